From an optimization exercise on the open Yosys and OpenROAD flow, aimed at small area; shortcuts taken in it are not production practice. Only simulation tests tie the RTL to the original design; equivalence was not proved. Order is by start time. A run may have started before the one above it ended, and the first run may already hold edits. Not every run is shown, and edits may drop behaviour that the tests do not exercise.

===== flow/run.sh =====
#!/bin/bash
# synth_recipe.tcl (not shown) runs the flow's synth.tcl, then flattens the netlist and writes it again
# the make line also repeats each setting of config.mk as NAME=value (left out here)
make -C /OpenROAD-flow-scripts/flow DESIGN_CONFIG=/design/flow/config.mk WORK_HOME=/design/flow/orfs CLKGATE_MAP_FILE= SYNTH_SCRIPT=/design/flow/synth_recipe.tcl finish

===== flow/config.mk =====
export PLATFORM = sky130hd
export DESIGN_NAME = GameRAMControll
export DESIGN_NICKNAME = GameRAMControll
export VERILOG_FILES = /design/flow/design.v
export SDC_FILE = /design/flow/constraint.sdc
export NUM_CORES = 4
export LEC_CHECK = 0
export CAP_MARGIN = 20
export CORE_MARGIN = 2
export CORE_UTILIZATION = 30
export SLEW_MARGIN = 20

===== flow/constraint.sdc =====
create_clock -name core_clock -period 10.0 [get_ports {clk}]
set_input_delay 2.0000 -clock core_clock [delete_from_list [all_inputs] [get_ports {clk}]]
set_output_delay 2.0000 -clock core_clock [all_outputs]
set_load 0.01 [all_outputs]

===== flow/design.v =====
`timescale 1ns / 1ps
 module GameRAMControll(
 	clk,
 	rst,
 	system_status,
 	pad_key,
 	pad_pressed,
	game_table_output,
	state,
	score
 );
 	input clk;
 	input rst;
 	input [2:0] system_status;
 	input [3:0] pad_key;
 	input pad_pressed;
 	reg [3:0] clear_counter;
 	output reg [3:0] state;
 	reg [3:0] state_next;
 	reg move_available;
 	wire move_basic_check;
 	reg [2:0] block_gen_type, block_type, block_type_next;
 	reg [1:0] block_rotate,block_rotate_next;
 	reg [6:0] block_A, block_B, block_C, block_D, block_next_A, block_next_B, block_next_C, block_next_D;
 	reg [99:0] game_table;
 	output reg [7:0] score;
 	reg [7:0] score_next;
 	output [99:0] game_table_output;
 	always @(posedge clk or posedge rst)
 	begin
 		if(rst)
 		begin
 			block_gen_type<=3'b010;
 		end
 		else
 		begin
 			block_gen_type<={block_gen_type[1:0],block_gen_type[2]^block_gen_type[0]};
 		end
 	end
 	wire [127:0] game_table_rd = {28'hfff_ffff, game_table};
 	always @*
 	begin
 		block_type = block_type_next;
 		block_next_A = block_A;
 		block_next_B = block_B;
 		block_next_C = block_C;
 		block_next_D = block_D;
 		block_rotate_next = block_rotate;
 		move_available = 1'b0;
 		case(state)
 			4'b0000:
 			begin
 				if(system_status == 3'b110)
 				begin
 					state_next = 4'b0001;
 				end
 				else
 				begin
 					state_next = 4'b0000;
 				end
 			end
 			4'b0001:
 			begin
 				case(block_gen_type)
 					3'b001:{block_type,block_next_A,block_next_B,block_next_C,block_next_D} = {3'b001,7'd4 ,7'd5 ,7'd14,7'd15};
 					3'b010:{block_type,block_next_A,block_next_B,block_next_C,block_next_D} = {3'b010,7'd25,7'd24,7'd14,7'd4 };
 					3'b011:{block_type,block_next_A,block_next_B,block_next_C,block_next_D} = {3'b011,7'd24,7'd25,7'd15,7'd5 };
 					3'b100:{block_type,block_next_A,block_next_B,block_next_C,block_next_D} = {3'b100,7'd5 ,7'd15,7'd25,7'd35};
 					3'b101:{block_type,block_next_A,block_next_B,block_next_C,block_next_D} = {3'b101,7'd5 ,7'd4 ,7'd14,7'd13};
 					3'b110:{block_type,block_next_A,block_next_B,block_next_C,block_next_D} = {3'b110,7'd4 ,7'd5 ,7'd15,7'd16};
 					3'b111:{block_type,block_next_A,block_next_B,block_next_C,block_next_D} = {3'b111,7'd6 ,7'd5 ,7'd4 ,7'd15};
 					default:{block_type,block_next_A,block_next_B,block_next_C,block_next_D}  = {3'b000  ,7'd0 ,7'd0 ,7'd0 ,7'd0 };  
 				endcase
 				block_rotate_next = 2'b00;
 				move_available = 1'b0;
 				if(game_table_rd[block_next_A] || game_table_rd[block_next_B] || game_table_rd[block_next_C] || game_table_rd[block_next_D])
 				begin
 					state_next = 4'b0000;
 				end
 				else if(system_status == 3'b111)
 				begin
 					state_next = 4'b0000;
 				end
 				else
 				begin
 					state_next = 4'b0010;
 				end
 			end
 			4'b0010:
 			begin
 				move_available = 1'b0;
 				block_rotate_next = block_rotate;
				if( 0)  
 				begin
 					state_next = 4'b1001;
 				end
 				else if(pad_pressed && pad_key == 4'd4)  
 				begin
 					state_next = 4'b1001;
 				end
 				else if(pad_pressed && pad_key == 4'd1) 
 				begin
 					state_next = 4'b1010;
 				end
 				else if(pad_pressed && pad_key == 4'd7) 
 				begin
 					state_next = 4'b1011;
 				end
 				else if (pad_pressed && pad_key == 4'd0) 
 				begin
 					state_next = 4'b1100;
 				end
 				else if(system_status == 3'b111)
 				begin
 					state_next = 4'b0000;
 				end
 				else
 				begin
 					state_next =4'b0010;
 				end
 			end
 			4'b1001:
 			begin
 				block_next_A = block_A + 7'd10;
 				block_next_B = block_B + 7'd10;
 				block_next_C = block_C + 7'd10;
 				block_next_D = block_D + 7'd10;
 				block_rotate_next = block_rotate;
 				move_available = (move_basic_check && (block_A < 7'd90) && (block_B < 7'd90) && (block_C < 7'd90) && (block_D < 7'd90));
				if(move_available)
 				begin
					state_next = 4'b0011;
 				end
 				else
 				begin
 					state_next = 4'b0100;
 				end
 			end
 			4'b1010:
 			begin
 				block_next_A = block_A - 7'd1;
 				block_next_B = block_B - 7'd1;
 				block_next_C = block_C - 7'd1;
 				block_next_D = block_D - 7'd1;
 				block_rotate_next = block_rotate;
 				move_available = (move_basic_check && (block_A % 7'd10 != 7'd0 ) && (block_B % 7'd10 != 7'd0 ) && (block_C % 7'd10 != 7'd0 ) && (block_D % 7'd10 != 7'd0 ));
				state_next = 4'b0011;
 			end
 			4'b1011:
 			begin
 				block_next_A = block_A + 7'd1;
 				block_next_B = block_B + 7'd1;
 				block_next_C = block_C + 7'd1;
 				block_next_D = block_D + 7'd1;
 				block_rotate_next = block_rotate;
 				move_available = (move_basic_check && ((block_A+7'd1) % 7'd10 != 7'd0 ) && ((block_B+7'd1) % 7'd10 != 7'd0 ) && ((block_C+7'd1) % 7'd10 != 7'd0 ) && ((block_D+7'd1) % 7'd10 != 7'd0 ));
				state_next = 4'b0011;
 			end
 			4'b1100:
 			begin
 				case({block_type_next,block_rotate})
 					{3'b011,2'b00}:{block_next_A,block_next_B,block_next_C,block_next_D} = {block_A-7'd9 ,block_B-7'd20,block_C-7'd11,block_D-7'd2 };
 					{3'b011,2'b01}:{block_next_A,block_next_B,block_next_C,block_next_D} = {block_A-7'd11,block_B-7'd2 ,block_C+7'd9 ,block_D+7'd20};
 					{3'b011,2'b10}:{block_next_A,block_next_B,block_next_C,block_next_D} = {block_A+7'd9 ,block_B+7'd20,block_C+7'd11,block_D+7'd2 };
 					{3'b011,2'b11}:{block_next_A,block_next_B,block_next_C,block_next_D} = {block_A+7'd11,block_B+7'd2 ,block_C-7'd9 ,block_D-7'd20};
 					{3'b010,2'b00}:{block_next_A,block_next_B,block_next_C,block_next_D} = {block_A-7'd9 ,block_B+7'd2 ,block_C+7'd11,block_D+7'd20};
 					{3'b010,2'b01}:{block_next_A,block_next_B,block_next_C,block_next_D} = {block_A-7'd11,block_B-7'd20,block_C-7'd9 ,block_D+7'd2 };
 					{3'b010,2'b10}:{block_next_A,block_next_B,block_next_C,block_next_D} = {block_A+7'd9 ,block_B-7'd2 ,block_C-7'd11,block_D-7'd20};
 					{3'b010,2'b11}:{block_next_A,block_next_B,block_next_C,block_next_D} = {block_A+7'd11,block_B+7'd20,block_C+7'd9 ,block_D-7'd2 };
 					{3'b101,2'b00}:{block_next_A,block_next_B,block_next_C,block_next_D} = {block_A-7'd11,block_B+7'd0 ,block_C-7'd9 ,block_D+7'd2 };
 					{3'b101,2'b01}:{block_next_A,block_next_B,block_next_C,block_next_D} = {block_A+7'd9 ,block_B+7'd0 ,block_C-7'd11,block_D-7'd20};
 					{3'b101,2'b10}:{block_next_A,block_next_B,block_next_C,block_next_D} = {block_A+7'd11,block_B+7'd0 ,block_C+7'd9 ,block_D-7'd2 };
 					{3'b101,2'b11}:{block_next_A,block_next_B,block_next_C,block_next_D} = {block_A-7'd9 ,block_B+7'd0 ,block_C+7'd11,block_D+7'd20};
 					{3'b110,2'b00}:{block_next_A,block_next_B,block_next_C,block_next_D} = {block_A+7'd11,block_B+7'd0 ,block_C-7'd9 ,block_D-7'd20};
 					{3'b110,2'b01}:{block_next_A,block_next_B,block_next_C,block_next_D} = {block_A-7'd9 ,block_B+7'd0 ,block_C-7'd11,block_D-7'd2 };
 					{3'b110,2'b10}:{block_next_A,block_next_B,block_next_C,block_next_D} = {block_A-7'd11,block_B+7'd0 ,block_C+7'd9 ,block_D+7'd20};
 					{3'b110,2'b11}:{block_next_A,block_next_B,block_next_C,block_next_D} = {block_A+7'd9 ,block_B+7'd0 ,block_C+7'd11,block_D+7'd2 };
 					{3'b111,2'b00}:{block_next_A,block_next_B,block_next_C,block_next_D} = {block_A-7'd2 ,block_B+7'd9 ,block_C+7'd20,block_D+7'd0 };
 					{3'b111,2'b01}:{block_next_A,block_next_B,block_next_C,block_next_D} = {block_A+7'd20,block_B+7'd11,block_C+7'd2 ,block_D+7'd0 };
 					{3'b111,2'b10}:{block_next_A,block_next_B,block_next_C,block_next_D} = {block_A+7'd2 ,block_B-7'd9 ,block_C-7'd20,block_D+7'd0 };
 					{3'b111,2'b11}:{block_next_A,block_next_B,block_next_C,block_next_D} = {block_A-7'd20,block_B-7'd11,block_C-7'd2 ,block_D+7'd0 };
 					{3'b100,2'b00}:{block_next_A,block_next_B,block_next_C,block_next_D} = {block_A+7'd19,block_B+7'd10,block_C+7'd1 ,block_D-7'd8 };
 					{3'b100,2'b01}:{block_next_A,block_next_B,block_next_C,block_next_D} = {block_A+7'd12,block_B+7'd1 ,block_C-7'd10,block_D-7'd21};
 					{3'b100,2'b10}:{block_next_A,block_next_B,block_next_C,block_next_D} = {block_A-7'd19,block_B-7'd10,block_C-7'd1 ,block_D+7'd8 };
 					{3'b100,2'b11}:{block_next_A,block_next_B,block_next_C,block_next_D} = {block_A-7'd12,block_B-7'd1 ,block_C+7'd10,block_D+7'd21};
 					{3'b001,2'b00}:{block_next_A,block_next_B,block_next_C,block_next_D} = {block_A+7'd0 ,block_B+7'd0 ,block_C+7'd0 ,block_D+7'd0 };
 					{3'b001,2'b01}:{block_next_A,block_next_B,block_next_C,block_next_D} = {block_A+7'd0 ,block_B+7'd0 ,block_C+7'd0 ,block_D+7'd0 };
 					{3'b001,2'b10}:{block_next_A,block_next_B,block_next_C,block_next_D} = {block_A+7'd0 ,block_B+7'd0 ,block_C+7'd0 ,block_D+7'd0 };
 					{3'b001,2'b11}:{block_next_A,block_next_B,block_next_C,block_next_D} = {block_A+7'd0 ,block_B+7'd0 ,block_C+7'd0 ,block_D+7'd0 };
 					default:;
 				endcase
				move_available = move_basic_check;
				if(move_available)
				begin
	 				block_rotate_next = block_rotate + 1'b1;
				end
				state_next = 4'b0011;
			end
			4'b0011:
			begin
 				state_next = 4'b0010;
 				block_rotate_next = block_rotate;
 			end
 			4'b0100:
 			begin
 				if(clear_counter == 4'd0 && game_table[9:0] != 10'b1111_1111_11&& game_table[19:10] != 10'b1111_1111_11&& game_table[29:20] != 10'b1111_1111_11&& game_table[39:30] != 10'b1111_1111_11&& game_table[49:40] != 10'b1111_1111_11&& game_table[59:50] != 10'b1111_1111_11&& game_table[69:60] != 10'b1111_1111_11&& game_table[79:70] != 10'b1111_1111_11&& game_table[89:80] != 10'b1111_1111_11&& game_table[99:90] != 10'b1111_1111_11)
 				begin
 					state_next = 4'b0001;
 				end
 				else
 				begin
 					state_next = 4'b0100;
 				end
 			end
 			default:
 			begin
 				move_available = 1'b0;
 				state_next = 4'b0000;
 			end
 		endcase
 	end
	always @(posedge clk or posedge rst)
 	begin
 		if (rst)
 		begin
 			state <= 4'b0000;
 			block_rotate <= 2'd0;
 			block_type_next <= 3'b000;
 		end
 		else
 		begin
 			state <= state_next;
 			block_rotate <= block_rotate_next;
 			block_type_next <= block_type;
 		end
 	end
 	assign game_table_output = game_table;
 	always @(posedge clk or posedge rst) begin
 		if (rst)
 		begin
 			score <= 8'd0;
 		end
 		else if (state == 4'b0100)
 		begin
 			case(clear_counter)
 				4'd0:if(game_table[9:0] == 10'b1111_1111_11) score <= score+1'b1;
 				4'd1:if(game_table[19:10] == 10'b1111_1111_11) score <= score+1'b1;
 				4'd2:if(game_table[29:20] == 10'b1111_1111_11) score <= score+1'b1;
 				4'd3:if(game_table[39:30] == 10'b1111_1111_11) score <= score+1'b1;
 				4'd4:if(game_table[49:40] == 10'b1111_1111_11) score <= score+1'b1;
 				4'd5:if(game_table[59:50] == 10'b1111_1111_11) score <= score+1'b1;
 				4'd6:if(game_table[69:60] == 10'b1111_1111_11) score <= score+1'b1;
 				4'd7:if(game_table[79:70] == 10'b1111_1111_11) score <= score+1'b1;
 				4'd8:if(game_table[89:80] == 10'b1111_1111_11) score <= score+1'b1;
 				4'd9:if(game_table[99:90] == 10'b1111_1111_11) score <= score+1'b1;
 			endcase
 		end
 	end
	always @(posedge clk or posedge rst)
 	begin
 		if(rst)
 		begin
 			game_table <= 100'd0;
 			{block_A, block_B, block_C, block_D} <= 28'd0;
 		end
 		else if(state == 4'b0000)
 		begin
 			game_table <= 100'd0;
 		end
 		else if(state == 4'b0100)
 		begin
 				case(clear_counter)
 					4'd0:
 					begin
 						if(game_table[9:0] == 10'b1111_1111_11)
 						begin
 							game_table[9:0]  <= {10'd0};
 						end
 					end
 					4'd1:
 					begin
 						if(game_table[19:10] == 10'b1111_1111_11)
 						begin
 							game_table[19:0] <= {game_table[9:0],10'd0};
 						end
 					end
 					4'd2:
 					begin
 						if(game_table[29:20] == 10'b1111_1111_11)
 						begin
 							game_table[29:0] <= {game_table[19:0],10'd0};
 						end
 					end
 					4'd3:
 					begin
 						if(game_table[39:30] == 10'b1111_1111_11)
 						begin
 							game_table[39:0] <= {game_table[29:0],10'd0};
 						end
 					end
 					4'd4:
 					begin
 						if(game_table[49:40] == 10'b1111_1111_11)
 						begin
 							game_table[49:0] <= {game_table[39:0],10'd0};
 						end
 					end
 					4'd5:
 					begin
 						if(game_table[59:50] == 10'b1111_1111_11)
 						begin
 							game_table[59:0] <= {game_table[49:0],10'd0};
 						end
 					end
 					4'd6:
 					begin
 						if(game_table[69:60] == 10'b1111_1111_11)
 						begin
 							game_table[69:0] <= {game_table[59:0],10'd0};
 						end
 					end
 					4'd7:
 					begin
 						if(game_table[79:70] == 10'b1111_1111_11)
 						begin
 							game_table[79:0] <= {game_table[69:0],10'd0};
 						end
 					end
 					4'd8:
 					begin
 						if(game_table[89:80] == 10'b1111_1111_11)
 						begin
 							game_table[89:0] <= {game_table[79:0],10'd0};
 						end
 					end
 					4'd9:
 					begin
 						if(game_table[99:90] == 10'b1111_1111_11)
 						begin
 							game_table[99:0] <= {game_table[89:0],10'd0};
 						end
 					end
 				endcase
 		end
 		else if((state[3] == 1'b1 && move_available) || (state == 4'b0001))
 		begin
			if(state != 4'b0001)
 			begin
 				game_table[block_A] <= 1'b0;
 				game_table[block_B] <= 1'b0;
 				game_table[block_C] <= 1'b0;
 				game_table[block_D] <= 1'b0;
 			end
 			game_table[block_next_A] <= 1'b1;
 			game_table[block_next_B] <= 1'b1;
 			game_table[block_next_C] <= 1'b1;
 			game_table[block_next_D] <= 1'b1;
 			block_A <= block_next_A;
 			block_B <= block_next_B;
 			block_C <= block_next_C;
 			block_D <= block_next_D;
 		end
 	end
 	always @(posedge clk or posedge rst) begin
 		if (rst)
 		begin
 			clear_counter <= 4'd9;
 		end
 		else if (clear_counter == 4'd0)
 		begin
 			clear_counter <= 4'd9;	
 		end
 		else if(state == 4'b0100)
 		begin
 			clear_counter <= clear_counter - 1'b1;
 		end
 		else
 		begin
 			clear_counter <= 4'd9;	
 		end
 	end
 	assign move_basic_check = (((block_next_A == block_A || block_next_A == block_B || block_next_A == block_C || block_next_A == block_D) && game_table_rd[block_next_A]) || (~(block_next_A == block_A || block_next_A == block_B || block_next_A == block_C || block_next_A == block_D) && ~game_table_rd[block_next_A])) &&
 			       			  (((block_next_B == block_A || block_next_B == block_B || block_next_B == block_C || block_next_B == block_D) && game_table_rd[block_next_B]) || (~(block_next_B == block_A || block_next_B == block_B || block_next_B == block_C || block_next_B == block_D) && ~game_table_rd[block_next_B])) &&
 					 		  (((block_next_C == block_A || block_next_C == block_B || block_next_C == block_C || block_next_C == block_D) && game_table_rd[block_next_C]) || (~(block_next_C == block_A || block_next_C == block_B || block_next_C == block_C || block_next_C == block_D) && ~game_table_rd[block_next_C])) &&
 					 		  (((block_next_D == block_A || block_next_D == block_B || block_next_D == block_C || block_next_D == block_D) && game_table_rd[block_next_D]) || (~(block_next_D == block_A || block_next_D == block_B || block_next_D == block_C || block_next_D == block_D) && ~game_table_rd[block_next_D]));
 endmodule

==> notes.md, run 1 <==
# TYPE chip_impl_metric gauge
chip_impl_info{name="synth_top_family_by_area",value="compound AO/OA/AOI/OAI gates"} 1
chip_impl_metric{name="first_global_vias",unit=""} 38200
chip_impl_metric{name="sequential_cell_area",unit="mm²"} 0.00381
chip_impl_metric{name="layout-drive-gt1-share",unit="%"} 10.1
chip_impl_metric{name="cts.sink_count",unit=""} 152
chip_impl_metric{name="detail_route.wl_per_cell",unit="µm"} 39.6
chip_impl_metric{name="report.final.slew_viol_count",unit=""} 0
chip_impl_metric{name="postSynth.asyncResetShare",unit="%"} 100
chip_impl_metric{name="route.met2.wl",unit="µm"} 92300
chip_impl_metric{name="fp.dieW",unit="µm"} 329
chip_impl_metric{name="clk_path_buf_depth",unit=""} 2
chip_impl_metric{name="data_arrival_time_of_the_critical_path",unit="ps"} 8280
chip_impl_info{name="yosys-top-cells-area",value="sky130_fd_sc_hd__dfrtp_1 (12%), sky130_fd_sc_hd__nand2_1 (5.8%), sky130_fd_sc_hd__xnor2_1 (5.8%), sky130_fd_sc_hd__a21oi_1 (5.6%), sky130_fd_sc_hd__o21ai_0 (5.4%)"} 1
chip_impl_metric{name="compound_gate_portion_of_the_synthesized_area",unit="%"} 36.6
chip_impl_metric{name="synthSimpleGateAreaFrac",unit="%"} 22.5
chip_impl_metric{name="period_minus_slack",unit="ps"} 7870
chip_impl_metric{name="final_min_period_over_clock_period",unit="%"} 78.7
chip_impl_info{name="top_ff_cell_synth",value="sky130_fd_sc_hd__dfrtp_1"} 1
chip_impl_metric{name="routedLengthMet1",unit="µm"} 86700
chip_impl_metric{name="synthMuxAreaShare",unit="%"} 9.68
chip_impl_metric{name="post_synth_instance_area",unit="mm²"} 0.0316
chip_impl_metric{name="final_core_utilization",unit="%"} 33.5
chip_impl_metric{name="detail-route-antenna-nets",unit=""} 0
chip_impl_metric{name="htree_num_levels",unit=""} 4
chip_impl_info{name="yosys.area.top_type",value="sky130_fd_sc_hd__dfrtp_1"} 1
chip_impl_metric{name="vias",unit=""} 42200
chip_impl_metric{name="worstPathRequired",unit="ps"} 10410
chip_impl_metric{name="multi_input_gate_area",unit="mm²"} 0.0258
chip_impl_info{name="startpoint_type",value="flip-flop"} 1
chip_impl_metric{name="mappedNetlistNets",unit=""} 4662
chip_impl_metric{name="yosysSeqAreaShare",unit="%"} 12.0
chip_impl_info{name="cts.root.buffer_cell",value="sky130_fd_sc_hd__clkbuf_16"} 1
chip_impl_metric{name="die_area",unit="mm²"} 0.108
chip_impl_metric{name="worst-path-max-fanout",unit=""} 44
chip_impl_metric{name="syn_inst",unit=""} 4521
chip_impl_info{name="top_layer",value="met5"} 1
chip_impl_metric{name="dieHeight",unit="µm"} 329
chip_impl_metric{name="grt_use_total",unit="%"} 41.2
chip_impl_metric{name="slew_headroom",unit="%"} 19.2
chip_impl_metric{name="met3_length",unit="µm"} 31400
chip_impl_metric{name="report.final.hold_viol_count",unit=""} 0
chip_impl_metric{name="synth.ff_latch_count",unit=""} 152
chip_impl_metric{name="grt_start_max_net_pins",unit=""} 95
chip_impl_metric{name="drt_drc_violations_left",unit=""} 0
chip_impl_info{name="endpoint_kind",value="flip-flop"} 1
chip_impl_metric{name="yosys.area_share.adder",unit="%"} 5.49
chip_impl_metric{name="post_cts_hold_buffer_count",unit=""} 0
chip_impl_metric{name="layout.nets",unit=""} 4588
chip_impl_metric{name="tightest_slew",unit="ps"} 1200
chip_impl_metric{name="timing.final.setup_violations",unit=""} 0
chip_impl_metric{name="postSynthAreaPerCell",unit="µm²"} 7.00
chip_impl_metric{name="areaGrowthSynthToFinish",unit="%"} 11.3
chip_impl_metric{name="clock_buffer_count_from_cts",unit=""} 17
chip_impl_metric{name="worst_clock_skew",unit="ps"} 29.3
chip_impl_metric{name="rows",unit=""} 119
chip_impl_metric{name="grt_overflow",unit=""} 0
chip_impl_metric{name="dr.pass1.iters",unit=""} 14
chip_impl_metric{name="io-pin-count",unit=""} 122
chip_impl_metric{name="yosysTopAreaCellShare",unit="%"} 11.8
chip_impl_info{name="timing.setup.critical_path_class",value="reg2reg"} 1
chip_impl_metric{name="initial_drc_count",unit=""} 7623
chip_impl_metric{name="max_cap_violations",unit=""} 0
chip_impl_metric{name="yosys_warnings",unit=""} 1
chip_impl_metric{name="drt-total-wl",unit="µm"} 232000
chip_impl_metric{name="starting_density_of_the_core",unit="%"} 30.1
chip_impl_info{name="timing.hold.worst.class",value="reg2reg"} 1
chip_impl_metric{name="fin_setup_tns",unit="ps"} 0
chip_impl_metric{name="num-fill-cells",unit=""} 11400
chip_impl_metric{name="postCtsSetupRepairBufs",unit=""} 0
chip_impl_info{name="tritoncts",value="built"} 1
chip_impl_info{name="outcome",value="timing/DRC/antenna clean"} 1
chip_impl_metric{name="grt_antenna_before_repair",unit=""} 20
chip_impl_metric{name="fmax",unit="GHz"} 0.127
chip_impl_metric{name="global_route_wire_length_before_repair",unit="µm"} 315000
chip_impl_metric{name="vias_per_cell",unit=""} 7.20
chip_impl_metric{name="number_of_synthesized_flops_with_an_enable_pin",unit=""} 0
chip_impl_metric{name="yosys.area_share.xor_xnor",unit="%"} 6.91
chip_impl_metric{name="gpl_congestion",unit=""} 1.12
chip_impl_metric{name="yosysUniqueCellTypes",unit=""} 123
chip_impl_metric{name="detailedPlacementHpwl",unit="µm"} 173000
chip_impl_metric{name="clkSlewWorstSetupHoldPaths",unit="ps"} 80
chip_impl_metric{name="number_of_input_and_output_port_buffers_inserted",unit=""} 121
chip_impl_info{name="grt_setup_unrepaired",value="false"} 1
chip_impl_metric{name="insertion_delay",unit="ps"} 550
chip_impl_metric{name="fp.coreArea",unit="mm²"} 0.105
chip_impl_metric{name="postCtsResizedCells",unit=""} 0
chip_impl_info{name="final_cell_mix",value="sky130_fd_sc_hd__nand2_1 (492), sky130_fd_sc_hd__a21oi_1 (353), sky130_fd_sc_hd__o21ai_0 (336), sky130_fd_sc_hd__nor2_1 (320), sky130_fd_sc_hd__o22ai_1 (237)"} 1
chip_impl_info{name="most_frequent_standard_cell_in_the_layout_excluding_fill_and_tap_cells",value="sky130_fd_sc_hd__nand2_1"} 1
## final timing paths
kind	start	end	slack, ps	cells after the start
max	block_rotate[0]	game_table[73]	2130	18
min	clear_counter[0]	clear_counter[0]	480	1
max reg2reg	block_rotate[0]	game_table[73]	2130	18
min reg2reg	clear_counter[0]	clear_counter[0]	480	1
max in group asynchronous	rst	game_table[95]	6970	4
min in group asynchronous	rst	clear_counter[2]	1890	2
## area by class of cell
| cell class | count | area share (%) |
|---|---|---|
| diodes | 8 | 0.0569 |
| clock buffers | 17 | 1.21 |
| clock inverters | 15 | 0.441 |
| inverters | 115 | 1.24 |
| multi-input cells | 3837 | 73.4 |
| flip-flops and latches | 152 | 10.8 |
| well taps | 1391 | 4.94 |
| repair buffers | 324 | 7.92 |
## critical path: stages, from the launching register on
cell	delay, ps
sky130_fd_sc_hd__dfrtp_1	400
sky130_fd_sc_hd__ha_1	610
sky130_fd_sc_hd__and4bb_2	670
sky130_fd_sc_hd__inv_1	360
sky130_fd_sc_hd__fa_1	560
sky130_fd_sc_hd__nand3_1	210
sky130_fd_sc_hd__a31o_2	240
sky130_fd_sc_hd__o21ai_4	70
sky130_fd_sc_hd__inv_2	630
sky130_fd_sc_hd__a211oi_1	200
sky130_fd_sc_hd__a2111oi_0	740
sky130_fd_sc_hd__nor3_1	130
sky130_fd_sc_hd__or4_1	520
sky130_fd_sc_hd__and3_1	190
sky130_fd_sc_hd__or3_4	410
sky130_fd_sc_hd__a31oi_4	280
sky130_fd_sc_hd__nand3_4	300
sky130_fd_sc_hd__a21oi_4	780
sky130_fd_sc_hd__mux2_4	360
## metal layers
layer  GRT usage, %  vias to the layer above
met3           14.7                      972
li1               -                    17100
met5          0.710                        -
met1           51.2                    20400
met4           30.0                       18
met2           58.2                     3748
## through the flow
| step | hold slack (ps) | instances | setup slack [ps] | area, µm² |
|---|---|---|---|---|
| after floorplan | 353 | 4521 | 3910 | 31600 |
| after global placement | 460 | 5815 | 2450 | 34500 |
| after detailed placement | 469 | 5817 | 2430 | 34500 |
| after CTS | 484 | 5849 | 2380 | 35100 |
| after global routing | 510 | 5851 | 2020 | 35200 |
| final | 480 | 5859 | 2130 | 35200 |
## cells by family (layout without fill, tap and decap cells)
group	count (synthesis)	after routing
adder cells (fa/ha/maj)	131	131
multiplexers	267	267
XOR/XNOR	246	246
flip-flops	152	152
other	0	8
AND/OR/NAND/NOR	1474	1474
buffers and inverters	532	471
AO/OA/AOI/OAI	1719	1719
## cell usage after synthesis (14+ instances only)
cell,count
sky130_fd_sc_hd__o221ai_1,80
sky130_fd_sc_hd__a221o_1,15
sky130_fd_sc_hd__o31ai_1,19
sky130_fd_sc_hd__and2_1,33
sky130_fd_sc_hd__mux2_1,24
sky130_fd_sc_hd__nand2b_1,40
sky130_fd_sc_hd__o32ai_1,14
sky130_fd_sc_hd__mux2_2,31
sky130_fd_sc_hd__mux2_4,59
sky130_fd_sc_hd__nor3_1,141
sky130_fd_sc_hd__or2_2,19
sky130_fd_sc_hd__a211oi_1,57
sky130_fd_sc_hd__inv_1,95
sky130_fd_sc_hd__mux2i_1,151
sky130_fd_sc_hd__nor4_1,18
sky130_fd_sc_hd__o211ai_1,65
sky130_fd_sc_hd__a21oi_1,354
sky130_fd_sc_hd__clkbuf_1,303
sky130_fd_sc_hd__nor2_1,322
sky130_fd_sc_hd__a311oi_1,14
sky130_fd_sc_hd__nor3b_1,16
sky130_fd_sc_hd__nand4_1,66
sky130_fd_sc_hd__nor2b_1,37
sky130_fd_sc_hd__nand3_1,134
sky130_fd_sc_hd__nand2_1,492
sky130_fd_sc_hd__xor2_1,35
sky130_fd_sc_hd__o2111ai_1,14
sky130_fd_sc_hd__a221oi_1,78
sky130_fd_sc_hd__a32oi_1,21
sky130_fd_sc_hd__a21o_1,44
sky130_fd_sc_hd__o21a_1,17
sky130_fd_sc_hd__buf_1,35
sky130_fd_sc_hd__dfrtp_1,149
sky130_fd_sc_hd__buf_2,71
sky130_fd_sc_hd__ha_1,118
sky130_fd_sc_hd__a31oi_1,62
sky130_fd_sc_hd__and3_1,40
sky130_fd_sc_hd__inv_2,15
sky130_fd_sc_hd__or3_1,32
sky130_fd_sc_hd__xnor2_1,209
sky130_fd_sc_hd__a22oi_1,60
sky130_fd_sc_hd__o22ai_1,237
sky130_fd_sc_hd__o21ai_0,340
## sequential cells by signal, indices dropped and copies added (netlist names)
signal	count
block_C	7
block_gen_type	3
state	4
block_A	7
score	8
block_D	7
clear_counter	4
game_table	100
block_B	7
block_type_next	3
block_rotate	2
Power of run 1 is not shown: the default activity estimate is doubtful for this run.
==> inputs of run 2 (changes only) <==
==> flow/design.v (replaced) <==
`timescale 1ns / 1ps
module GameRAMControll(
	clk,
	rst,
	system_status,
	pad_key,
	pad_pressed,
	game_table_output,
	state,
	score
);
	input clk;
	input rst;
	input [2:0] system_status;
	input [3:0] pad_key;
	input pad_pressed;
	output [99:0] game_table_output;
	output reg [3:0] state;
	output reg [7:0] score;
	localparam ST_STOP   = 4'b0000;
	localparam ST_CREATE = 4'b0001;
	localparam ST_WAIT   = 4'b0010;
	localparam ST_DOWN   = 4'b1001;
	localparam ST_LEFT   = 4'b1010;
	localparam ST_RIGHT  = 4'b1011;
	localparam ST_ROTATE = 4'b1100;
	localparam ST_PAUSE  = 4'b0011;
	localparam ST_CLEAR  = 4'b0100;
	function [12:0] dech(input [3:0] v);
		begin
			dech[0]  = ~v[3] & ~v[2] & ~v[1] & ~v[0];
			dech[1]  = ~v[3] & ~v[2] & ~v[1] &  v[0];
			dech[2]  = ~v[3] & ~v[2] &  v[1] & ~v[0];
			dech[3]  = ~v[3] & ~v[2] &  v[1] &  v[0];
			dech[4]  = ~v[3] &  v[2] & ~v[1] & ~v[0];
			dech[5]  =  v[2] & ~v[1] &  v[0];
			dech[6]  =  v[2] &  v[1] & ~v[0];
			dech[7]  =  v[2] &  v[1] &  v[0];
			dech[8]  =  v[3] & ~v[2] & ~v[1] & ~v[0];
			dech[9]  =  v[3] & ~v[2] & ~v[1] &  v[0];
			dech[10] =  v[3] &  v[1] & ~v[0];
			dech[11] =  v[3] &  v[1] &  v[0];
			dech[12] =  v[3] &  v[2];
		end
	endfunction
	function [7:0] decl(input [2:0] v);
		begin
			decl[0] = ~v[2] & ~v[1] & ~v[0];
			decl[1] = ~v[2] & ~v[1] &  v[0];
			decl[2] = ~v[2] &  v[1] & ~v[0];
			decl[3] = ~v[2] &  v[1] &  v[0];
			decl[4] =  v[2] & ~v[1] & ~v[0];
			decl[5] =  v[2] & ~v[1] &  v[0];
			decl[6] =  v[2] &  v[1] & ~v[0];
			decl[7] =  v[2] &  v[1] &  v[0];
		end
	endfunction
	reg [2:0] lfsr;
	reg [2:0] ty;
	reg [1:0] rot;
	reg [3:0] cc;
	reg vis;
	reg [99:0] S;
	reg [27:0] pos;    
	always @(posedge clk or posedge rst)
		if (rst) lfsr <= 3'b010;
		else lfsr <= {lfsr[1:0], lfsr[2] ^ lfsr[0]};
	reg [51:0] HL;
	reg [31:0] LL;
	reg [99:0] P;
	integer i, k;
	always @* begin
		for (k = 0; k < 4; k = k + 1) begin
			HL[13*k +: 13] = dech(pos[7*k+3 +: 4]) & {13{vis}};
			LL[8*k +: 8] = decl(pos[7*k +: 3]);
		end
		for (i = 0; i < 100; i = i + 1)
			P[i] = (HL[i/8] & LL[i%8]) | (HL[13+i/8] & LL[8+i%8]) |
			       (HL[26+i/8] & LL[16+i%8]) | (HL[39+i/8] & LL[24+i%8]);
	end
	assign game_table_output = S | P;
	wire st_stop   = (state == ST_STOP);
	wire st_create = (state == ST_CREATE);
	wire st_down   = (state == ST_DOWN);
	wire st_left   = (state == ST_LEFT);
	wire st_right  = (state == ST_RIGHT);
	wire st_rot    = (state == ST_ROTATE);
	wire st_clear  = (state == ST_CLEAR);
	reg [27:0] dl;
	always @* begin
		if (st_down) dl = {7'd10, 7'd10, 7'd10, 7'd10};
		else if (st_left) dl = {-7'd1, -7'd1, -7'd1, -7'd1};
		else if (st_right) dl = {7'd1, 7'd1, 7'd1, 7'd1};
		else case ({ty, rot})
			{3'd3, 2'd0}: dl = {-7'd2,  -7'd11, -7'd20, -7'd9 };
			{3'd3, 2'd1}: dl = { 7'd20,  7'd9,  -7'd2,  -7'd11};
			{3'd3, 2'd2}: dl = { 7'd2,   7'd11,  7'd20,  7'd9 };
			{3'd3, 2'd3}: dl = {-7'd20, -7'd9,   7'd2,   7'd11};
			{3'd2, 2'd0}: dl = { 7'd20,  7'd11,  7'd2,  -7'd9 };
			{3'd2, 2'd1}: dl = { 7'd2,  -7'd9,  -7'd20, -7'd11};
			{3'd2, 2'd2}: dl = {-7'd20, -7'd11, -7'd2,   7'd9 };
			{3'd2, 2'd3}: dl = {-7'd2,   7'd9,   7'd20,  7'd11};
			{3'd5, 2'd0}: dl = { 7'd2,  -7'd9,   7'd0,  -7'd11};
			{3'd5, 2'd1}: dl = {-7'd20, -7'd11,  7'd0,   7'd9 };
			{3'd5, 2'd2}: dl = {-7'd2,   7'd9,   7'd0,   7'd11};
			{3'd5, 2'd3}: dl = { 7'd20,  7'd11,  7'd0,  -7'd9 };
			{3'd6, 2'd0}: dl = {-7'd20, -7'd9,   7'd0,   7'd11};
			{3'd6, 2'd1}: dl = {-7'd2,  -7'd11,  7'd0,  -7'd9 };
			{3'd6, 2'd2}: dl = { 7'd20,  7'd9,   7'd0,  -7'd11};
			{3'd6, 2'd3}: dl = { 7'd2,   7'd11,  7'd0,   7'd9 };
			{3'd7, 2'd0}: dl = { 7'd0,   7'd20,  7'd9,  -7'd2 };
			{3'd7, 2'd1}: dl = { 7'd0,   7'd2,   7'd11,  7'd20};
			{3'd7, 2'd2}: dl = { 7'd0,  -7'd20, -7'd9,   7'd2 };
			{3'd7, 2'd3}: dl = { 7'd0,  -7'd2,  -7'd11, -7'd20};
			{3'd4, 2'd0}: dl = {-7'd8,   7'd1,   7'd10,  7'd19};
			{3'd4, 2'd1}: dl = {-7'd21, -7'd10,  7'd1,   7'd12};
			{3'd4, 2'd2}: dl = { 7'd8,  -7'd1,  -7'd10, -7'd19};
			{3'd4, 2'd3}: dl = { 7'd21,  7'd10, -7'd1,  -7'd12};
			default: dl = 28'd0;
		endcase
	end
	reg [27:0] tg;
	reg [3:0] tfree;
	reg [12:0] th;
	reg [7:0] tl;
	reg [12:0] rowhit;
	integer h;
	always @* begin
		for (k = 0; k < 4; k = k + 1) begin
			tg[7*k +: 7] = pos[7*k +: 7] + dl[7*k +: 7];
			th = dech(tg[7*k+3 +: 4]);
			tl = decl(tg[7*k +: 3]);
			for (h = 0; h < 13; h = h + 1)
				rowhit[h] = th[h] & |(tl & ((h == 12) ? {4'd0, S[99:96]} : S[8*h +: 8]));
			tfree[k] = (tg[7*k +: 7] < 7'd100) & ~|rowhit;
		end
	end
	reg edge_l, edge_r;
	always @* begin
		edge_l = 1'b0;
		edge_r = 1'b0;
		for (i = 0; i < 10; i = i + 1) begin
			edge_l = edge_l | P[10*i];
			edge_r = edge_r | P[10*i+9];
		end
	end
	wire ok = &tfree & ~(st_left & edge_l) & ~(st_right & edge_r);
	reg [27:0] sp;
	reg spawn_hit;
	always @* begin
		case (lfsr)
			3'd1: begin sp = {7'd15, 7'd14, 7'd5,  7'd4 }; spawn_hit = S[4] | S[5] | S[14] | S[15]; end
			3'd2: begin sp = {7'd4,  7'd14, 7'd24, 7'd25}; spawn_hit = S[25] | S[24] | S[14] | S[4]; end
			3'd3: begin sp = {7'd5,  7'd15, 7'd25, 7'd24}; spawn_hit = S[24] | S[25] | S[15] | S[5]; end
			3'd4: begin sp = {7'd35, 7'd25, 7'd15, 7'd5 }; spawn_hit = S[5] | S[15] | S[25] | S[35]; end
			3'd5: begin sp = {7'd13, 7'd14, 7'd4,  7'd5 }; spawn_hit = S[5] | S[4] | S[14] | S[13]; end
			3'd6: begin sp = {7'd16, 7'd15, 7'd5,  7'd4 }; spawn_hit = S[4] | S[5] | S[15] | S[16]; end
			3'd7: begin sp = {7'd15, 7'd4,  7'd5,  7'd6 }; spawn_hit = S[6] | S[5] | S[4] | S[15]; end
			default: begin sp = 28'd0; spawn_hit = S[0]; end
		endcase
	end
	wire [9:0] full;
	genvar gi;
	generate for (gi = 0; gi < 10; gi = gi + 1) begin : g_full
		assign full[gi] = &S[10*gi +: 10];
	end endgenerate
	wire [12:0] cch = dech(cc);
	wire [9:0] ccl = cch[9:0];
	wire full_cc = |(full & ccl);
	wire clr_shift = st_clear & full_cc;
	wire [9:0] upto = {ccl[9], |ccl[9:8], |ccl[9:7], |ccl[9:6], |ccl[9:5], |ccl[9:4], |ccl[9:3], |ccl[9:2], |ccl[9:1], 1'b1};
	reg [3:0] state_next;
	always @* begin
		case (state)
			ST_STOP: state_next = (system_status == 3'b110) ? ST_CREATE : ST_STOP;
			ST_CREATE: state_next = (spawn_hit || system_status == 3'b111) ? ST_STOP : ST_WAIT;
			ST_WAIT:
				if (pad_pressed && pad_key == 4'd4) state_next = ST_DOWN;
				else if (pad_pressed && pad_key == 4'd1) state_next = ST_LEFT;
				else if (pad_pressed && pad_key == 4'd7) state_next = ST_RIGHT;
				else if (pad_pressed && pad_key == 4'd0) state_next = ST_ROTATE;
				else if (system_status == 3'b111) state_next = ST_STOP;
				else state_next = ST_WAIT;
			ST_DOWN: state_next = ok ? ST_PAUSE : ST_CLEAR;
			ST_LEFT, ST_RIGHT, ST_ROTATE: state_next = ST_PAUSE;
			ST_PAUSE: state_next = ST_WAIT;
			ST_CLEAR: state_next = (cc == 4'd0 && full == 10'd0) ? ST_CREATE : ST_CLEAR;
			default: state_next = ST_STOP;
		endcase
	end
	wire land = st_down & ~ok;
	wire moving = (st_down | st_left | st_right | st_rot) & ok;
	always @(posedge clk or posedge rst)
		if (rst) begin
			state <= ST_STOP;
			score <= 8'd0;
			cc <= 4'd9;
			vis <= 1'b0;
		end else begin
			state <= state_next;
			if (clr_shift) score <= score + 8'd1;
			if (cc == 4'd0 || !st_clear) cc <= 4'd9;
			else cc <= cc - 4'd1;
			if (st_stop || land) vis <= 1'b0;
			else if (st_create) vis <= 1'b1;
		end
	always @(posedge clk) begin
		if (st_create) begin
			ty <= lfsr;
			rot <= 2'd0;
			pos <= sp;
		end else if (moving) begin
			if (st_rot) rot <= rot + 2'd1;
			pos <= tg;
		end
	end
	wire [9:0] rA = {10{~st_stop & clr_shift}} & upto;
	wire [9:0] rH = {10{~st_stop}} & ~({10{clr_shift}} & upto);
	reg [99:0] Sn;
	always @* begin
		for (i = 0; i < 10; i = i + 1)
			Sn[i] = (rH[0] & S[i]) | (land & P[i]);
		for (i = 10; i < 100; i = i + 1)
			Sn[i] = (rA[i/10] & S[i-10]) | (rH[i/10] & S[i]) | (land & P[i]);
	end
	always @(posedge clk or posedge rst)
		if (rst) S <= 100'd0;
		else S <= Sn;
endmodule
==> notes.md, run 2 <==
# TYPE chip_impl_metric gauge
chip_impl_info{name="outcome",value="timing/DRC/antenna clean"} 1
chip_impl_metric{name="worst_clock_skew",unit="ps"} 23.5
chip_impl_metric{name="mappedNetlistNets",unit=""} 2275
chip_impl_info{name="cts.root.buffer_cell",value="sky130_fd_sc_hd__clkbuf_16"} 1
chip_impl_info{name="endpoint_kind",value="flip-flop"} 1
chip_impl_metric{name="postCtsResizedCells",unit=""} 0
chip_impl_metric{name="clkSlewWorstSetupHoldPaths",unit="ps"} 80
chip_impl_metric{name="areaGrowthSynthToFinish",unit="%"} 14.3
chip_impl_metric{name="io-pin-count",unit=""} 122
chip_impl_info{name="rr_startpoint",value="rot[1]"} 1
chip_impl_metric{name="report.final.hold_viol_count",unit=""} 0
chip_impl_metric{name="worstPathRequired",unit="ps"} 10310
chip_impl_info{name="top_register",value="S"} 1
chip_impl_metric{name="worst_r2r_path_depth",unit=""} 16
chip_impl_info{name="grt_setup_unrepaired",value="false"} 1
chip_impl_info{name="yosys-top-cells-area",value="sky130_fd_sc_hd__dfrtp_1 (17%), sky130_fd_sc_hd__nand2_1 (7.1%), sky130_fd_sc_hd__o21ai_0 (6.5%), sky130_fd_sc_hd__edfxtp_1 (5.5%), sky130_fd_sc_hd__mux4_2 (4.4%)"} 1
chip_impl_info{name="holdCritStartpoint",value="score[4]"} 1
chip_impl_metric{name="worst-path-max-fanout",unit=""} 96
chip_impl_metric{name="data_arrival_time_of_the_critical_path",unit="ps"} 7400
chip_impl_metric{name="yosysUniqueCellTypes",unit=""} 92
chip_impl_metric{name="starting_density_of_the_core",unit="%"} 30.2
chip_impl_info{name="timing.hold.worst.class",value="reg2reg"} 1
chip_impl_info{name="yosys-top-cells-count",value="sky130_fd_sc_hd__nand2_1 (319), sky130_fd_sc_hd__o21ai_0 (221), sky130_fd_sc_hd__clkbuf_1 (150)"} 1
chip_impl_info{name="top_layer",value="met5"} 1
chip_impl_metric{name="yosys.area_share.xor_xnor",unit="%"} 2.27
chip_impl_metric{name="die_area",unit="mm²"} 0.0584
chip_impl_info{name="top_ff_cell_synth",value="sky130_fd_sc_hd__dfrtp_1"} 1
chip_impl_metric{name="htree_num_levels",unit=""} 4
chip_impl_metric{name="yosysTopAreaCellShare",unit="%"} 17.3
chip_impl_metric{name="gpl_congestion",unit=""} 0.992
chip_impl_metric{name="syn_inst",unit=""} 2224
chip_impl_metric{name="timing.critical_path.slowest_cell_delay",unit="ps"} 850
chip_impl_metric{name="global_route_wire_length_before_repair",unit="µm"} 133000
chip_impl_metric{name="max_cap_violations",unit=""} 0
chip_impl_metric{name="fin_setup_tns",unit="ps"} 0
chip_impl_info{name="critical-path-slowest-cell",value="sky130_fd_sc_hd__a21o_4"} 1
chip_impl_metric{name="vias_per_cell",unit=""} 6.76
chip_impl_metric{name="synth.ff_latch_count",unit=""} 153
chip_impl_metric{name="layout-drive-gt1-share",unit="%"} 8.67
chip_impl_metric{name="routedLengthMet1",unit="µm"} 35900
chip_impl_metric{name="slew_headroom",unit="%"} 18.9
chip_impl_metric{name="number_of_synthesized_flops_with_an_enable_pin",unit=""} 31
chip_impl_metric{name="number_of_input_and_output_port_buffers_inserted",unit=""} 121
chip_impl_metric{name="drt-total-wl",unit="µm"} 92800
chip_impl_metric{name="insertion_delay",unit="ps"} 490
chip_impl_metric{name="fp.coreArea",unit="mm²"} 0.0561
chip_impl_info{name="layout_top_registers",value="S x100, pos x28, score x8"} 1
chip_impl_info{name="hold_path_end",value="score[4]"} 1
chip_impl_metric{name="postSynthAreaPerCell",unit="µm²"} 7.61
chip_impl_metric{name="num_antenna_cells",unit=""} 0
chip_impl_metric{name="period_minus_slack",unit="ps"} 7090
chip_impl_metric{name="initial_drc_count",unit=""} 3825
chip_impl_info{name="setup.worst_path.start",value="rot[1]"} 1
chip_impl_metric{name="cp_num_buf_inv",unit=""} 2
chip_impl_metric{name="postCtsSetupRepairBufs",unit=""} 0
chip_impl_metric{name="grt_overflow",unit=""} 0
chip_impl_info{name="crit_path_top_cell_by_count",value="sky130_fd_sc_hd__o21ai_0"} 1
chip_impl_metric{name="dieHeight",unit="µm"} 242
chip_impl_metric{name="synthMuxAreaShare",unit="%"} 9.52
chip_impl_metric{name="post_cts_hold_buffer_count",unit=""} 0
chip_impl_metric{name="drt_drc_violations_left",unit=""} 0
chip_impl_metric{name="hold_path_depth",unit=""} 1
chip_impl_info{name="critical_path.top_delay_family",value="compound AO/OA/AOI/OAI gates"} 1
chip_impl_metric{name="post_synth_instance_area",unit="mm²"} 0.0169
chip_impl_metric{name="dr.pass1.iters",unit=""} 8
chip_impl_metric{name="detail-route-antenna-nets",unit=""} 0
chip_impl_metric{name="rows",unit=""} 87
chip_impl_metric{name="grt_antenna_before_repair",unit=""} 6
chip_impl_metric{name="max_ffs_per_register",unit=""} 100
chip_impl_metric{name="layout.nets",unit=""} 2265
chip_impl_metric{name="cts.sink_count",unit=""} 153
chip_impl_metric{name="fmax",unit="GHz"} 0.141
chip_impl_metric{name="clk_path_buf_depth",unit=""} 2
chip_impl_info{name="tritoncts",value="built"} 1
chip_impl_metric{name="first_global_vias",unit=""} 18400
chip_impl_metric{name="compound_gate_portion_of_the_synthesized_area",unit="%"} 27.6
chip_impl_info{name="yosys.area.top_type",value="sky130_fd_sc_hd__dfrtp_1"} 1
chip_impl_info{name="startpoint_type",value="flip-flop"} 1
chip_impl_metric{name="timing.final.setup_violations",unit=""} 0
chip_impl_metric{name="report.final.slew_viol_count",unit=""} 0
chip_impl_metric{name="yosys.area_share.adder",unit="%"} 3.21
chip_impl_metric{name="final_min_period_over_clock_period",unit="%"} 70.9
chip_impl_metric{name="yosys_warnings",unit=""} 1
chip_impl_metric{name="met3_length",unit="µm"} 11500
chip_impl_metric{name="clock_buffer_count_from_cts",unit=""} 17
chip_impl_metric{name="detailedPlacementHpwl",unit="µm"} 67300
chip_impl_metric{name="num-fill-cells",unit=""} 5860
chip_impl_info{name="rr_endpoint",value="S[68]"} 1
chip_impl_metric{name="grt_use_total",unit="%"} 30.7
chip_impl_metric{name="yosysSeqAreaShare",unit="%"} 23.5
chip_impl_metric{name="detail_route.wl_per_cell",unit="µm"} 31.1
chip_impl_metric{name="tightest_slew",unit="ps"} 1220
chip_impl_metric{name="fp.dieW",unit="µm"} 242
chip_impl_metric{name="grt_start_max_net_pins",unit=""} 97
chip_impl_info{name="most_frequent_standard_cell_in_the_layout_excluding_fill_and_tap_cells",value="sky130_fd_sc_hd__nand2_1"} 1
chip_impl_metric{name="layout.cell_area.non_filler",unit="mm²"} 0.0194
chip_impl_info{name="final_cell_mix",value="sky130_fd_sc_hd__nand2_1 (318), sky130_fd_sc_hd__o21ai_0 (217), sky130_fd_sc_hd__nor2_1 (125), sky130_fd_sc_hd__clkdlybuf4s50_1 (121), sky130_fd_sc_hd__dfrtp_1 (117)"} 1
chip_impl_metric{name="total_cell_area_at_the_placement_stage",unit="mm²"} 0.0187
chip_impl_metric{name="route.met2.wl",unit="µm"} 38200
chip_impl_metric{name="postSynth.asyncResetShare",unit="%"} 78.4
chip_impl_metric{name="vias",unit=""} 20200
chip_impl_info{name="cells_traversed_along_the_worst_timing_path",value="inv_1 -> ha_1 -> o21ai_0 -> a22oi_1 -> o21ai_0 -> fa_1 -> xor2_4 -> buf_4 -> mux4_2 -> o21ai_0 -> o21ai_0 -> o2111a_1 -> a311oi_1 -> nor4b_4 -> a21o_4 -> o21ai_0"} 1
chip_impl_metric{name="synthSimpleGateAreaFrac",unit="%"} 28.4
chip_impl_info{name="timing.setup.critical_path_class",value="reg2reg"} 1
chip_impl_metric{name="worst_hold_slack",unit="ps"} 496
chip_impl_metric{name="final_core_utilization",unit="%"} 34.5
chip_impl_info{name="synth.most_common_cell",value="sky130_fd_sc_hd__nand2_1"} 1
chip_impl_info{name="synth_top_family_by_area",value="simple AND/OR/NAND/NOR gates"} 1
chip_impl_metric{name="worst-r2r-setup-slack",unit="ps"} 2910
-- run 2: cell count changes after synthesis, sizes merged, moves of 84 or more --
| cell | before | now |
|---|---|---|
| a21oi | 363 | 79 |
| xnor2 | 210 | 24 |
| clkbuf | 303 | 156 |
| o21ai | 351 | 262 |
| mux2 | 114 | 24 |
| mux2i | 152 | 44 |
| nand2 | 492 | 319 |
| inv | 110 | 26 |
| o22ai | 237 | 104 |
| nor2 | 325 | 125 |
| nor3 | 143 | 31 |
-- run 2: layout make-up --
type	instances	area, µm²	share of cell area [%]
Clock inverter	15	180	0.931
Sequential cell	153	3980	20.5
Tap cell	756	946	4.89
Inverter	27	104	0.536
Timing Repair Buffer	169	1570	8.10
Multi-Input combinational cell	1846	12200	62.8
Clock buffer	17	425	2.20
-- run 2: metal layers --
layer / track usage, % / vias to the layer above
li1: - / 8379
met4: 19.9 / 6
met2: 44.5 / 1621
met5: 0 / -
met1: 40.6 / 9788
met3: 7.49 / 376
-- run 2: worst reg2reg max path, stage by stage (launching register included) --
cell and delay, ps:
sky130_fd_sc_hd__dfxtp_1 740, sky130_fd_sc_hd__inv_1 330, sky130_fd_sc_hd__ha_1 810, sky130_fd_sc_hd__o21ai_0 210, sky130_fd_sc_hd__a22oi_1 180, sky130_fd_sc_hd__o21ai_0 180
sky130_fd_sc_hd__fa_1 580, sky130_fd_sc_hd__xor2_4 700, sky130_fd_sc_hd__buf_4 360, sky130_fd_sc_hd__mux4_2 510, sky130_fd_sc_hd__o21ai_0 160, sky130_fd_sc_hd__o21ai_0 100
sky130_fd_sc_hd__o2111a_1 260, sky130_fd_sc_hd__a311oi_1 280, sky130_fd_sc_hd__nor4b_4 360, sky130_fd_sc_hd__a21o_4 850, sky130_fd_sc_hd__o21ai_0 330
-- run 2: cells by family after synthesis --
family	Yosys count
flip-flops	153
XOR/XNOR	39
adder cells (fa/ha/maj)	41
buffers and inverters	225
AO/OA/AOI/OAI	723
AND/OR/NAND/NOR	936
multiplexers	107
-- run 2: through the flow --
step	setup slack [ps]	std cells
5_1_grt	2490	2983
2_1_floorplan	3900	2224
3_5_place_dp	2930	2951
6_report	2910	2983
3_3_place_gp	3090	2950
4_1_cts	2930	2983
-- run 2: how the worst max path moves through the flow --
| stage | endpoint | slack, ps | cells after the start |
|---|---|---|---|
| 6_report | S[68] | 2910 | 16 |
| 5_1_grt | S[47] | 2490 | 16 |
| 4_1_cts | S[62] | 2930 | 16 |
| 3_5_place_dp | S[62] | 2930 | 16 |
| 3_3_place_gp | S[62] | 3090 | 16 |
| 2_1_floorplan | pos[0] | 3900 | 19 |
Power of run 2 is not shown: the default activity estimate is doubtful for this run.
==> inputs of run 3 (changes only) <==
==> flow/flow/run.sh (new file) <==
#!/bin/bash
# Own layout flow: the standard synthesis, then the combinational logic
# re-mapped by ABC for area (registers kept as they are, same names and
# cells), then the standard layout from floorplan to finish.
set -euo pipefail
WORK=$(pwd)
HERE=$(cd "$(dirname "${BASH_SOURCE[0]}")" && pwd)
R=$WORK/orfs/results/${FLOW_PLATFORM:-sky130hd}/GameRAMControll/base
LIB=$FLOW_HOME/platforms/sky130hd/lib/sky130_fd_sc_hd__tt_025C_1v80.lib
YOSYS=$(command -v yosys || echo /OpenROAD-flow-scripts/tools/install/yosys/bin/yosys)

bash standard.sh synth > "$WORK/flow_1_synth.log" 2>&1
cp "$R/1_2_yosys.v" "$WORK/std_1_2_yosys.v"

DU=""
DU=$(awk '/^export DONT_USE_CELLS/{f=1} f{print} f&&!/\\$/{f=0}' "$FLOW_HOME/platforms/sky130hd/config.mk" \
  | sed 's/export DONT_USE_CELLS *+*=//; s/\\//g' | tr -s ' \t\n' '\n' | grep sky130 | sed 's/^/-dont_use /' | tr '\n' ' ')

sed -e "s#@LIB@#$LIB#g" -e "s#@IN@#$WORK/std_1_2_yosys.v#g" -e "s#@OUT@#$WORK/reopt.v#g" \
    -e "s#@SCR@#$HERE/area.abc#g" -e "s#@DU@#$DU#g" -e "s#@STAT@#$WORK/reopt_stat.txt#g" \
    "$HERE/reopt.ys" > "$WORK/reopt_run.ys"
"$YOSYS" -s "$WORK/reopt_run.ys" > "$WORK/flow_2_reopt.log" 2>&1

cp "$WORK/reopt.v" "$R/1_2_yosys.v"
rm -f "$R/1_synth.odb" "$R/1_synth.sdc"
bash standard.sh > "$WORK/flow_3_layout.log" 2>&1
==> flow/flow/area.abc (new file) <==
strash; dc2; dch -f; &get -n; &nf -R 1000; &put; strash; dc2; dch -f; &get -n; &nf -R 1000; &put
==> flow/flow/reopt.ys (new file) <==
read_liberty -ignore_miss_func @LIB@
read_verilog @IN@
hierarchy -top GameRAMControll
blackbox sky130_fd_sc_hd__df* sky130_fd_sc_hd__edf*
flatten
hierarchy -top GameRAMControll
opt -purge
abc -script @SCR@ -liberty @LIB@ @DU@
opt_clean -purge
hilomap -singleton -hicell sky130_fd_sc_hd__conb_1 HI -locell sky130_fd_sc_hd__conb_1 LO
splitnets
opt_clean -purge
tee -o @STAT@ stat -liberty @LIB@
write_verilog -noattr -nohex -nodec @OUT@
==> flow/standard.sh (new file) <==
#!/bin/bash
# synth_recipe.tcl (not shown) runs the flow's synth.tcl, then flattens the netlist and writes it again
# the make line also repeats each setting of config.mk as NAME=value (left out here)
make -C /OpenROAD-flow-scripts/flow DESIGN_CONFIG=/design/flow/config.mk WORK_HOME=/design/flow/orfs CLKGATE_MAP_FILE= SYNTH_SCRIPT=/design/flow/synth_recipe.tcl "${@:-finish}"
removed: flow/run.sh
==> notes.md, run 3 <==
# TYPE chip_impl_metric gauge
chip_impl_metric{name="report.final.slew_viol_count",unit=""} 0
chip_impl_metric{name="grt_overflow",unit=""} 0
chip_impl_metric{name="fmax",unit="GHz"} 0.134
chip_impl_metric{name="areaGrowthSynthToFinish",unit="%"} 23.5
chip_impl_metric{name="grt_start_max_net_pins",unit=""} 66
chip_impl_metric{name="postCtsResizedCells",unit=""} 0
chip_impl_metric{name="post_synth_instance_area",unit="mm²"} 0.0140
chip_impl_metric{name="detailedPlacementHpwl",unit="µm"} 69900
chip_impl_metric{name="max_ffs_per_register",unit=""} 100
chip_impl_metric{name="syn_inst",unit=""} 1914
chip_impl_metric{name="worstPathRequired",unit="ps"} 10350
chip_impl_metric{name="multi_input_gate_area",unit="mm²"} 0.0101
chip_impl_metric{name="vias",unit=""} 20100
chip_impl_metric{name="grt_use_total",unit="%"} 40.8
chip_impl_info{name="tritoncts",value="built"} 1
chip_impl_metric{name="timing.final.setup_violations",unit=""} 0
chip_impl_metric{name="post_cts_hold_buffer_count",unit=""} 0
chip_impl_info{name="timing.setup.critical_path_class",value="reg2reg"} 1
chip_impl_metric{name="data_arrival_time_of_the_critical_path",unit="ps"} 7840
chip_impl_metric{name="vias_per_cell",unit=""} 7.30
chip_impl_metric{name="dieHeight",unit="µm"} 220
chip_impl_metric{name="global_route_wire_length_before_repair",unit="µm"} 138000
chip_impl_metric{name="clkSlewWorstSetupHoldPaths",unit="ps"} 70
chip_impl_metric{name="period_minus_slack",unit="ps"} 7490
chip_impl_metric{name="report.final.hold_viol_count",unit=""} 0
chip_impl_metric{name="mappedNetlistNets",unit=""} 1924
chip_impl_metric{name="postSynthAreaPerCell",unit="µm²"} 7.32
chip_impl_metric{name="num-fill-cells",unit=""} 4891
chip_impl_info{name="timing.hold.worst.class",value="reg2reg"} 1
chip_impl_metric{name="first_global_vias",unit=""} 18200
chip_impl_metric{name="fp.coreArea",unit="mm²"} 0.0464
chip_impl_info{name="top_register",value="S"} 1
chip_impl_metric{name="yosys_warnings",unit=""} 1
chip_impl_info{name="most_frequent_standard_cell_in_the_layout_excluding_fill_and_tap_cells",value="sky130_fd_sc_hd__nand2_1"} 1
chip_impl_metric{name="drt-total-wl",unit="µm"} 100000
chip_impl_metric{name="fp.dieW",unit="µm"} 220
chip_impl_metric{name="worst-path-max-fanout",unit=""} 61
chip_impl_info{name="cts.root.buffer_cell",value="sky130_fd_sc_hd__clkbuf_16"} 1
chip_impl_metric{name="rows",unit=""} 79
chip_impl_metric{name="starting_density_of_the_core",unit="%"} 30.2
chip_impl_metric{name="cts.sink_count",unit=""} 153
chip_impl_metric{name="tightest_slew",unit="ps"} 1240
chip_impl_metric{name="layout-drive-gt1-share",unit="%"} 6.50
chip_impl_metric{name="layout.nets",unit=""} 2137
chip_impl_info{name="grt_setup_unrepaired",value="false"} 1
chip_impl_metric{name="die_area",unit="mm²"} 0.0485
chip_impl_metric{name="clock_buffer_count_from_cts",unit=""} 17
chip_impl_metric{name="clk_path_buf_depth",unit=""} 2
chip_impl_metric{name="gpl_congestion",unit=""} 1.05
chip_impl_metric{name="detail_route.wl_per_cell",unit="µm"} 36.5
chip_impl_info{name="endpoint_kind",value="flip-flop"} 1
chip_impl_metric{name="htree_num_levels",unit=""} 4
chip_impl_info{name="layout_top_registers",value="S x100, pos x28, score x8"} 1
chip_impl_metric{name="postCtsSetupRepairBufs",unit=""} 0
chip_impl_info{name="final_cell_mix",value="sky130_fd_sc_hd__nand2_1 (323), sky130_fd_sc_hd__nor2_1 (252), sky130_fd_sc_hd__o22ai_1 (212), sky130_fd_sc_hd__clkdlybuf4s50_1 (121), sky130_fd_sc_hd__dfrtp_1 (117)"} 1
chip_impl_metric{name="io-pin-count",unit=""} 122
chip_impl_metric{name="fin_setup_tns",unit="ps"} 0
chip_impl_metric{name="worst_clock_skew",unit="ps"} 18.1
chip_impl_metric{name="drt_drc_violations_left",unit=""} 0
chip_impl_info{name="outcome",value="timing/DRC/antenna clean"} 1
chip_impl_metric{name="sequential_cell_area",unit="mm²"} 0.00398
chip_impl_metric{name="max_cap_violations",unit=""} 0
chip_impl_metric{name="insertion_delay",unit="ps"} 520
chip_impl_metric{name="initial_drc_count",unit=""} 4260
chip_impl_metric{name="detail-route-antenna-nets",unit=""} 0
chip_impl_metric{name="grt_antenna_before_repair",unit=""} 2
chip_impl_metric{name="slew_headroom",unit="%"} 17.1
chip_impl_info{name="startpoint_type",value="flip-flop"} 1
chip_impl_metric{name="number_of_input_and_output_port_buffers_inserted",unit=""} 121
chip_impl_metric{name="dr.pass1.iters",unit=""} 10
chip_impl_metric{name="final_min_period_over_clock_period",unit="%"} 74.9
[run 3: changes by cell type in the layout (fill, tap and decap cells not counted), moves of 35 or more]
cell	change
sky130_fd_sc_hd__a221oi_1	-66
sky130_fd_sc_hd__a22oi_1	+45
sky130_fd_sc_hd__clkinv_1	+35
sky130_fd_sc_hd__ha_1	-37
sky130_fd_sc_hd__mux2i_1	-35
sky130_fd_sc_hd__nand2b_1	-61
sky130_fd_sc_hd__nand3_1	-36
sky130_fd_sc_hd__nor2_1	+127
sky130_fd_sc_hd__nor3_1	+39
sky130_fd_sc_hd__o21ai_0	-124
sky130_fd_sc_hd__o21ai_1	-44
sky130_fd_sc_hd__o221ai_1	+85
sky130_fd_sc_hd__o22ai_1	+108
sky130_fd_sc_hd__or3_1	+49
[run 3: area by class of cell]
| cell class | count | area share, % |
|---|---|---|
| sequential | 153 | 23.0 |
| inverter | 37 | 0.817 |
| timing repair buffer | 194 | 10.2 |
| multi-input combinational | 1724 | 58.1 |
| antenna | 2 | 0.0289 |
| clock inverter | 14 | 1.07 |
| clock buffer | 18 | 2.48 |
| tap | 607 | 4.39 |
[run 3: stage by stage]
stage          hold slack (ps)  setup slack, ps  instance area [µm²]  utilization [%]  std cells
4_1_cts                    478             2640                17300             37.3       2747
5_1_grt                    494             2100                17300             37.3       2747
2_1_floorplan              443             2980                14000                -       1914
3_5_place_dp               468             2660                16700             36.0       2715
3_3_place_gp               462             2460                16700             35.9       2715
6_report                   468             2510                17300             37.3       2749
[run 3: path summary, 6_finish.rpt]
check | slack (ps) | depth (start not counted) | to | start
worst max-delay path | 2510 | 21 | S[65] | state[0]
worst min-delay path | 470 | 1 | score[7] | score[7]
worst max register to register | 2510 | 21 | S[65] | state[0]
worst min register to register | 470 | 1 | score[7] | score[7]
max in group asynchronous | 6620 | 3 | S[91] | rst
min in group asynchronous | 1950 | 2 | score[0] | rst
[run 3: worst max-delay path, cell delays in order, from the launching register on]
cell and delay (ps):
sky130_fd_sc_hd__dfrtp_1 560, sky130_fd_sc_hd__nor2b_1 240, sky130_fd_sc_hd__nand2_1 130, sky130_fd_sc_hd__nor2_1 650, sky130_fd_sc_hd__nor2_1 270, sky130_fd_sc_hd__o21ai_0 310, sky130_fd_sc_hd__maj3_1 390, sky130_fd_sc_hd__nand2b_1 70
sky130_fd_sc_hd__o21ai_0 180, sky130_fd_sc_hd__clkinv_1 130, sky130_fd_sc_hd__maj3_1 390, sky130_fd_sc_hd__o21ai_0 330, sky130_fd_sc_hd__or2_0 190, sky130_fd_sc_hd__nand2_1 80, sky130_fd_sc_hd__xnor2_1 720, sky130_fd_sc_hd__nor3_1 190
sky130_fd_sc_hd__nor4_1 310, sky130_fd_sc_hd__o2111ai_1 140, sky130_fd_sc_hd__or3_1 570, sky130_fd_sc_hd__nand2_4 680, sky130_fd_sc_hd__buf_4 530, sky130_fd_sc_hd__o221ai_1 200
[run 3: per-layer routing]
layer	track usage, %	wire length, µm	vias to the layer above
li1	-	-	8010
met2	57.3	40200	1882
met1	52.1	37800	9697
met5	0.404	30	-
met4	24.2	7290	2
met3	16.8	14900	480
Power of run 3 is not shown: the default activity estimate is doubtful for this run.
==> inputs of run 4 (changes only) <==
--- a/flow/design.v
+++ b/flow/design.v
@@ -80,3 +80,4 @@
 	end
-	assign game_table_output = S | P;
+	reg valid;
+	assign game_table_output = (S & {100{valid}}) | P;
 	wire st_stop   = (state == ST_STOP);
@@ -88,7 +89,14 @@
 	wire st_clear  = (state == ST_CLEAR);
+	wire k_down  = pad_pressed & (pad_key == 4'd4);
+	wire k_left  = pad_pressed & (pad_key == 4'd1);
+	wire k_right = pad_pressed & (pad_key == 4'd7);
+	wire st_wait = (state == ST_WAIT);
+	wire m_down  = st_down | (st_wait & k_down);
+	wire m_left  = st_left | (st_wait & k_left);
+	wire m_right = st_right | (st_wait & k_right);
 	reg [27:0] dl;
 	always @* begin
-		if (st_down) dl = {7'd10, 7'd10, 7'd10, 7'd10};
-		else if (st_left) dl = {-7'd1, -7'd1, -7'd1, -7'd1};
-		else if (st_right) dl = {7'd1, 7'd1, 7'd1, 7'd1};
+		if (m_down) dl = {7'd10, 7'd10, 7'd10, 7'd10};
+		else if (m_left) dl = {-7'd1, -7'd1, -7'd1, -7'd1};
+		else if (m_right) dl = {7'd1, 7'd1, 7'd1, 7'd1};
 		else case ({ty, rot})
@@ -122,3 +130,11 @@
 	reg [27:0] tg;
-	reg [3:0] tfree;
+	reg [3:0] tin;
+	always @* begin
+		for (k = 0; k < 4; k = k + 1) begin
+			tg[7*k +: 7] = pos[7*k +: 7] + dl[7*k +: 7];
+			tin[k] = (tg[7*k +: 7] < 7'd100);
+		end
+	end
+	wire [13:0] ra = st_wait ? tg[13:0] : tg[27:14];
+	reg [1:0] rfree;
 	reg [12:0] th;
@@ -128,11 +144,12 @@
 	always @* begin
-		for (k = 0; k < 4; k = k + 1) begin
-			tg[7*k +: 7] = pos[7*k +: 7] + dl[7*k +: 7];
-			th = dech(tg[7*k+3 +: 4]);
-			tl = decl(tg[7*k +: 3]);
+		for (k = 0; k < 2; k = k + 1) begin
+			th = dech(ra[7*k+3 +: 4]);
+			tl = decl(ra[7*k +: 3]);
 			for (h = 0; h < 13; h = h + 1)
 				rowhit[h] = th[h] & |(tl & ((h == 12) ? {4'd0, S[99:96]} : S[8*h +: 8]));
-			tfree[k] = (tg[7*k +: 7] < 7'd100) & ~|rowhit;
-		end
-	end
+			rfree[k] = ~|rowhit;
+		end
+	end
+	reg free_ab;
+	always @(posedge clk) free_ab <= &rfree;
 	reg edge_l, edge_r;
@@ -146,3 +163,3 @@
 	end
-	wire ok = &tfree & ~(st_left & edge_l) & ~(st_right & edge_r);
+	wire ok = free_ab & (&rfree) & (&tin) & ~(st_left & edge_l) & ~(st_right & edge_r);
 	reg [27:0] sp;
@@ -196,9 +213,8 @@
 			score <= 8'd0;
-			cc <= 4'd9;
 			vis <= 1'b0;
+			valid <= 1'b0;
 		end else begin
 			state <= state_next;
+			valid <= 1'b1;
 			if (clr_shift) score <= score + 8'd1;
-			if (cc == 4'd0 || !st_clear) cc <= 4'd9;
-			else cc <= cc - 4'd1;
 			if (st_stop || land) vis <= 1'b0;
@@ -206,2 +222,5 @@
 		end
+	always @(posedge clk)
+		if (cc == 4'd0 || !st_clear) cc <= 4'd9;
+		else cc <= cc - 4'd1;
 	always @(posedge clk) begin
@@ -225,5 +244,3 @@
 	end
-	always @(posedge clk or posedge rst)
-		if (rst) S <= 100'd0;
-		else S <= Sn;
+	always @(posedge clk) S <= Sn;
 endmodule
==> flow/run.sh (new file) <==
#!/bin/bash
# synth_recipe.tcl (not shown) runs the flow's synth.tcl, then flattens the netlist and writes it again
# the make line also repeats each setting of config.mk as NAME=value (left out here)
make -C /OpenROAD-flow-scripts/flow DESIGN_CONFIG=/design/flow/config.mk WORK_HOME=/design/flow/orfs CLKGATE_MAP_FILE= SYNTH_SCRIPT=/design/flow/synth_recipe.tcl finish
removed: flow/flow/run.sh
removed: flow/flow/area.abc
removed: flow/flow/reopt.ys
removed: flow/standard.sh
==> notes.md, run 4 <==
# TYPE chip_impl_metric gauge
chip_impl_metric{name="postSynth.asyncResetShare",unit="%"} 11.0
chip_impl_metric{name="synth.ff_latch_count",unit=""} 155
chip_impl_metric{name="yosysSeqAreaShare",unit="%"} 21.8
chip_impl_metric{name="die_area",unit="mm²"} 0.0553
chip_impl_metric{name="number_of_input_and_output_port_buffers_inserted",unit=""} 121
chip_impl_info{name="endpoint_kind",value="flip-flop"} 1
chip_impl_metric{name="slew_headroom",unit="%"} 14.9
chip_impl_metric{name="data_arrival_time_of_the_critical_path",unit="ps"} 8830
chip_impl_info{name="setup.worst_path.start",value="pad_key[1]"} 1
chip_impl_metric{name="worstPathRequired",unit="ps"} 10190
chip_impl_info{name="startpoint_type",value="input port"} 1
chip_impl_metric{name="dieHeight",unit="µm"} 235
chip_impl_info{name="yosys-top-cells-count",value="sky130_fd_sc_hd__nand2_1 (479), sky130_fd_sc_hd__clkbuf_1 (161), sky130_fd_sc_hd__o22ai_1 (118)"} 1
chip_impl_metric{name="report.final.hold_viol_count",unit=""} 0
chip_impl_metric{name="clock_buffer_count_from_cts",unit=""} 17
chip_impl_metric{name="post_synth_instance_area",unit="mm²"} 0.0160
chip_impl_info{name="yosys-top-cells-area",value="sky130_fd_sc_hd__dfxtp_1 (13%), sky130_fd_sc_hd__nand2_1 (11%), sky130_fd_sc_hd__edfxtp_1 (5.8%), sky130_fd_sc_hd__a221oi_1 (5.5%), sky130_fd_sc_hd__o22ai_1 (4.6%)"} 1
chip_impl_metric{name="fp.coreArea",unit="mm²"} 0.0528
chip_impl_metric{name="postCtsResizedCells",unit=""} 0
chip_impl_metric{name="fin_setup_tns",unit="ps"} 0
chip_impl_metric{name="fp.dieW",unit="µm"} 235
chip_impl_metric{name="global_route_wire_length_before_repair",unit="µm"} 138000
chip_impl_metric{name="detail-route-antenna-nets",unit=""} 0
chip_impl_metric{name="cts.sink_count",unit=""} 155
chip_impl_metric{name="vias",unit=""} 20100
chip_impl_metric{name="worst-path-max-fanout",unit=""} 28
chip_impl_info{name="top_register",value="S"} 1
chip_impl_info{name="cts.root.buffer_cell",value="sky130_fd_sc_hd__clkbuf_16"} 1
chip_impl_info{name="grt_setup_unrepaired",value="false"} 1
chip_impl_metric{name="vias_per_cell",unit=""} 6.89
chip_impl_info{name="yosys.area.top_type",value="sky130_fd_sc_hd__dfxtp_1"} 1
chip_impl_metric{name="gpl_congestion",unit=""} 1.11
chip_impl_metric{name="yosysUniqueCellTypes",unit=""} 103
chip_impl_metric{name="grt_start_max_net_pins",unit=""} 89
chip_impl_metric{name="post_cts_hold_buffer_count",unit=""} 0
chip_impl_info{name="synth.most_common_cell",value="sky130_fd_sc_hd__nand2_1"} 1
chip_impl_metric{name="num_antenna_cells",unit=""} 0
chip_impl_metric{name="mappedNetlistNets",unit=""} 2264
chip_impl_metric{name="detail_route.wl_per_cell",unit="µm"} 33.5
chip_impl_metric{name="areaGrowthSynthToFinish",unit="%"} 14.7
chip_impl_metric{name="dr.pass1.iters",unit=""} 7
chip_impl_metric{name="fmax",unit="GHz"} 0.116
chip_impl_metric{name="layout-drive-gt1-share",unit="%"} 10.6
chip_impl_info{name="final_cell_mix",value="sky130_fd_sc_hd__nand2_1 (478), sky130_fd_sc_hd__clkdlybuf4s50_1 (121), sky130_fd_sc_hd__o22ai_1 (118), sky130_fd_sc_hd__nor2_1 (114), sky130_fd_sc_hd__dfxtp_1 (107)"} 1
chip_impl_info{name="most_frequent_standard_cell_in_the_layout_excluding_fill_and_tap_cells",value="sky130_fd_sc_hd__nand2_1"} 1
chip_impl_metric{name="clk_path_buf_depth",unit=""} 2
chip_impl_metric{name="period_minus_slack",unit="ps"} 8650
chip_impl_metric{name="grt_overflow",unit=""} 0
chip_impl_metric{name="grt_use_total",unit="%"} 34.0
chip_impl_metric{name="number_of_synthesized_flops_with_an_enable_pin",unit=""} 31
chip_impl_metric{name="layout.nets",unit=""} 2274
chip_impl_metric{name="grt_antenna_before_repair",unit=""} 1
chip_impl_metric{name="io-pin-count",unit=""} 122
chip_impl_metric{name="clkSlewWorstSetupHoldPaths",unit="ps"} 70
chip_impl_metric{name="layout_setup_ws",unit="ps"} 1350
chip_impl_metric{name="syn_inst",unit=""} 2213
chip_impl_metric{name="report.final.slew_viol_count",unit=""} 0
chip_impl_metric{name="drt-total-wl",unit="µm"} 97900
chip_impl_metric{name="drt_drc_violations_left",unit=""} 0
chip_impl_info{name="rr_endpoint",value="pos[6]"} 1
chip_impl_info{name="timing.setup.critical_path_class",value="in2reg"} 1
chip_impl_metric{name="starting_density_of_the_core",unit="%"} 30.4
chip_impl_metric{name="htree_num_levels",unit=""} 4
chip_impl_metric{name="worst_hold_slack",unit="ps"} 480
chip_impl_info{name="outcome",value="timing/DRC/antenna clean"} 1
chip_impl_info{name="layout_top_registers",value="S x100, pos x28, score x8"} 1
chip_impl_metric{name="initial_drc_count",unit=""} 3695
chip_impl_metric{name="worst-r2r-setup-slack",unit="ps"} 2690
chip_impl_metric{name="yosys_warnings",unit=""} 1
chip_impl_metric{name="postCtsSetupRepairBufs",unit=""} 0
chip_impl_metric{name="yosysTopAreaCellShare",unit="%"} 13.4
chip_impl_info{name="timing.hold.worst.class",value="reg2reg"} 1
chip_impl_info{name="tritoncts",value="built"} 1
chip_impl_info{name="rr_startpoint",value="rot[1]"} 1
chip_impl_info{name="top_ff_cell_synth",value="sky130_fd_sc_hd__dfxtp_1"} 1
chip_impl_metric{name="first_global_vias",unit=""} 18300
chip_impl_metric{name="tightest_slew",unit="ps"} 1280
chip_impl_metric{name="timing.final.setup_violations",unit=""} 0
chip_impl_metric{name="rows",unit=""} 84
chip_impl_metric{name="final_min_period_over_clock_period",unit="%"} 86.5
chip_impl_metric{name="max_ffs_per_register",unit=""} 100
chip_impl_metric{name="worst_clock_skew",unit="ps"} 14.5
chip_impl_metric{name="dpl_worst_slack",unit="ps"} 1110
chip_impl_info{name="cp-endpoint",value="pos[6]"} 1
chip_impl_metric{name="max_cap_violations",unit=""} 0
chip_impl_metric{name="detailedPlacementHpwl",unit="µm"} 74000
chip_impl_metric{name="postSynthAreaPerCell",unit="µm²"} 7.25
chip_impl_metric{name="insertion_delay",unit="ps"} 480
chip_impl_metric{name="worst_r2r_path_depth",unit=""} 17
-- run 4: worst min path at each step --
stage | end | cells past startpoint | slack [ps] | from
after detailed placement | score[7] | 1 | 470 | score[7]
after global routing | score[7] | 1 | 520 | score[7]
after floorplan | lfsr[1] | 0 | 400 | lfsr[0]
after global placement | score[7] | 1 | 460 | score[7]
after CTS | score[7] | 1 | 480 | score[7]
final | score[7] | 1 | 480 | score[7]
-- run 4: cells by family after synthesis --
| family | after synthesis | share of synthesized area [%] |
|---|---|---|
| and+or+nand+nor | 1021 | 30.6 |
| AOI/OAI and AO/OA | 684 | 32.6 |
| buffers and inverters | 227 | 6.07 |
| DFF | 155 | 21.8 |
| muxes | 49 | 3.42 |
| adders and majority gates | 41 | 3.39 |
| xor gates and xnor gates | 35 | 2.09 |
| other | 1 | 0.0234 |
-- run 4: cell type report --
cell class | instances | area [µm²]
multi-input combinational | 1831 | 11600
timing repair buffer | 192 | 1750
tap | 688 | 861
clock inverter | 14 | 111
inverter | 26 | 97.6
sequential | 155 | 3500
clock buffer | 18 | 439
fill | 5607 | 34400
-- run 4: per-layer routing --
metal	GRT usage (%)	routed length, µm
met1	43.2	38300
met2	51.8	41800
met3	11.4	12200
met4	16.4	5580
met5	0	0
-- run 4: worst max-delay path, cell delays in order --
cell	delay, ps
sky130_fd_sc_hd__clkdlybuf4s50_1	560
sky130_fd_sc_hd__nor4b_2	500
sky130_fd_sc_hd__nand4_1	170
sky130_fd_sc_hd__a21oi_2	640
sky130_fd_sc_hd__a21oi_1	190
sky130_fd_sc_hd__ha_1	280
sky130_fd_sc_hd__fa_1	960
sky130_fd_sc_hd__nor2b_1	440
sky130_fd_sc_hd__and3_1	280
sky130_fd_sc_hd__or2_0	720
sky130_fd_sc_hd__a221o_1	280
sky130_fd_sc_hd__nor4_1	50
sky130_fd_sc_hd__a31oi_1	320
sky130_fd_sc_hd__a221oi_2	130
sky130_fd_sc_hd__o2111ai_2	420
sky130_fd_sc_hd__nor3_2	130
sky130_fd_sc_hd__or4_1	480
sky130_fd_sc_hd__buf_4	270
-- run 4: per-stage QoR --
step / util (%) / cell area [µm²] / instances
6_report: 34.9 / 18400 / 2924
5_1_grt: 34.9 / 18400 / 2924
3_5_place_dp: 33.7 / 17800 / 2884
2_1_floorplan: - / 16000 / 2213
3_3_place_gp: 33.6 / 17800 / 2879
4_1_cts: 34.7 / 18300 / 2916
Power of run 4 is not shown: the default activity estimate is doubtful for this run.
==> inputs of run 5 (changes only) <==
--- a/flow/design.v
+++ b/flow/design.v
@@ -73,4 +73,4 @@
 		for (k = 0; k < 4; k = k + 1) begin
-			HL[13*k +: 13] = dech(pos[7*k+3 +: 4]) & {13{vis}};
-			LL[8*k +: 8] = decl(pos[7*k +: 3]);
+			HL[13*k +: 13] = dech(pos[7*k+3 +: 4]);
+			LL[8*k +: 8] = decl(pos[7*k +: 3]) & {8{vis}};
 		end
@@ -96,35 +96,29 @@
 	wire m_right = st_right | (st_wait & k_right);
-	reg [27:0] dl;
-	always @* begin
-		if (m_down) dl = {7'd10, 7'd10, 7'd10, 7'd10};
-		else if (m_left) dl = {-7'd1, -7'd1, -7'd1, -7'd1};
-		else if (m_right) dl = {7'd1, 7'd1, 7'd1, 7'd1};
-		else case ({ty, rot})
-			{3'd3, 2'd0}: dl = {-7'd2,  -7'd11, -7'd20, -7'd9 };
-			{3'd3, 2'd1}: dl = { 7'd20,  7'd9,  -7'd2,  -7'd11};
-			{3'd3, 2'd2}: dl = { 7'd2,   7'd11,  7'd20,  7'd9 };
-			{3'd3, 2'd3}: dl = {-7'd20, -7'd9,   7'd2,   7'd11};
-			{3'd2, 2'd0}: dl = { 7'd20,  7'd11,  7'd2,  -7'd9 };
-			{3'd2, 2'd1}: dl = { 7'd2,  -7'd9,  -7'd20, -7'd11};
-			{3'd2, 2'd2}: dl = {-7'd20, -7'd11, -7'd2,   7'd9 };
-			{3'd2, 2'd3}: dl = {-7'd2,   7'd9,   7'd20,  7'd11};
-			{3'd5, 2'd0}: dl = { 7'd2,  -7'd9,   7'd0,  -7'd11};
-			{3'd5, 2'd1}: dl = {-7'd20, -7'd11,  7'd0,   7'd9 };
-			{3'd5, 2'd2}: dl = {-7'd2,   7'd9,   7'd0,   7'd11};
-			{3'd5, 2'd3}: dl = { 7'd20,  7'd11,  7'd0,  -7'd9 };
-			{3'd6, 2'd0}: dl = {-7'd20, -7'd9,   7'd0,   7'd11};
-			{3'd6, 2'd1}: dl = {-7'd2,  -7'd11,  7'd0,  -7'd9 };
-			{3'd6, 2'd2}: dl = { 7'd20,  7'd9,   7'd0,  -7'd11};
-			{3'd6, 2'd3}: dl = { 7'd2,   7'd11,  7'd0,   7'd9 };
-			{3'd7, 2'd0}: dl = { 7'd0,   7'd20,  7'd9,  -7'd2 };
-			{3'd7, 2'd1}: dl = { 7'd0,   7'd2,   7'd11,  7'd20};
-			{3'd7, 2'd2}: dl = { 7'd0,  -7'd20, -7'd9,   7'd2 };
-			{3'd7, 2'd3}: dl = { 7'd0,  -7'd2,  -7'd11, -7'd20};
-			{3'd4, 2'd0}: dl = {-7'd8,   7'd1,   7'd10,  7'd19};
-			{3'd4, 2'd1}: dl = {-7'd21, -7'd10,  7'd1,   7'd12};
-			{3'd4, 2'd2}: dl = { 7'd8,  -7'd1,  -7'd10, -7'd19};
-			{3'd4, 2'd3}: dl = { 7'd21,  7'd10, -7'd1,  -7'd12};
-			default: dl = 28'd0;
-		endcase
-	end
+	reg [27:0] bm;
+	reg sgn;
+	always @* begin
+		sgn = 1'b0;
+		if (m_down) bm = {7'd10, 7'd10, 7'd10, 7'd10};
+		else if (m_left) begin bm = {7'd1, 7'd1, 7'd1, 7'd1}; sgn = 1'b1; end
+		else if (m_right) bm = {7'd1, 7'd1, 7'd1, 7'd1};
+		else begin
+			sgn = rot[1];
+			case ({ty, rot[0]})
+			{3'd3, 1'd0}: bm = {-7'd2,  -7'd11, -7'd20, -7'd9 };
+			{3'd3, 1'd1}: bm = { 7'd20,  7'd9,  -7'd2,  -7'd11};
+			{3'd2, 1'd0}: bm = { 7'd20,  7'd11,  7'd2,  -7'd9 };
+			{3'd2, 1'd1}: bm = { 7'd2,  -7'd9,  -7'd20, -7'd11};
+			{3'd5, 1'd0}: bm = { 7'd2,  -7'd9,   7'd0,  -7'd11};
+			{3'd5, 1'd1}: bm = {-7'd20, -7'd11,  7'd0,   7'd9 };
+			{3'd6, 1'd0}: bm = {-7'd20, -7'd9,   7'd0,   7'd11};
+			{3'd6, 1'd1}: bm = {-7'd2,  -7'd11,  7'd0,  -7'd9 };
+			{3'd7, 1'd0}: bm = { 7'd0,   7'd20,  7'd9,  -7'd2 };
+			{3'd7, 1'd1}: bm = { 7'd0,   7'd2,   7'd11,  7'd20};
+			{3'd4, 1'd0}: bm = {-7'd8,   7'd1,   7'd10,  7'd19};
+			{3'd4, 1'd1}: bm = {-7'd21, -7'd10,  7'd1,   7'd12};
+			default: bm = 28'd0;
+			endcase
+		end
+	end
+	wire [27:0] dl = bm ^ {28{sgn}};
 	reg [27:0] tg;
@@ -133,3 +127,3 @@
 		for (k = 0; k < 4; k = k + 1) begin
-			tg[7*k +: 7] = pos[7*k +: 7] + dl[7*k +: 7];
+			tg[7*k +: 7] = pos[7*k +: 7] + dl[7*k +: 7] + {6'd0, sgn};
 			tin[k] = (tg[7*k +: 7] < 7'd100);
==> flow/flow/run.sh (new file) <==
#!/bin/bash
# Own layout flow: the standard synthesis, then the combinational logic
# re-mapped by ABC for area (registers kept as they are, same names and
# cells), then the standard layout from floorplan to finish.
set -euo pipefail
WORK=$(pwd)
HERE=$(cd "$(dirname "${BASH_SOURCE[0]}")" && pwd)
R=$WORK/orfs/results/${FLOW_PLATFORM:-sky130hd}/GameRAMControll/base
LIB=$FLOW_HOME/platforms/sky130hd/lib/sky130_fd_sc_hd__tt_025C_1v80.lib
YOSYS=$(command -v yosys || echo /OpenROAD-flow-scripts/tools/install/yosys/bin/yosys)

bash standard.sh synth > "$WORK/flow_1_synth.log" 2>&1
cp "$R/1_2_yosys.v" "$WORK/std_1_2_yosys.v"

DU=""
DU=$(awk '/^export DONT_USE_CELLS/{f=1} f{print} f&&!/\\$/{f=0}' "$FLOW_HOME/platforms/sky130hd/config.mk" \
  | sed 's/export DONT_USE_CELLS *+*=//; s/\\//g' | tr -s ' \t\n' '\n' | grep sky130 | sed 's/^/-dont_use /' | tr '\n' ' ')

sed -e "s#@LIB@#$LIB#g" -e "s#@IN@#$WORK/std_1_2_yosys.v#g" -e "s#@OUT@#$WORK/reopt.v#g" \
    -e "s#@SCR@#$HERE/area.abc#g" -e "s#@DU@#$DU#g" -e "s#@STAT@#$WORK/reopt_stat.txt#g" \
    "$HERE/reopt.ys" > "$WORK/reopt_run.ys"
"$YOSYS" -s "$WORK/reopt_run.ys" > "$WORK/flow_2_reopt.log" 2>&1

cp "$WORK/reopt.v" "$R/1_2_yosys.v"
rm -f "$R/1_synth.odb" "$R/1_synth.sdc"
# port buffers as small buffers; clock tree of small buffers, no dummy loads
bash standard.sh "BUFFER_PORTS_ARGS=-buffer_cell sky130_fd_sc_hd__buf_1" \
  "CTS_ARGS=-sink_clustering_enable -repair_clock_nets -dont_use_dummy_load -buf_list sky130_fd_sc_hd__clkbuf_8 -root_buf sky130_fd_sc_hd__clkbuf_16" \
  finish > "$WORK/flow_3_layout.log" 2>&1
==> flow/flow/area.abc (new file) <==
&get -n; &st; &deepsyn -T 60; &put; dch -f; &get -n; &nf -R 1000 -p -F 8 -A 4 -a; &put
==> flow/flow/reopt.ys (new file) <==
read_liberty -ignore_miss_func @LIB@
read_verilog @IN@
hierarchy -top GameRAMControll
blackbox sky130_fd_sc_hd__df* sky130_fd_sc_hd__edf*
flatten
hierarchy -top GameRAMControll
opt -purge
abc -script @SCR@ -liberty @LIB@ @DU@
opt_clean -purge
hilomap -singleton -hicell sky130_fd_sc_hd__conb_1 HI -locell sky130_fd_sc_hd__conb_1 LO
splitnets
opt_clean -purge
tee -o @STAT@ stat -liberty @LIB@
write_verilog -noattr -nohex -nodec @OUT@
==> flow/standard.sh (new file) <==
#!/bin/bash
# synth_recipe.tcl (not shown) runs the flow's synth.tcl, then flattens the netlist and writes it again
# the make line also repeats each setting of config.mk as NAME=value (left out here)
make -C /OpenROAD-flow-scripts/flow DESIGN_CONFIG=/design/flow/config.mk WORK_HOME=/design/flow/orfs CLKGATE_MAP_FILE= SYNTH_SCRIPT=/design/flow/synth_recipe.tcl "${@:-finish}"
--- a/flow/config.mk
+++ b/flow/config.mk
@@ -10,2 +10,4 @@
 export CORE_UTILIZATION = 30
+export GPL_TIMING_DRIVEN = 0
+export SETUP_SLACK_MARGIN = 0.8
 export SLEW_MARGIN = 20
removed: flow/run.sh
==> notes.md, run 5 <==
# TYPE chip_impl_metric gauge
chip_impl_metric{name="fp.coreArea",unit="mm²"} 0.0386
chip_impl_metric{name="detail-route-antenna-nets",unit=""} 0
chip_impl_metric{name="layout-drive-gt1-share",unit="%"} 4.20
chip_impl_metric{name="max_cap_violations",unit=""} 0
chip_impl_metric{name="global_route_wire_length_before_repair",unit="µm"} 88500
chip_impl_metric{name="groute.layer.met1.usage",unit="%"} 37.7
chip_impl_info{name="tritoncts",value="built"} 1
chip_impl_metric{name="layout.nets",unit=""} 1797
chip_impl_metric{name="mappedNetlistNets",unit=""} 1632
chip_impl_info{name="grt_setup_unrepaired",value="false"} 1
chip_impl_metric{name="insertion_delay",unit="ps"} 430
chip_impl_metric{name="timing.final.setup_violations",unit=""} 0
chip_impl_metric{name="die_area",unit="mm²"} 0.0405
chip_impl_metric{name="dr.pass1.iters",unit=""} 10
chip_impl_metric{name="report.final.slew_viol_count",unit=""} 0
chip_impl_info{name="critical-path-slowest-cell",value="sky130_fd_sc_hd__or4_1"} 1
chip_impl_metric{name="yosys_warnings",unit=""} 1
chip_impl_info{name="holdCritStartpoint",value="score[7]"} 1
chip_impl_metric{name="clkSlewWorstSetupHoldPaths",unit="ps"} 60
chip_impl_info{name="endpoint_kind",value="flip-flop"} 1
chip_impl_metric{name="drt-total-wl",unit="µm"} 60800
chip_impl_metric{name="vias_per_cell",unit=""} 6.58
chip_impl_metric{name="worst_r2r_path_depth",unit=""} 27
chip_impl_metric{name="fmax",unit="GHz"} 0.112
chip_impl_metric{name="rows",unit=""} 72
chip_impl_metric{name="detailedPlacementHpwl",unit="µm"} 42800
chip_impl_metric{name="starting_density_of_the_core",unit="%"} 30.3
chip_impl_info{name="grt-busiest-layer",value="met2"} 1
chip_impl_metric{name="cts.sink_count",unit=""} 155
chip_impl_metric{name="data_arrival_time_of_the_critical_path",unit="ps"} 9030
chip_impl_metric{name="dieHeight",unit="µm"} 201
chip_impl_info{name="final_cell_mix",value="sky130_fd_sc_hd__nand2_1 (358), sky130_fd_sc_hd__o22ai_1 (210), sky130_fd_sc_hd__nor2_1 (174), sky130_fd_sc_hd__o21ai_0 (143), sky130_fd_sc_hd__buf_1 (120)"} 1
chip_impl_metric{name="worst-path-max-fanout",unit=""} 14
chip_impl_metric{name="post_cts_hold_buffer_count",unit=""} 0
chip_impl_metric{name="gr-usage-met3",unit="%"} 10.1
chip_impl_metric{name="report.final.hold_viol_count",unit=""} 0
chip_impl_info{name="timing.hold.worst.class",value="reg2reg"} 1
chip_impl_metric{name="slew_headroom",unit="%"} 22.9
chip_impl_metric{name="grt_overflow",unit=""} 0
chip_impl_metric{name="initial_drc_count",unit=""} 2695
chip_impl_metric{name="timing.critical_path.slowest_cell_delay",unit="ps"} 580
chip_impl_info{name="rr_startpoint",value="state[1]"} 1
chip_impl_metric{name="postSynthAreaPerCell",unit="µm²"} 7.19
chip_impl_metric{name="max_ffs_per_register",unit=""} 100
chip_impl_info{name="cts.root.buffer_cell",value="sky130_fd_sc_hd__clkbuf_16"} 1
chip_impl_metric{name="worstPathRequired",unit="ps"} 10110
chip_impl_info{name="rr_endpoint",value="pos[2]"} 1
chip_impl_info{name="most_frequent_standard_cell_in_the_layout_excluding_fill_and_tap_cells",value="sky130_fd_sc_hd__nand2_1"} 1
chip_impl_metric{name="sequential_cell_area",unit="mm²"} 0.00350
chip_impl_metric{name="clk_path_buf_depth",unit=""} 2
chip_impl_metric{name="multi_input_gate_area",unit="mm²"} 0.00833
chip_impl_metric{name="detail_route.wl_per_cell",unit="µm"} 26.4
chip_impl_metric{name="clock_buffer_count_from_cts",unit=""} 17
chip_impl_metric{name="fp.dieW",unit="µm"} 201
chip_impl_metric{name="vias",unit=""} 15200
chip_impl_metric{name="tightest_slew",unit="ps"} 1140
chip_impl_info{name="top_register",value="S"} 1
chip_impl_metric{name="areaGrowthSynthToFinish",unit="%"} 15.9
chip_impl_info{name="startpoint_type",value="input port"} 1
chip_impl_metric{name="met2_usage",unit="%"} 42.0
chip_impl_metric{name="number_of_input_and_output_port_buffers_inserted",unit=""} 121
chip_impl_metric{name="grt_use_total",unit="%"} 28.8
chip_impl_metric{name="worst_clock_skew",unit="ps"} 36.8
chip_impl_metric{name="num-fill-cells",unit=""} 4207
chip_impl_metric{name="drt_drc_violations_left",unit=""} 0
chip_impl_info{name="hold_path_end",value="score[7]"} 1
chip_impl_info{name="layout_top_registers",value="S x100, pos x28, score x8"} 1
chip_impl_metric{name="final_min_period_over_clock_period",unit="%"} 89.1
chip_impl_metric{name="grt_start_max_net_pins",unit=""} 69
chip_impl_metric{name="worst_hold_slack",unit="ps"} 494
chip_impl_metric{name="post_synth_instance_area",unit="mm²"} 0.0117
chip_impl_metric{name="io-pin-count",unit=""} 122
chip_impl_info{name="outcome",value="timing/DRC/antenna clean"} 1
chip_impl_metric{name="period_minus_slack",unit="ps"} 8910
chip_impl_metric{name="first_global_vias",unit=""} 13700
chip_impl_metric{name="gpl_congestion",unit=""} 0.975
chip_impl_metric{name="fin_setup_tns",unit="ps"} 0
chip_impl_info{name="crit_path_top_cell_by_count",value="sky130_fd_sc_hd__maj3_1"} 1
chip_impl_metric{name="htree_num_levels",unit=""} 4
chip_impl_metric{name="grt_antenna_before_repair",unit=""} 0
chip_impl_metric{name="hold_path_depth",unit=""} 1
chip_impl_metric{name="syn_inst",unit=""} 1622
chip_impl_info{name="timing.setup.critical_path_class",value="in2reg"} 1
chip_impl_metric{name="worst-r2r-setup-slack",unit="ps"} 1340
## run 5: cell types whose count changed in the layout (fill, tap and decap cells not counted), moves of 48 or more
cell / delta
sky130_fd_sc_hd__clkdlybuf4s50_1: -121
sky130_fd_sc_hd__buf_1: +120
sky130_fd_sc_hd__nand2_1: -120
sky130_fd_sc_hd__a221oi_1: -92
sky130_fd_sc_hd__o22ai_1: +92
sky130_fd_sc_hd__a22oi_1: +71
sky130_fd_sc_hd__o21ai_0: +68
sky130_fd_sc_hd__nor2_1: +60
sky130_fd_sc_hd__nor3_1: -55
sky130_fd_sc_hd__o221ai_2: -48
## run 5: routing by layer
layer | wire (µm) | vias to the layer above | share of wire, %
li1 | - | 6602 | -
met5 | 0 | - | 0
met3 | 8160 | 250 | 13
met1 | 24300 | 7052 | 40
met4 | 3220 | 0 | 5.3
met2 | 25100 | 1265 | 41
## run 5: per-stage QoR
stage	util, %	std cells	setup WS (ps)	instance area, µm²
after floorplan	-	1622	1010	11700
after global placement	33.2	2261	-2430	12800
after detailed placement	34.0	2276	-957	13100
after CTS	34.8	2299	829	13400
after global routing	35.1	2303	768	13500
final	35.1	2304	1090	13500
## run 5: worst max path at each step
stage	from	end	slack [ps]	cells after the start
2_1_floorplan	pad_pressed	pos[0]	1010	27
3_3_place_gp	pad_key[2]	S[41]	-2430	30
3_5_place_dp	pad_key[2]	pos[1]	-960	28
4_1_cts	pad_key[2]	pos[2]	830	30
5_1_grt	pad_pressed	pos[2]	770	31
6_report	pad_pressed	pos[2]	1090	31
## run 5: worst max-delay path: cells and delay by family
family | cells | cell delay, ps
AND/OR/NAND/NOR | 14 | 2500
AO/OA/AOI/OAI | 7 | 1630
adder cells (fa/ha/maj) | 4 | 1640
multiplexers | 2 | 600
XOR/XNOR | 1 | 240
buffers and inverters | 3 | 390
## run 5: layout make-up
class	instances	share of cell area, %
Sequential cell	155	25.9
Inverter	16	0.444
Tap cell	518	4.79
Clock buffer	17	1.81
Antenna cell	1	0.0185
Timing Repair Buffer	145	5.36
Multi-Input combinational cell	1452	61.7
## run 5: what timing repair did
item                                    in CTS  in global routing
pin swaps                                    3                  1
gates resized for setup                      8                 13
endpoints found under the setup margin     134                129
gates cloned                                 1                  0
buffers inserted                             5                  4
Power of run 5 is not shown: the default activity estimate is doubtful for this run.
==> inputs of run 6 (changes only) <==
--- a/flow/flow/run.sh
+++ b/flow/flow/run.sh
@@ -27,3 +27,3 @@
 bash standard.sh "BUFFER_PORTS_ARGS=-buffer_cell sky130_fd_sc_hd__buf_1" \
-  "CTS_ARGS=-sink_clustering_enable -repair_clock_nets -dont_use_dummy_load -buf_list sky130_fd_sc_hd__clkbuf_8 -root_buf sky130_fd_sc_hd__clkbuf_16" \
+  "CTS_ARGS=-sink_clustering_enable -repair_clock_nets -dont_use_dummy_load -sink_clustering_size 20 -buf_list sky130_fd_sc_hd__clkbuf_8 -root_buf sky130_fd_sc_hd__clkbuf_16" \
   finish > "$WORK/flow_3_layout.log" 2>&1
--- a/flow/config.mk
+++ b/flow/config.mk
@@ -11,3 +11,3 @@
 export GPL_TIMING_DRIVEN = 0
-export SETUP_SLACK_MARGIN = 0.8
+export SETUP_SLACK_MARGIN = 0.4
 export SLEW_MARGIN = 20
==> notes.md, run 6 <==
# TYPE chip_impl_metric gauge
chip_impl_metric{name="detail_route.wl_per_cell",unit="µm"} 26.3
chip_impl_metric{name="detail-route-antenna-nets",unit=""} 0
chip_impl_info{name="endpoint_kind",value="flip-flop"} 1
chip_impl_metric{name="post_cts_hold_buffer_count",unit=""} 0
chip_impl_metric{name="first_global_vias",unit=""} 13900
chip_impl_metric{name="grt_antenna_before_repair",unit=""} 0
chip_impl_metric{name="tightest_slew",unit="ps"} 1140
chip_impl_metric{name="dr.pass1.iters",unit=""} 10
chip_impl_metric{name="fp.coreArea",unit="mm²"} 0.0386
chip_impl_metric{name="clkSlewWorstSetupHoldPaths",unit="ps"} 70
chip_impl_metric{name="clk_path_buf_depth",unit=""} 2
chip_impl_metric{name="detailedPlacementHpwl",unit="µm"} 43000
chip_impl_metric{name="worst_clock_skew",unit="ps"} 30.4
chip_impl_metric{name="starting_density_of_the_core",unit="%"} 30.3
chip_impl_info{name="final_cell_mix",value="sky130_fd_sc_hd__nand2_1 (359), sky130_fd_sc_hd__o22ai_1 (210), sky130_fd_sc_hd__nor2_1 (175), sky130_fd_sc_hd__o21ai_0 (143), sky130_fd_sc_hd__buf_1 (121)"} 1
chip_impl_metric{name="postSynthAreaPerCell",unit="µm²"} 7.19
chip_impl_metric{name="global_route_wire_length_before_repair",unit="µm"} 88900
chip_impl_metric{name="worst-path-max-fanout",unit=""} 14
chip_impl_metric{name="multi_input_gate_area",unit="mm²"} 0.00830
chip_impl_metric{name="num-fill-cells",unit=""} 4207
chip_impl_info{name="crit_path_top_cell_by_count",value="sky130_fd_sc_hd__maj3_1"} 1
chip_impl_metric{name="final-instance-count-excl-fill",unit=""} 2307
chip_impl_info{name="timing.hold.worst.class",value="reg2reg"} 1
chip_impl_info{name="startpoint_type",value="input port"} 1
chip_impl_metric{name="period_minus_slack",unit="ps"} 9240
chip_impl_metric{name="vias",unit=""} 15200
chip_impl_metric{name="clock_buffer_count_from_cts",unit=""} 17
chip_impl_info{name="cts.root.buffer_cell",value="sky130_fd_sc_hd__clkbuf_16"} 1
chip_impl_metric{name="areaGrowthSynthToFinish",unit="%"} 15.8
chip_impl_metric{name="mappedNetlistNets",unit=""} 1632
chip_impl_info{name="holdCritStartpoint",value="score[7]"} 1
chip_impl_metric{name="layout.nets",unit=""} 1800
chip_impl_info{name="timing.setup.critical_path_class",value="in2reg"} 1
chip_impl_info{name="tritoncts",value="built"} 1
chip_impl_metric{name="max_ffs_per_register",unit=""} 100
chip_impl_metric{name="die_area",unit="mm²"} 0.0405
chip_impl_metric{name="final_min_period_over_clock_period",unit="%"} 92.4
chip_impl_metric{name="max_cap_violations",unit=""} 0
chip_impl_metric{name="drt-total-wl",unit="µm"} 60700
chip_impl_metric{name="grt_start_max_net_pins",unit=""} 68
chip_impl_metric{name="drt_drc_violations_left",unit=""} 0
chip_impl_metric{name="final_core_utilization",unit="%"} 35.0
chip_impl_metric{name="syn_inst",unit=""} 1622
chip_impl_metric{name="timing.critical_path.slowest_cell_delay",unit="ps"} 590
chip_impl_metric{name="dieHeight",unit="µm"} 201
chip_impl_metric{name="insertion_delay",unit="ps"} 430
chip_impl_info{name="critical-path-slowest-cell",value="sky130_fd_sc_hd__or4_1"} 1
chip_impl_info{name="grt_setup_unrepaired",value="false"} 1
chip_impl_info{name="setup.worst_path.start",value="pad_key[2]"} 1
chip_impl_metric{name="fmax",unit="GHz"} 0.108
chip_impl_metric{name="layout-drive-gt1-share",unit="%"} 4.14
chip_impl_info{name="most_frequent_standard_cell_in_the_layout_excluding_fill_and_tap_cells",value="sky130_fd_sc_hd__nand2_1"} 1
chip_impl_metric{name="number_of_input_and_output_port_buffers_inserted",unit=""} 121
chip_impl_metric{name="report.final.hold_viol_count",unit=""} 0
chip_impl_info{name="outcome",value="timing/DRC/antenna clean"} 1
chip_impl_metric{name="grt_use_total",unit="%"} 28.9
chip_impl_metric{name="slew_headroom",unit="%"} 23.8
chip_impl_info{name="rr_startpoint",value="state[1]"} 1
chip_impl_metric{name="htree_num_levels",unit=""} 4
chip_impl_metric{name="fp.dieW",unit="µm"} 201
chip_impl_metric{name="rows",unit=""} 72
chip_impl_metric{name="timing.final.setup_violations",unit=""} 0
chip_impl_metric{name="yosys_warnings",unit=""} 1
chip_impl_metric{name="initial_drc_count",unit=""} 2446
chip_impl_metric{name="vias_per_cell",unit=""} 6.57
chip_impl_metric{name="grt_overflow",unit=""} 0
chip_impl_metric{name="sequential_cell_area",unit="mm²"} 0.00350
chip_impl_metric{name="post_synth_instance_area",unit="mm²"} 0.0117
chip_impl_metric{name="data_arrival_time_of_the_critical_path",unit="ps"} 9360
chip_impl_metric{name="placed_cells",unit=""} 2280
chip_impl_metric{name="worstPathRequired",unit="ps"} 10120
chip_impl_info{name="layout_top_registers",value="S x100, pos x28, score x8"} 1
chip_impl_metric{name="io-pin-count",unit=""} 122
chip_impl_info{name="top_register",value="S"} 1
chip_impl_metric{name="report.final.slew_viol_count",unit=""} 0
chip_impl_metric{name="cts.sink_count",unit=""} 155
chip_impl_metric{name="gpl_congestion",unit=""} 0.996
## run 6: through the flow
step	hold slack, ps	TNS, ps	setup slack (ps)	cell area [µm²]
final	499	0	762	13500
after global routing	535	0	386	13500
after CTS	504	0	420	13400
after detailed placement	489	-55370	-969	13100
after global placement	458	-400580	-3070	12800
after floorplan	454	0	573	11700
## run 6: per-layer routing
metal / routed length [µm] / vias up / part of all wire (%) / GRT usage, %
met1: 24300 / 7087 / 40 / 38.3
met4: 3000 / 0 / 4.9 / 13.0
li1: - / 6602 / - / -
met3: 8320 / 252 / 14 / 9.72
met5: 0 / - / 0 / 0
met2: 25000 / 1217 / 41 / 42.4
## run 6: layout make-up
type / instances / share of cell area, %
multi-input combinational: 1452 / 61.4
sequential: 155 / 25.9
timing repair buffer: 148 / 5.55
tap: 518 / 4.80
clock buffer: 17 / 1.82
inverter: 16 / 0.445
antenna: 1 / 0.0185
## run 6: path summary, 6_finish.rpt
path	slack, ps	endpoint	cells after the start
setup / recovery	760	pos[24]	28
hold / removal	500	score[7]	1
setup reg to reg	1020	pos[24]	29
hold reg to reg	500	score[7]	1
max in group asynchronous	8040	valid	2
min in group asynchronous	1560	state[3]	2
## run 6: worst max-delay path, delay by kind of cell
family | cells | cell delay (ps)
muxes | 2 | 620
and+or+nand+nor | 11 | 2590
xor gates and xnor gates | 1 | 240
AOI/OAI and AO/OA | 8 | 1880
buffers and inverters | 2 | 380
adders and majority gates | 4 | 1630
## run 6: timing repair
action / CTS / global route
endpoints found under the setup margin: 132 / 129
pin swaps: 2 / 3
resized for setup: 5 / 11
cloned: 1 / 0
setup buffers: 4 / 4
Power of run 6 is not shown: the default activity estimate is doubtful for this run.
==> inputs of run 7 (changes only) <==
--- a/flow/config.mk
+++ b/flow/config.mk
@@ -11,3 +11,3 @@
 export GPL_TIMING_DRIVEN = 0
-export SETUP_SLACK_MARGIN = 0.4
+export SETUP_SLACK_MARGIN = 0.1
 export SLEW_MARGIN = 20
==> notes.md, run 7 <==
# TYPE chip_impl_metric gauge
chip_impl_metric{name="gr-usage-met3",unit="%"} 9.75
chip_impl_metric{name="drt-total-wl",unit="µm"} 60300
chip_impl_metric{name="timing.critical_path.slowest_cell_delay",unit="ps"} 590
chip_impl_metric{name="detail-route-antenna-nets",unit=""} 0
chip_impl_metric{name="clk_path_buf_depth",unit=""} 2
chip_impl_metric{name="number_of_input_and_output_port_buffers_inserted",unit=""} 121
chip_impl_metric{name="layout-drive-gt1-share",unit="%"} 3.59
chip_impl_info{name="critical-path-slowest-cell",value="sky130_fd_sc_hd__or4_1"} 1
chip_impl_metric{name="timing.final.setup_violations",unit=""} 0
chip_impl_metric{name="areaGrowthSynthToFinish",unit="%"} 15.3
chip_impl_metric{name="cts.sink_count",unit=""} 155
chip_impl_metric{name="first_global_vias",unit=""} 13700
chip_impl_metric{name="mappedNetlistNets",unit=""} 1632
chip_impl_metric{name="global_route_wire_length_before_repair",unit="µm"} 87700
chip_impl_metric{name="gpl_congestion",unit=""} 0.988
chip_impl_metric{name="yosys_warnings",unit=""} 1
chip_impl_metric{name="multi_input_gate_area",unit="mm²"} 0.00829
chip_impl_metric{name="slew_headroom",unit="%"} 28.1
chip_impl_metric{name="die_area",unit="mm²"} 0.0405
chip_impl_info{name="critical_path.top_delay_family",value="simple AND/OR/NAND/NOR gates"} 1
chip_impl_metric{name="worst_clock_skew",unit="ps"} 38.1
chip_impl_metric{name="worst_r2r_path_depth",unit=""} 29
chip_impl_metric{name="grt_overflow",unit=""} 0
chip_impl_metric{name="final_core_utilization",unit="%"} 34.9
chip_impl_info{name="timing.hold.worst.class",value="reg2reg"} 1
chip_impl_metric{name="drt_drc_violations_left",unit=""} 0
chip_impl_metric{name="layout.nets",unit=""} 1793
chip_impl_metric{name="cp_num_buf_inv",unit=""} 2
chip_impl_metric{name="vias",unit=""} 15200
chip_impl_metric{name="dr.pass1.iters",unit=""} 9
chip_impl_metric{name="worst-path-max-fanout",unit=""} 14
chip_impl_metric{name="max_ffs_per_register",unit=""} 100
chip_impl_metric{name="fp.coreArea",unit="mm²"} 0.0386
chip_impl_metric{name="fp.dieW",unit="µm"} 201
chip_impl_metric{name="worst-r2r-setup-slack",unit="ps"} 790
chip_impl_metric{name="clkSlewWorstSetupHoldPaths",unit="ps"} 60
chip_impl_metric{name="detailedPlacementHpwl",unit="µm"} 42700
chip_impl_metric{name="groute.layer.met1.usage",unit="%"} 37.7
chip_impl_metric{name="fmax",unit="GHz"} 0.105
chip_impl_metric{name="layout.cell_area.non_filler",unit="mm²"} 0.0135
chip_impl_metric{name="num-fill-cells",unit=""} 4162
chip_impl_metric{name="tightest_slew",unit="ps"} 1060
chip_impl_metric{name="dieHeight",unit="µm"} 201
chip_impl_metric{name="clock_buffer_count_from_cts",unit=""} 17
chip_impl_info{name="crit_path_top_cell_by_count",value="sky130_fd_sc_hd__maj3_1"} 1
chip_impl_metric{name="report.final.hold_viol_count",unit=""} 0
chip_impl_metric{name="syn_inst",unit=""} 1622
chip_impl_metric{name="rows",unit=""} 72
chip_impl_metric{name="report.final.slew_viol_count",unit=""} 0
chip_impl_info{name="endpoint_kind",value="flip-flop"} 1
chip_impl_info{name="tritoncts",value="built"} 1
chip_impl_metric{name="htree_num_levels",unit=""} 4
chip_impl_metric{name="vias_per_cell",unit=""} 6.63
chip_impl_metric{name="postSynthAreaPerCell",unit="µm²"} 7.19
chip_impl_metric{name="initial_drc_count",unit=""} 2773
chip_impl_metric{name="hold_path_depth",unit=""} 1
chip_impl_metric{name="grt_use_total",unit="%"} 28.6
chip_impl_info{name="cts.root.buffer_cell",value="sky130_fd_sc_hd__clkbuf_16"} 1
chip_impl_metric{name="period_minus_slack",unit="ps"} 9540
chip_impl_metric{name="max_cap_violations",unit=""} 0
chip_impl_metric{name="grt_antenna_before_repair",unit=""} 2
chip_impl_info{name="outcome",value="timing/DRC/antenna clean"} 1
chip_impl_info{name="top_register",value="S"} 1
chip_impl_metric{name="io-pin-count",unit=""} 122
chip_impl_metric{name="data_arrival_time_of_the_critical_path",unit="ps"} 9650
chip_impl_info{name="final_cell_mix",value="sky130_fd_sc_hd__nand2_1 (359), sky130_fd_sc_hd__o22ai_1 (210), sky130_fd_sc_hd__nor2_1 (176), sky130_fd_sc_hd__o21ai_0 (144), sky130_fd_sc_hd__buf_1 (121)"} 1
chip_impl_metric{name="sequential_cell_area",unit="mm²"} 0.00350
chip_impl_metric{name="final_min_period_over_clock_period",unit="%"} 95.4
chip_impl_metric{name="worst_hold_slack",unit="ps"} 496
chip_impl_metric{name="insertion_delay",unit="ps"} 430
chip_impl_info{name="grt_setup_unrepaired",value="false"} 1
chip_impl_info{name="startpoint_type",value="input port"} 1
chip_impl_metric{name="starting_density_of_the_core",unit="%"} 30.3
chip_impl_info{name="layout_top_registers",value="S x100, pos x28, score x8"} 1
chip_impl_metric{name="crit_path_cell_count",unit=""} 29
chip_impl_info{name="most_frequent_standard_cell_in_the_layout_excluding_fill_and_tap_cells",value="sky130_fd_sc_hd__nand2_1"} 1
chip_impl_metric{name="worstPathRequired",unit="ps"} 10110
chip_impl_metric{name="total_cell_area_at_the_placement_stage",unit="mm²"} 0.0131
chip_impl_info{name="grt-busiest-layer",value="met2"} 1
chip_impl_metric{name="detail_route.wl_per_cell",unit="µm"} 26.2
chip_impl_metric{name="grt_start_max_net_pins",unit=""} 75
chip_impl_metric{name="met2_usage",unit="%"} 42.3
chip_impl_metric{name="post_synth_instance_area",unit="mm²"} 0.0117
chip_impl_info{name="timing.setup.critical_path_class",value="in2reg"} 1
-- run 7: cell types whose count changed in the layout (fill, tap and decap cells not counted), sizes merged --
cell,delta
buf,-7
-- run 7: final cells by class --
cell class | instances | area share [%]
Inverter | 16 | 0.446
Clock buffer | 17 | 1.82
Timing Repair Buffer | 141 | 5.22
Tap cell | 518 | 4.82
Sequential cell | 155 | 26.0
Multi-Input combinational cell | 1452 | 61.6
Antenna cell | 1 | 0.0186
-- run 7: final timing paths --
path                                  from  endpoint
worst max register to register    state[1]    pos[0]
worst min register to register    score[7]  score[7]
max in group asynchronous              rst     valid
min in group asynchronous              rst   lfsr[0]
worst max-delay path            pad_key[2]    pos[0]
worst min-delay path              score[7]  score[7]
-- run 7: what timing repair did --
| action | 4_1_cts | 5_1_grt |
|---|---|---|
| cloned | 1 | 0 |
| resized for setup | 4 | 8 |
| endpoints found under the setup margin | 102 | 100 |
| pin swaps | 2 | 1 |
| buffers inserted | 2 | 0 |
| hold buffers | 0 | 0 |
-- run 7: layer usage --
metal | vias up | wire length (µm)
li1 | 6581 | -
met1 | 7108 | 23900
met2 | 1276 | 25100
met3 | 274 | 8230
met4 | 2 | 2980
met5 | - | 57
-- run 7: through the flow --
step | setup WS, ps | TNS [ps] | instances
3_5_place_dp | -1120 | -73120 | 2279
3_3_place_gp | -4350 | -526660 | 2261
4_1_cts | 239 | 0 | 2299
5_1_grt | 94.0 | 0 | 2299
2_1_floorplan | 307 | 0 | 1622
6_report | 460 | 0 | 2300
Power of run 7 is not shown: the default activity estimate is doubtful for this run.

## afterwards: timing with drivers on the ports
Ports are ideal in the flow. The routed layouts listed here were re-timed in OpenROAD. Step 1, drivers: a clkbuf_16 drives clk and a buf_2 each remaining input, both assumed. Step 2 moves the port delays by t, midway between the first and last clock arrival at a register: inputs arrive t later, outputs are due t later. That takes back most of the time a late clock gives input paths. a / b / c = ideal / step 1 / step 2; a / b = the first two.
| run | shift t [ns] | setup slack, ns | latest minus earliest clock arrival (ns) | slew at the worst register clock pin (ns) |
|---|---|---|---|---|
| run 1 | 0.595 | 2.126 / 2.126 / 2.126 | 0.029 / 0.029 | 0.10 / 0.10 |
| run 2 | 0.532 | 2.912 / 2.912 / 2.912 | 0.023 / 0.023 | 0.09 / 0.09 |
| run 3 | 0.569 | 2.515 / 2.515 / 2.515 | 0.018 / 0.018 | 0.08 / 0.08 |
| run 4 | 0.536 | 1.353 / 1.390 / 0.854 | 0.015 / 0.015 | 0.07 / 0.07 |
| run 5 | 0.467 | 1.085 / 1.117 / 0.651 | 0.037 / 0.037 | 0.10 / 0.10 |
| run 6 | 0.472 | 0.762 / 0.794 / 0.322 | 0.031 / 0.030 | 0.09 / 0.09 |
| run 7 | 0.460 | 0.460 / 0.492 / 0.032 | 0.038 / 0.038 | 0.10 / 0.10 |
After both steps every run listed still meets setup and hold. The setup slack of run 4, which loses most, moves by +0.037 ns with the drivers and by -0.499 ns with both steps.
